What follows belongs to an exercise in optimizing a design on an open flow for small area, a short achievable clock period and few clock cycles per item; a production flow would make more cautious choices.
At most, simulation tests tie the RTL to the original design; equivalence was not proved.
The runs stand in the order in which they began. Some may have run side by side, so a run need not build on the results above it, and the first need not be the original design.
Some runs may be left out. An edit can pass the tests and still lose a function that they never use.
Function not checked in run 3: the RTL went through the layout flow alone.
Power is estimated from default activity; no workload was simulated.

`design/flow/run.sh`:
```
#!/bin/bash
# synth_recipe.tcl (not shown) runs the flow's synth.tcl, then flattens the netlist and writes it again
# the make line also repeats each setting of config.mk as NAME=value (left out here)
make -C /OpenROAD-flow-scripts/flow DESIGN_CONFIG=/design/flow/config.mk WORK_HOME=/design/flow/orfs CLKGATE_MAP_FILE= SYNTH_SCRIPT=/design/flow/synth_recipe.tcl finish
```
`design/flow/config.mk`:
```
export PLATFORM = sky130hd
export DESIGN_NAME = LASER
export DESIGN_NICKNAME = LASER
export VERILOG_FILES = /design/flow/design.v
export SDC_FILE = /design/flow/constraint.sdc
export NUM_CORES = 4
export LEC_CHECK = 0
export CAP_MARGIN = 20
export CORE_MARGIN = 2
export CORE_UTILIZATION = 40
export SLEW_MARGIN = 20
```
`design/flow/constraint.sdc`:
```
create_clock -name core_clock -period 8.0 [get_ports {CLK}]
set_input_delay 1.6000 -clock core_clock [delete_from_list [all_inputs] [get_ports {CLK}]]
set_output_delay 1.6000 -clock core_clock [all_outputs]
set_load 0.01 [all_outputs]
```
`design/flow/design.v`:
```
module LASER (
input CLK,
input RST,
input [3:0] X,
input [3:0] Y,
output reg [3:0] C1X,
output reg [3:0] C1Y,
output reg [3:0] C2X,
output reg [3:0] C2Y,
output  DONE);
    reg [2:0] curr_state,next_state;
    localparam READDATA = 3'b000,
                BUSY = 3'b001,
                FINISH = 3'b010;
    always @(posedge CLK or posedge RST) begin
        if(RST)
            curr_state <= 3'b000;
        else
            curr_state <= next_state;
    end
    wire read_done;
    wire busy_done;
    reg [3:0] reg_X [39:0]; 
    reg [3:0] reg_Y [39:0]; 
    reg [5:0] cnt;
    reg [3:0] tmp_x,tmp_y;
        reg [3:0] find_cnt;
    assign DONE = (curr_state == FINISH);
    assign read_done = (curr_state == READDATA) & (cnt == 6'd40);
    assign busy_done = find_cnt == 4'd3;
    always @(*) begin
        case(curr_state)
            READDATA:begin
                if(read_done)                                              
                    next_state = BUSY;
                else
                    next_state = READDATA;  
            end
            BUSY:begin
                if(busy_done)
                    next_state = FINISH;
                else
                    next_state = BUSY;
            end
            default:begin
                next_state = READDATA;
            end
        endcase
    end
    always @(posedge CLK or posedge RST) begin
        if(RST)
            cnt <= 6'b0;
        else if((curr_state == READDATA) & (next_state == BUSY))
            cnt <= 6'b0;
        else if(curr_state == READDATA)
            cnt <= cnt + 1'b1; 
        else if(curr_state == BUSY)
            cnt <=(cnt == 6'd40)?6'b0 :( cnt + 1'b1);
        else 
            cnt <= 6'b0;
    end
    always @(posedge CLK) begin
        if(curr_state == READDATA) begin
            reg_X[cnt] <= X;
            reg_Y[cnt] <= Y;
        end
    end
    always @(posedge CLK or posedge RST) begin
        if(RST) begin
            tmp_x <= 4'b0;
            tmp_y <= 4'b0;
        end 
        else if(curr_state == BUSY) begin
            if((tmp_x == 4'd15) & (cnt == 6'd40)) begin
                tmp_x <= 4'd0;
                tmp_y <= tmp_y + 1'b1;
            end
            else if(cnt == 6'd40)
                tmp_x <= tmp_x + 1'b1;
            else begin
                tmp_x <= tmp_x;
                tmp_y <= tmp_y;
            end            
        end
        else begin
            tmp_x <= 4'b0;
            tmp_y <= 4'b0;
        end
    end
    reg cur_circle;
    reg [4:0] dist_x1, dist_x2, dist_y1, dist_y2;
    reg [4:0] tmp_max_x,tmp_max_y;
    reg [5:0] max_point, tmp_max;
    always @(posedge CLK or posedge RST) begin
        if(RST) begin
            cur_circle <= 1'b1;
        end
        else if(DONE) begin
            cur_circle <= 1'b1;
        end
        else if((curr_state == BUSY) & (cnt == 6'd40) & (tmp_y == 6'd15) & (tmp_x == 6'd15)) begin
            cur_circle <= !cur_circle;
        end
        else begin
            cur_circle <= cur_circle;
        end
    end
    always @(posedge CLK or posedge RST) begin
        if(RST) begin
            find_cnt <= 4'b0;
        end
        else if(find_cnt == 4'd3)
            find_cnt <= 4'b0 ;
        else if((curr_state == BUSY) & (cnt == 6'd40) & (tmp_y == 6'd15) & (tmp_x == 6'd15)) begin
            find_cnt <= find_cnt + 4'b1;
        end
        else begin
            find_cnt <= find_cnt ;
        end
    end
    always @(posedge CLK or posedge RST) begin
        if(RST)
            max_point <= 6'd0;
        else if(tmp_max > max_point)
            max_point <= tmp_max;
        else if(busy_done)
            max_point <= 6'd0;
        else
            max_point <= max_point;
    end
    always @(posedge CLK or posedge RST) begin
        if(RST) begin
            C1X <= 4'b0;
            C2X <= 4'b0;
            C1Y <= 4'b0;
            C2Y <= 4'b0;
        end
        else if(DONE) begin
            C1X <= 4'b0;
            C2X <= 4'b0;
            C1Y <= 4'b0;
            C2Y <= 4'b0;
        end
        else if(tmp_max >= max_point) begin
            if(cur_circle) begin
                C2X <= tmp_x;
                C2Y <= tmp_y;
            end
            else begin
                C1X <= tmp_x;
                C1Y <= tmp_y;
            end
        end
        else if(DONE )begin
            C1X <= 4'b0;
            C2X <= 4'b0;
            C1Y <= 4'b0;
            C2Y <= 4'b0;
        end
        else begin
            C1X <= C1X;
            C2X <= C2X;
            C1Y <= C1Y;
            C2Y <= C2Y;
        end
    end
    always @(posedge CLK or posedge RST) begin
        if(RST)
            tmp_max <= 6'b0;
        else if(cnt == 6'd40)
            tmp_max <= 6'b0;
        else if(curr_state == BUSY)
            tmp_max <= tmp_max + 
            ((dist_x1 + dist_y1 <= 6'd4) || (dist_x1 <= 3 & dist_y1 <= 2) || (dist_x1 <= 2 & dist_y1 <= 3)
            || (dist_x2 + dist_y2 <= 6'd4) || (dist_x2 <= 3 & dist_y2 <= 2) || (dist_x2 <= 2 & dist_y2 <= 3));
        else
            tmp_max <= 6'b0;
    end
    always @(*) begin
        if(cnt ==6'd40) begin
            dist_x1 = 5'd10;
            dist_y1 = 5'd10;
            dist_x2 = 5'd10;
            dist_y2 = 5'd10;
        end
        else if(!cur_circle) begin
            dist_x1 = (tmp_x > reg_X[cnt])? tmp_x - reg_X[cnt] : reg_X[cnt] - tmp_x;
            dist_y1 = (tmp_y > reg_Y[cnt])? tmp_y - reg_Y[cnt] : reg_Y[cnt] - tmp_y;
            dist_x2 = (C2X > reg_X[cnt])? C2X - reg_X[cnt] : reg_X[cnt] - C2X;
            dist_y2 = (C2Y > reg_Y[cnt])? C2Y - reg_Y[cnt] : reg_Y[cnt] - C2Y;
        end else begin
            dist_x1 = (tmp_x > reg_X[cnt])? tmp_x - reg_X[cnt] : reg_X[cnt] - tmp_x;
            dist_y1 = (tmp_y > reg_Y[cnt])? tmp_y - reg_Y[cnt] : reg_Y[cnt] - tmp_y;
            dist_x2 = (C1X > reg_X[cnt])? C1X - reg_X[cnt] : reg_X[cnt] - C1X;
            dist_y2 = (C1Y > reg_Y[cnt])? C1Y - reg_Y[cnt] : reg_Y[cnt] - C1Y;
        end
    end
endmodule
```
==> results of run 1 <==
## layout make-up
type / instances / area [sq um]
clock buffer: 41 / 1000
clock inverter: 28 / 282
fill: 3630 / 22800
inverter: 52 / 195
multi-input combinational: 746 / 5550
sequential: 369 / 10800
tap: 539 / 674
timing repair buffer: 48 / 425
## cell usage in the layout (no fill, tap or decap), drive strengths merged, types with 6 or more instances in the layout
master | synthesis | routed
and3 | 17 | 17
o2111ai | 9 | 9
o31ai | 7 | 7
a22oi | 130 | 130
inv | 51 | 53
nor3b | 6 | 6
nand3 | 23 | 23
a211oi | 7 | 7
mux2i | 20 | 20
buf | 28 | 22
edfxtp | 320 | 320
fa | 14 | 14
clkinv | 1 | 20
a221oi | 21 | 21
clkdlybuf4s50 | 0 | 26
a41o | 7 | 7
xnor2 | 18 | 18
mux2 | 6 | 6
o21ai | 42 | 42
nand2b | 8 | 8
nor2b | 20 | 20
dfrtp | 48 | 48
o211ai | 6 | 6
nand2 | 47 | 47
a21oi | 29 | 29
nand3b | 11 | 11
xor2 | 6 | 6
nor3 | 16 | 16
nand4 | 37 | 37
a22o | 19 | 19
ha | 71 | 71
clkbuf | 40 | 41
nor2 | 87 | 87
## report_power, final
group | switching (mW) | internal (mW)
Combinational | 0.0317 | 0.00675
Clock | 0.754 | 1.08
Sequential | 0 | 2.09
## cells by family after synthesis
group | count (synthesis) | share of synthesized area
AO/OA/AOI/OAI | 316 | 0.139
XOR/XNOR | 24 | 0.0125
adder cells (fa/ha/maj) | 85 | 0.0694
buffers and inverters | 120 | 0.0282
flip-flops | 369 | 0.644
multiplexers | 26 | 0.0159
AND/OR/NAND/NOR | 295 | 0.0908
## layer usage
| metal | part of all wire | vias up | track usage | routed length, microns |
|---|---|---|---|---|
| met4 | 0.025 | 0 | 0.0611 | 1060 |
| met2 | 0.48 | 397 | 0.325 | 20400 |
| li1 | - | 4871 | - | - |
| met5 | 0 | - | 0 | 0 |
| met1 | 0.43 | 5332 | 0.270 | 18300 |
| met3 | 0.069 | 75 | 0.0283 | 2950 |
## metrics by stage
stage / power (mW) / util / cells / instance area, sq um / hold WS (ps)
after detailed placement: 2.17 / 0.423 / 1754 / 17700 / 506
after global placement: 2.17 / 0.423 / 1754 / 17700 / 502
after global routing: 4.05 / 0.454 / 1823 / 19000 / 568
after floorplan: 2.14 / - / 1235 / 16800 / 478
after CTS: 3.98 / 0.454 / 1823 / 19000 / 518
final: 3.96 / 0.454 / 1823 / 19000 / 535
## worst min-delay path by stage
stage | start | endpoint | slack (ps) | cells past startpoint
3_5_place_dp | find_cnt[3] | find_cnt[3] | 510 | 1
2_1_floorplan | tmp_max[0] | max_point[0] | 480 | 2
3_3_place_gp | find_cnt[3] | find_cnt[3] | 500 | 1
6_report | find_cnt[3] | find_cnt[3] | 540 | 1
5_1_grt | find_cnt[3] | find_cnt[3] | 570 | 1
4_1_cts | find_cnt[3] | find_cnt[3] | 520 | 1
## flip-flops by register name, summed over array words and instances (netlist names)
signal and cells:
C1X 4, C1Y 4, C2X 4, C2Y 4, cnt 6, cur_circle 1
curr_state 2, find_cnt 4, max_point 6, reg_X 160, reg_Y 160, tmp_max 6
tmp_x 4, tmp_y 4
==> impl_metrics.env, run 1 <==
export IMPL_die_area_sq_mm=0.0437
export IMPL_ctsHoldBuffers=0
export IMPL_pin_count=27
export IMPL_max_cap_violations=0
export IMPL_syn_nets=1330
export IMPL_cp_arrival_ps=7060
export IMPL_ys_types=73
export IMPL_start_util=0.403
export IMPL_rr_endpoint="tmp_max[4]"
export IMPL_async_reset_ff_frac=0.133
export IMPL_reg2reg_depth=27
export IMPL_synth_edf_count=320
export IMPL_avgSynthCellArea_sq_um=13.6
export IMPL_cp_num_buf_inv=2
export IMPL_crit_path_end="tmp_max[4]"
export IMPL_ys_warn_count=1
export IMPL_synth_top_cell_by_area="edfxtp_1"
export IMPL_run_status="no timing/DRC/antenna violations"
export IMPL_cts_root_buffer_cell="clkbuf_16"
export IMPL_crit_top_cell="ha_1"
export IMPL_area_growth_pct=12.7
export IMPL_num_vias=10700
export IMPL_yosys_top_cells_count="edfxtp_1 (320), a22oi_1 (130), nor2_1 (87)"
export IMPL_cts_tree="built"
export IMPL_reg2reg_slack_ps=1370
export IMPL_maxSlewHeadroom=0.276
export IMPL_viasPerCell=5.86
export IMPL_ir_drop_v=0.000208
export IMPL_worstSetupStartpoint="cnt[0]"
export IMPL_die_y_microns=209
export IMPL_worst_setup_path_start_kind="flop"
export IMPL_path_delay_family="compound AO/OA/AOI/OAI gates"
export IMPL_synth_seq_cells=369
export IMPL_cp_end_kind="flop"
export IMPL_port_buffers=26
export IMPL_slowest_delay_ps=610
export IMPL_hold_viol=0
export IMPL_timing_rr_start="cnt[0]"
export IMPL_grt_pass1_vias=10700
export IMPL_synth_area_leaders="edfxtp_1 (57%), dfrtp_1 (7.1%), a22oi_1 (5.8%)"
export IMPL_wire_per_inst_microns=23.4
export IMPL_required_ps=8430
export IMPL_postRouteAntennaNets=0
export IMPL_syn_cell_area_sq_mm=0.0168
export IMPL_first_iter_violations=935
export IMPL_cts_buffers=39
export IMPL_cts_sinks=369
export IMPL_cp_max_fo=41
export IMPL_fin_crit_sh=0.829
export IMPL_fp_dieW_microns=209
export IMPL_post_cts_setup_buffers=0
export IMPL_rsz0062_at_grt="false"
export IMPL_path_depth=27
export IMPL_grt_ovfl_total=0
export IMPL_fmax_mhz=151
export IMPL_skew_ps=18.1
export IMPL_yosysMostFrequentCell="edfxtp_1"
export IMPL_gp_congestion=0.913
export IMPL_fin_setup_tns_ps=0
export IMPL_ys_flop_type="edfxtp_1"
export IMPL_synthCells=1235
export IMPL_slew_viol_final=0
export IMPL_crit_type="flop to flop"
export IMPL_hp_class="flop to flop"
export IMPL_grt_antenna_before_repair=0
export IMPL_drtPass1Iterations=5
export IMPL_cts_path_max_buffers=3
export IMPL_powerDensity_mw_per_mm2=209
export IMPL_post_dp_hpwl_microns=26700
export IMPL_period_minus_slack_ps=6630
export IMPL_yosysSeqAreaShare=0.644
export IMPL_grt_total_usage=0.197
export IMPL_yosysTopAreaCellShare=0.571
export IMPL_setup_viol=0
export IMPL_n_antenna_cell=0
export IMPL_cp_slowest_cell="and3_2"
export IMPL_layout_drive_gt1_share=0.0903
export IMPL_nets=1351
export IMPL_cts_max_level=2
export IMPL_clk_latency_ps=550
export IMPL_drc=0
export IMPL_path_clk_slew_ps=60
export IMPL_p_leak_nw=6.58
export IMPL_core_sq_mm=0.0418
export IMPL_fin_ws_ps=1370
export IMPL_ctsResizeCount=0
export IMPL_wl_microns=42700
export IMPL_worst_pin_slew_ps=1090
export IMPL_grt_pass1_wl_microns=65300
export IMPL_grt_max_degree=50
export IMPL_rows=75
export IMPL_post_place_ws_ps=1390
Testbench counts, summed over its fixed seeds: cycles 1,513,488, items 48.
## Run 2: large edit since run 1, in outline
design/flow/design.v: 198 -> 2267 lines; modules unchanged: 0
  LASER: edited, 198 -> 2267 lines, shown in part
==> module LASER, changes in run 2, first 63 of 2458 lines <==
@@ -1,198 +1,2267 @@
 module LASER (
-input CLK,
-input RST,
-input [3:0] X,
-input [3:0] Y,
-output reg [3:0] C1X,
-output reg [3:0] C1Y,
-output reg [3:0] C2X,
-output reg [3:0] C2Y,
-output  DONE);
-    reg [2:0] curr_state,next_state;
-    localparam READDATA = 3'b000,
-                BUSY = 3'b001,
-                FINISH = 3'b010;
-    always @(posedge CLK or posedge RST) begin
-        if(RST)
-            curr_state <= 3'b000;
-        else
-            curr_state <= next_state;
+    input CLK,
+    input RST,
+    input [3:0] X,
+    input [3:0] Y,
+    output [3:0] C1X,
+    output [3:0] C1Y,
+    output [3:0] C2X,
+    output [3:0] C2Y,
+    output DONE);
+reg rd;             
+reg [5:0] cnt;      
+reg iss;            
+reg pre;            
+reg [3:0] cy;       
+reg [1:0] pass;     
+reg done;
+reg v2, l2, v3, l3, v4, l4;
+reg [3:0] y2, y3, y4;
+reg [3:0] ox, oy;   
+reg [3:0] bx, by;   
+reg [5:0] bc;       
+assign DONE = done;
+assign C1X = ox;
+assign C1Y = oy;
+assign C2X = bx;
+assign C2Y = by;
+function automatic covd;
+    input [3:0] dx, dy;
+    covd = (dx <= 4 && dy == 0) || (dx <= 3 && (dy == 1 || dy == 2)) ||
+           (dx <= 2 && dy == 3) || (dx == 0 && dy == 4);
+endfunction
+reg [4*40-1:0] PX, PY;
+reg [40-1:0] PA;
+wire [40-1:0] cov;    
+wire [15:0] ohx = 16'd1 << ox;
+always @(posedge CLK) begin
+    PX <= {PX[4*40-5:0], rd ? X : PX[4*40-1:4*40-4]};
+    PY <= {PY[4*40-5:0], rd ? Y : PY[4*40-1:4*40-4]};
+    PA <= {pre ? ~cov[40-2:0] : PA[40-2:0], rd ? !covd(X, Y) : (pre ? ~cov[40-1] : PA[40-1])};
+end
+wire [3:0] px0 = PX[3:0];
+wire [3:0] py0 = PY[3:0];
+wire [4:0] d0 = {1'b0, cy} - {1'b0, py0};
==> impl_metrics.env, run 2 <==
export IMPL_avgSynthCellArea_sq_um=7.53
export IMPL_wl_microns=415000
export IMPL_final_cell_mix="nor2_1 (1143), inv_1 (1013), nand2_1 (941), a21oi_1 (927), o21ai_0 (744)"
export IMPL_port_buffers=26
export IMPL_yosysSeqAreaShare=0.184
export IMPL_post_cts_setup_buffers=0
export IMPL_postRouteAntennaNets=0
export IMPL_synth_top_cell_by_area="dfxtp_1"
export IMPL_ys_types=141
export IMPL_grt_total_usage=0.368
export IMPL_slew_viol_final=0
export IMPL_synth_area_leaders="dfxtp_1 (17%), fa_1 (13%), ha_1 (5.5%)"
export IMPL_cp_arrival_ps=7210
export IMPL_synth_seq_cells=768
export IMPL_fin_setup_tns_ps=0
export IMPL_period_minus_slack_ps=6540
export IMPL_rr_endpoint="cy[0]"
export IMPL_crit_type="flop to flop"
export IMPL_synthCells=11300
export IMPL_core_sq_mm=0.212
export IMPL_fmax_mhz=153
export IMPL_gp_congestion=1.07
export IMPL_required_ps=8660
export IMPL_fillCellCount=21400
export IMPL_synth_edf_count=8
export IMPL_viasPerCell=6.75
export IMPL_cts_tree="built"
export IMPL_layout_drive_gt1_share=0.0644
export IMPL_rows=169
export IMPL_yosysTopAreaCellShare=0.171
export IMPL_path_clk_slew_ps=60
export IMPL_placed_cells=13600
export IMPL_reg_top3="PX: 160 flops, PY: 160 flops, PA: 40 flops"
export IMPL_ctsHoldBuffers=0
export IMPL_cts_root_buffer_cell="clkbuf_16"
export IMPL_yosysMostFrequentCell="nor2_1"
export IMPL_grt_pass1_vias=84700
export IMPL_ctsResizeCount=0
export IMPL_setup_viol=0
export IMPL_skew_ps=86.8
export IMPL_post_dp_hpwl_microns=310000
export IMPL_die_y_microns=465
export IMPL_cts_path_max_buffers=3
export IMPL_whs_path_depth=0
export IMPL_wire_per_inst_microns=30.1
export IMPL_cp_max_fo=12
export IMPL_worst_pin_slew_ps=1150
export IMPL_reg2reg_depth=31
export IMPL_fp_dieW_microns=465
export IMPL_syn_nets=12200
export IMPL_finalHoldWorstSlack_ps=339
export IMPL_hp_class="flop to flop"
export IMPL_start_util=0.402
export IMPL_fin_area_sq_mm=0.0914
export IMPL_hold_viol=0
export IMPL_clk_latency_ps=830
export IMPL_grt_ovfl_total=0
export IMPL_cts_sinks=768
export IMPL_crit_top_cell="a21o_1"
export IMPL_cp_end_kind="flop"
export IMPL_reg2reg_slack_ps=1460
export IMPL_drc=0
export IMPL_cts_buffers=99
export IMPL_final_common_cell="nor2_1"
export IMPL_placed_cell_area_sq_mm=0.0876
export IMPL_worstSetupStartpoint="g1[0]"
export IMPL_worst_setup_path_start_kind="flop"
export IMPL_cts_max_level=3
export IMPL_pin_count=27
export IMPL_cp_slowest_cell="nor2b_1"
export IMPL_async_reset_ff_frac=0.0443
export IMPL_area_growth_pct=7.49
export IMPL_fin_cells=13800
export IMPL_rsz0062_at_grt="false"
export IMPL_slowest_delay_ps=610
export IMPL_max_cap_violations=0
export IMPL_crit_path_end="cy[0]"
export IMPL_syn_cell_area_sq_mm=0.0850
export IMPL_timing_rr_start="g1[0]"
export IMPL_drtPass1Iterations=8
export IMPL_first_iter_violations=14800
export IMPL_nets=11800
export IMPL_die_area_sq_mm=0.216
export IMPL_maxSlewHeadroom=0.233
export IMPL_grt_max_degree=47
export IMPL_grt_pass1_wl_microns=595000
export IMPL_ys_warn_count=1
export IMPL_run_status="no timing/DRC/antenna violations"
export IMPL_grt_antenna_before_repair=30
export IMPL_num_vias=93100
export IMPL_ys_flop_type="dfxtp_1"
export IMPL_fin_crit_sh=0.818
export IMPL_yosys_top_cells_count="nor2_1 (1148), inv_1 (1015), nand2_1 (944)"
run 2: final cells by class:
type                    instances  area, sq um  area share
repair buffers                202         1710      0.0187
clock inverters                64         1000      0.0110
diodes                         26         65.1    0.000712
multi-input cells            8747        62800       0.687
flip-flops and latches        768        15600       0.171
well taps                    2821         3530      0.0386
inverters                    1045         3920      0.0429
clock buffers                 121         2720      0.0298
run 2: through the flow:
| step | util | setup WS [ps] |
|---|---|---|
| after global placement | 0.414 | 1380 |
| after detailed placement | 0.414 | 1510 |
| final | 0.432 | 1460 |
| after floorplan | - | 373 |
| after global routing | 0.431 | 968 |
| after CTS | 0.431 | 1450 |
run 2: worst min-delay path by stage:
stage                    to     from
global route        PY[116]  PY[112]
detailed placement    y4[2]    y3[2]
finish              PY[116]  PY[112]
CTS                 PY[116]  PY[112]
floorplan           PX[144]  PX[140]
global placement         v3       v2
run 2: critical path: cells and delay by family, from the launching register on:
kind	cells	cell delay, ps
AOI/OAI and AO/OA	16	2660
and+or+nand+nor	6	1140
muxes	3	1140
adders and majority gates	3	790
buffers and inverters	3	350
DFF	1	330
run 2: logic make-up after synthesis:
family,count (synthesis),synth area share
compound gates,3996,0.321
fa+ha+maj,975,0.191
flops,768,0.184
mux,141,0.0174
buf+inv,1782,0.0807
simple gates,3537,0.196
xor+xnor,98,0.0102
run 2: routing by layer:
metal  track usage  vias to the layer above  share of wire
li1              -                    40200              -
met1         0.491                    44800           0.40
met2         0.526                     6650           0.41
met3         0.105                     1408           0.12
met4         0.216                       18          0.072
met5             0                        -        0.00031
Testbench counts for the RTL of run 2, summed over its fixed seeds: cycles 4,800, items 48.
Power of run 2 is not shown: the default activity estimate is doubtful for this run.
## Run 3: large edit since run 2, in outline
design/flow/design.v: 2267 -> 2507 lines; modules unchanged: 0
  LASER: edited, 2267 -> 2507 lines, shown in part
==> module LASER, changes in run 3, first 51 of 2283 lines <==
@@ -11,12 +11,12 @@
 reg rd;             
 reg [5:0] cnt;      
 reg iss;            
-reg pre;            
+reg prf;            
 reg [3:0] cy;       
 reg [1:0] pass;     
 reg done;
-reg v2, l2, v3, l3, v4, l4;
-reg [3:0] y2, y3, y4;
+reg v1, p1, l1, v2, l2, v3, l3, v4, l4;
+reg [3:0] y1, y2, y3, y4;
 reg [3:0] ox, oy;   
 reg [3:0] bx, by;   
 reg [5:0] bc;       
@@ -37,967 +37,1129 @@
 always @(posedge CLK) begin
     PX <= {PX[4*40-5:0], rd ? X : PX[4*40-1:4*40-4]};
     PY <= {PY[4*40-5:0], rd ? Y : PY[4*40-1:4*40-4]};
-    PA <= {pre ? ~cov[40-2:0] : PA[40-2:0], rd ? !covd(X, Y) : (pre ? ~cov[40-1] : PA[40-1])};
+    PA <= {(p1 ? !cov[37] : PA[38]),
+           (p1 ? !cov[36] : PA[37]),
+           (p1 ? !cov[35] : PA[36]),
+           (p1 ? !cov[34] : PA[35]),
+           (p1 ? !cov[33] : PA[34]),
+           (p1 ? !cov[32] : PA[33]),
+           (p1 ? !cov[31] : PA[32]),
+           (p1 ? !cov[30] : PA[31]),
+           (p1 ? !cov[29] : PA[30]),
+           (p1 ? !cov[28] : PA[29]),
+           (p1 ? !cov[27] : PA[28]),
+           (p1 ? !cov[26] : PA[27]),
+           (p1 ? !cov[25] : PA[26]),
+           (p1 ? !cov[24] : PA[25]),
+           (p1 ? !cov[23] : PA[24]),
+           (p1 ? !cov[22] : PA[23]),
+           (p1 ? !cov[21] : PA[22]),
+           (p1 ? !cov[20] : PA[21]),
+           (p1 ? !cov[19] : PA[20]),
+           (p1 ? !cov[18] : PA[19]),
+           (p1 ? !cov[17] : PA[18]),
+           (p1 ? !cov[16] : PA[17]),
+           (p1 ? !cov[15] : PA[16]),
+           (p1 ? !cov[14] : PA[15]),
+           (p1 ? !cov[13] : PA[14]),
+           (p1 ? !cov[12] : PA[13]),
+           (p1 ? !cov[11] : PA[12]),
+           (p1 ? !cov[10] : PA[11]),
+           (p1 ? !cov[9] : PA[10]),
+           (p1 ? !cov[8] : PA[9]),
--- a/design/flow/config.mk
+++ b/design/flow/config.mk
@@ -8,4 +8,5 @@
 export CAP_MARGIN = 20
 export CORE_MARGIN = 2
 export CORE_UTILIZATION = 40
+export SETUP_SLACK_MARGIN = 4.5
 export SLEW_MARGIN = 20
==> impl_metrics.env, run 3 <==
export IMPL_run_status="no timing/DRC/antenna violations"
export IMPL_postRouteAntennaNets=0
export IMPL_path_delay_family="compound AO/OA/AOI/OAI gates"
export IMPL_cts_max_level=3
export IMPL_cp_arrival_ps=4270
export IMPL_cts_tree="built"
export IMPL_hp_class="flop to flop"
export IMPL_synthCells=9560
export IMPL_period_minus_slack_ps=3740
export IMPL_drtPass1Iterations=7
export IMPL_top_layer="met5"
export IMPL_worst_setup_path_start_kind="flop"
export IMPL_die_y_microns=434
export IMPL_fin_cells=12000
export IMPL_num_vias=73100
export IMPL_viasPerCell=6.11
export IMPL_fmax_mhz=268
export IMPL_cp_max_fo=6
export IMPL_crit_top_cell="buf_6"
export IMPL_multi_input_area_sq_mm=0.0516
export IMPL_ys_types=113
export IMPL_port_buffers=26
export IMPL_required_ps=8530
export IMPL_syn_nets=10400
export IMPL_grt_total_usage=0.308
export IMPL_max_cap_violations=0
export IMPL_grt_pass1_vias=66800
export IMPL_cts_buffers=112
export IMPL_ctsHoldBuffers=0
export IMPL_crit_type="flop to flop"
export IMPL_synth_seq_cells=935
export IMPL_path_clk_slew_ps=60
export IMPL_drc=0
export IMPL_reg_top3="PX: 160 flops, PY: 160 flops"
export IMPL_yosysMostFrequentCell="nor2_1"
export IMPL_final_cell_mix="nor2_1 (1006), inv_1 (883), a21oi_1 (856), nand2_1 (816), o21ai_0 (806)"
export IMPL_nets=10200
export IMPL_cts_path_max_buffers=3
export IMPL_wire_per_inst_microns=25.4
export IMPL_reg2reg_slack_ps=4260
export IMPL_grt_antenna_before_repair=12
export IMPL_syn_cell_area_sq_mm=0.0741
export IMPL_grt_pass1_wl_microns=438000
export IMPL_rsz0062_at_grt="true"
export IMPL_grt_max_degree=44
export IMPL_post_dp_hpwl_microns=226000
export IMPL_final_common_cell="nor2_1"
export IMPL_wl_microns=304000
export IMPL_fin_crit_sh=0.467
export IMPL_clk_latency_ps=810
export IMPL_grt_ovfl_total=0
export IMPL_placed_cells=11500
export IMPL_cts_sinks=935
export IMPL_rows=157
export IMPL_placed_cell_area_sq_mm=0.0757
export IMPL_setup_viol=0
export IMPL_path_cells="a22oi_2 > nand2_4 > buf_6 > a2111o_1 > o211ai_1 > a21o_2 > a41oi_4 > buf_6 > o311ai_4 > a211o_1 > nand2b_4 > o211a_4 > nor2_4 > mux2_4"
export IMPL_ys_warn_count=1
export IMPL_cp_slowest_cell="a2111o_1"
export IMPL_skew_ps=50.2
export IMPL_async_reset_ff_frac=0.0439
export IMPL_yosysTopAreaCellShare=0.239
export IMPL_first_iter_violations=9790
export IMPL_start_util=0.404
export IMPL_synth_edf_count=8
export IMPL_avgSynthCellArea_sq_um=7.75
export IMPL_route_met2_wl_microns=130000
export IMPL_gp_congestion=1.08
export IMPL_fin_area_sq_mm=0.0850
export IMPL_ys_flop_type="dfxtp_1"
export IMPL_hold_viol=0
export IMPL_dr_wl_met3_microns=30200
export IMPL_worst_pin_slew_ps=1150
export IMPL_cp_num_buf_inv=2
export IMPL_core_sq_mm=0.183
export IMPL_seq_area_sq_mm=0.0195
export IMPL_drt_met1_wl_microns=127000
export IMPL_pin_count=27
export IMPL_layout_drive_gt1_share=0.143
export IMPL_synth_area_leaders="dfxtp_1 (24%), fa_1 (15%), a21oi_1 (6.1%)"
export IMPL_fp_dieW_microns=434
export IMPL_maxSlewHeadroom=0.231
export IMPL_fin_setup_tns_ps=0
export IMPL_fillCellCount=17900
export IMPL_die_area_sq_mm=0.189
export IMPL_yosys_top_cells_count="nor2_1 (1083), inv_1 (941), a21oi_1 (908)"
export IMPL_slew_viol_final=0
export IMPL_finalHoldWorstSlack_ps=345
export IMPL_synth_top_cell_by_area="dfxtp_1"
export IMPL_area_growth_pct=14.7
export IMPL_cp_end_kind="flop"
export IMPL_cts_root_buffer_cell="clkbuf_16"
export IMPL_slowest_delay_ps=470
export IMPL_yosysSeqAreaShare=0.257
-- run 3: cell count changes after synthesis, sizes merged, moves of 75 or more --
cell    before   now
nor2      1159  1084
dfxtp      726   886
mux2i       88    12
o21a       151    61
inv       1016   941
o221ai     104    29
a31oi      188    96
nand2      947   825
ha         371   276
buf        137    52
-- run 3: stage by stage --
step           setup slack (ps)  utilization
5_1_grt                    4130        0.463
3_3_place_gp               3370        0.413
2_1_floorplan              4500            -
6_report                   4260        0.463
4_1_cts                    4240        0.449
3_5_place_dp               3550        0.413
-- run 3: worst register-to-register path, cell delays in order (launching register included) --
cell and delay (ps):
dfxtp_4 360, a22oi_2 230, nand2_4 90, buf_6 140, a2111o_1 470, o211ai_1 180
a21o_2 260, a41oi_4 170, buf_6 160, o311ai_4 290, a211o_1 240, nand2b_4 90
o211a_4 260, nor2_4 220, mux2_4 340
-- run 3: final timing paths --
check,endpoint,cells past startpoint,from
max,oy[2],14,gm1[4]
min,PY[134],0,PY[130]
max reg2reg,oy[2],14,gm1[4]
min reg2reg,PY[134],0,PY[130]
max in group asynchronous,cy[3],3,RST
min in group asynchronous,cy[2],2,RST
-- run 3: area by class of cell --
cell class | instances | area share
multi-input combinational | 7046 | 0.608
sequential | 935 | 0.230
inverter | 964 | 0.0441
tap | 2464 | 0.0363
clock buffer | 140 | 0.0361
timing repair buffer | 334 | 0.0347
clock inverter | 70 | 0.0112
antenna | 4 | 0.000118
-- run 3: logic make-up after synthesis --
family / count (synthesis) / synth area share
flops: 935 / 0.257
fa+ha+maj: 836 / 0.197
xor+xnor: 148 / 0.0175
buf+inv: 1579 / 0.0805
mux: 30 / 0.00436
simple gates: 2819 / 0.169
compound gates: 3213 / 0.275
-- run 3: per-layer routing --
| metal | global-route usage | vias to the layer above |
|---|---|---|
| met3 | 0.0747 | 773 |
| met2 | 0.461 | 3935 |
| met4 | 0.137 | 18 |
| li1 | - | 33000 |
| met5 | 0 | - |
| met1 | 0.420 | 35300 |
-- run 3: repair_timing --
action,CTS,global route
setup buffers,96,143
cloned,3,2
pin swaps,66,105
endpoints found under the setup margin,230,175
resized for setup,496,494
Power of run 3 is not shown: the default activity estimate is doubtful for this run.
--- run 4: outline of the changes from run 3 ---
design/flow/design.v: 2507 -> 2452 lines; modules unchanged: 0
  LASER: edited, 2507 -> 2452 lines, shown in part
==> module LASER as of run 4, first 61 of 2452 lines <==
module LASER (
    input CLK,
    input RST,
    input [3:0] X,
    input [3:0] Y,
    output [3:0] C1X,
    output [3:0] C1Y,
    output [3:0] C2X,
    output [3:0] C2Y,
    output DONE);
reg rd;             
reg [5:0] cnt;      
reg iss;            
reg prf;            
reg [3:0] cy;       
reg [1:0] pass;     
reg done;
reg v1, p1, l1, v2, l2, v3, l3, v4, l4;
reg [3:0] y1, y2, y3, y4;
reg [3:0] ox, oy;   
reg [3:0] bx, by;   
reg [5:0] bc;       
wire fin = v4 & l4;  
assign DONE = done;
assign C1X = ox;
assign C1Y = oy;
assign C2X = bx;
assign C2Y = by;
function automatic covd;
    input [3:0] dx, dy;
    covd = (dx <= 4 && dy == 0) || (dx <= 3 && (dy == 1 || dy == 2)) ||
           (dx <= 2 && dy == 3) || (dx == 0 && dy == 4);
endfunction
reg [4*40-1:0] PX, PY;
reg [40-1:0] PA;
wire [40-1:0] cov;    
wire [15:0] ohx = 16'd1 << ox;
always @(posedge CLK) begin
    PX <= {PX[4*40-5:0], rd ? X : PX[4*40-1:4*40-4]};
    PY <= {PY[4*40-5:0], rd ? Y : PY[4*40-1:4*40-4]};
    if (fin)
        PA <= {40{1'b1}};
    else
        PA <= {(p1 ? !cov[37] : PA[38]),
               (p1 ? !cov[36] : PA[37]),
               (p1 ? !cov[35] : PA[36]),
               (p1 ? !cov[34] : PA[35]),
               (p1 ? !cov[33] : PA[34]),
               (p1 ? !cov[32] : PA[33]),
               (p1 ? !cov[31] : PA[32]),
               (p1 ? !cov[30] : PA[31]),
               (p1 ? !cov[29] : PA[30]),
               (p1 ? !cov[28] : PA[29]),
               (p1 ? !cov[27] : PA[28]),
               (p1 ? !cov[26] : PA[27]),
               (p1 ? !cov[25] : PA[26]),
               (p1 ? !cov[24] : PA[25]),
               (p1 ? !cov[23] : PA[24]),
               (p1 ? !cov[22] : PA[23]),
               (p1 ? !cov[21] : PA[22]),
               (p1 ? !cov[20] : PA[21]),
--- a/design/flow/config.mk
+++ b/design/flow/config.mk
@@ -8,5 +8,5 @@
 export CAP_MARGIN = 20
 export CORE_MARGIN = 2
 export CORE_UTILIZATION = 40
-export SETUP_SLACK_MARGIN = 4.5
+export SETUP_SLACK_MARGIN = 5.0
 export SLEW_MARGIN = 20
==> impl_metrics.env, run 4 <==
export IMPL_run_status="no timing/DRC/antenna violations"
export IMPL_cts_buffers=117
export IMPL_fillCellCount=19200
export IMPL_cts_max_level=3
export IMPL_hp_class="flop to flop"
export IMPL_layout_drive_gt1_share=0.125
export IMPL_synth_area_leaders="dfxtp_1 (24%), fa_1 (13%), ha_1 (7.1%)"
export IMPL_synth_top_cell_by_area="dfxtp_1"
export IMPL_viasPerCell=6.36
export IMPL_fin_crit_sh=0.397
export IMPL_ys_flop_type="dfxtp_1"
export IMPL_pin_count=27
export IMPL_worstSetupStartpoint="n10[3]"
export IMPL_start_util=0.402
export IMPL_worst_pin_slew_ps=1040
export IMPL_grt_ovfl_total=0
export IMPL_final_common_cell="inv_1"
export IMPL_required_ps=8670
export IMPL_ys_types=93
export IMPL_skew_ps=59.5
export IMPL_wire_per_inst_microns=26.8
export IMPL_maxSlewHeadroom=0.305
export IMPL_multi_input_area_sq_mm=0.0563
export IMPL_fp_dieW_microns=452
export IMPL_wl_microns=327000
export IMPL_nets=10400
export IMPL_yosysTopAreaCellShare=0.241
export IMPL_path_clk_slew_ps=70
export IMPL_cts_sinks=1015
export IMPL_cts_root_buffer_cell="clkbuf_16"
export IMPL_grt_antenna_before_repair=25
export IMPL_fmax_mhz=315
export IMPL_worst_setup_path_start_kind="flop"
export IMPL_placed_cells=11900
export IMPL_cp_end_kind="flop"
export IMPL_synth_seq_cells=1015
export IMPL_timing_rr_start="n10[3]"
export IMPL_cts_tree="built"
export IMPL_yosys_top_cells_count="dfxtp_1 (966), a21oi_1 (788), inv_1 (778)"
export IMPL_slew_viol_final=0
export IMPL_die_area_sq_mm=0.204
export IMPL_drtPass1Iterations=9
export IMPL_die_y_microns=452
export IMPL_hp_start="PY[83]"
export IMPL_route_met2_wl_microns=138000
export IMPL_drt_met1_wl_microns=134000
export IMPL_grt_pass1_wl_microns=472000
export IMPL_core_sq_mm=0.199
export IMPL_postRouteAntennaNets=0
export IMPL_cts_path_max_buffers=3
export IMPL_post_dp_hpwl_microns=242000
export IMPL_synth_edf_count=8
export IMPL_cp_arrival_ps=3850
export IMPL_drc=0
export IMPL_grt_max_degree=42
export IMPL_yosysSeqAreaShare=0.257
export IMPL_fin_cells=12200
export IMPL_seq_area_sq_mm=0.0211
export IMPL_rows=164
export IMPL_hold_viol=0
export IMPL_synthCells=9805
export IMPL_port_buffers=26
export IMPL_grt_pass1_vias=70900
export IMPL_yosysMostFrequentCell="dfxtp_1"
export IMPL_rsz0062_at_grt="true"
export IMPL_grt_total_usage=0.306
export IMPL_first_iter_violations=11300
export IMPL_async_reset_ff_frac=0.0404
export IMPL_fin_setup_tns_ps=0
export IMPL_clk_latency_ps=810
export IMPL_syn_cell_area_sq_mm=0.0802
export IMPL_setup_viol=0
export IMPL_dr_wl_met3_microns=35100
export IMPL_reg_top3="PX: 160 flops, PY: 160 flops"
export IMPL_avgSynthCellArea_sq_um=8.18
export IMPL_max_cap_violations=0
export IMPL_syn_nets=10800
export IMPL_area_growth_pct=11.7
export IMPL_period_minus_slack_ps=3170
export IMPL_num_vias=77500
export IMPL_ys_warn_count=1
export IMPL_cp_max_fo=7
export IMPL_gp_congestion=1.02
export IMPL_top_layer="met5"
export IMPL_final_cell_mix="inv_1 (757), nor2_1 (750), a21oi_1 (740), dfxtp_1 (699), o21ai_0 (693)"
export IMPL_crit_type="flop to flop"
[run 4: metrics by stage]
stage | worst slack [ps] | utilization | hold slack (ps) | instance area [sq um]
after CTS | 4860 | 0.439 | 342 | 87500
after detailed placement | 4470 | 0.413 | 335 | 82400
after global routing | 4760 | 0.449 | 353 | 89500
after global placement | 4270 | 0.413 | 332 | 82400
after floorplan | 4840 | - | 326 | 80700
final | 4830 | 0.449 | 337 | 89500
[run 4: area by class of cell]
| cell class | count | share of cell area |
|---|---|---|
| multi-input cells | 7327 | 0.629 |
| flip-flops and latches | 1015 | 0.236 |
| well taps | 2656 | 0.0371 |
| clock buffers | 140 | 0.0351 |
| inverters | 791 | 0.0337 |
| repair buffers | 174 | 0.0161 |
| clock inverters | 76 | 0.0123 |
| diodes | 11 | 0.000308 |
[run 4: critical path: stages (launching register included)]
cell      delay [ps]
dfxtp_2          360
inv_2             50
ha_4             270
nand2_2           60
a211oi_2         230
o211ai_1         130
buf_4            170
o21ai_4          120
nor2_2            90
a21oi_4          240
ha_4             250
nand2b_1         150
a21oi_1          190
o211ai_1         150
o21ai_4          170
clkinv_4         190
nor2_4           160
a21oi_4           50
[run 4: routing by layer]
metal,global-route usage,vias to the layer above
met5,0.00187,-
li1,-,34400
met1,0.414,37500
met3,0.0731,947
met4,0.164,20
met2,0.451,4613
[run 4: path summary, 6_finish.rpt]
kind                            endpoint  slack, ps  cells after the start
worst max-delay path              gm2[2]       4830                     17
worst min-delay path              PY[87]        340                      0
worst max register to register    gm2[2]       4830                     17
worst min register to register    PY[87]        340                      0
max in group asynchronous          cy[2]       6370                      3
min in group asynchronous          y4[3]       1240                      3
[run 4: cells by family after synthesis]
kind of cell               after synthesis  share of synthesized area
AOI/OAI and AO/OA                     3423                      0.286
and+or+nand+nor                       2681                      0.160
buffers and inverters                 1465                     0.0695
DFF                                   1015                      0.257
adders and majority gates              960                      0.197
xor gates and xnor gates               183                     0.0200
muxes                                   78                     0.0103
[run 4: what timing repair did]
| item | 4_1_cts | 5_1_grt |
|---|---|---|
| pin swaps | 18 | 64 |
| resized for setup | 342 | 431 |
| endpoints found under the hold margin | 0 | 0 |
| cloned | 2 | 0 |
| setup buffers | 38 | 40 |
| hold buffers | 0 | 0 |
| setup endpoints to repair | 418 | 294 |
Testbench counts for the RTL of run 4, summed over its fixed seeds: cycles 4,944, items 48.
Power of run 4 is not shown: the default activity estimate is doubtful for this run.
--- run 5: outline of the changes from run 4 ---
design/flow/design.v: 2452 -> 2455 lines; modules unchanged: 0
  LASER: edited, 2452 -> 2455 lines, shown in part
==> module LASER, changes in run 5, first 36 of 1959 lines <==
@@ -9,6 +9,7 @@
     output [3:0] C2Y,
     output DONE);
 reg rd;             
+reg rdq;            
 reg [5:0] cnt;      
 reg iss;            
 reg prf;            
@@ -79,1091 +80,1091 @@
                (p1 ? !cov[2] : PA[3]),
                (p1 ? !cov[1] : PA[2]),
                (p1 ? !cov[0] : PA[1]),
-               (p1 ? !cov[39] : PA[0]),
-               (rd ? !covd(X, Y) : (p1 ? !cov[38] : PA[39]))};
+               (rdq ? !covd(PX[3:0], PY[3:0]) : (p1 ? !cov[39] : PA[0])),
+               (p1 ? !cov[38] : PA[39])};
 end
-reg [40-1:0] G0, G2, G3, G4;    
+reg [40-1:0] GA, GB, GC;    
 always @(posedge CLK) begin
     begin : s0_0
         reg [4:0] d;
         d = {1'b0, cy} - {1'b0, PY[3:0]};
-        G0[0] <= (d == 5'd0 || d == 5'd1 || d == 5'd2 || d == 5'd3 || d == 5'd4 || d == 5'd31 || d == 5'd30 || d == 5'd29 || d == 5'd28);
-        G2[0] <= (d == 5'd0 || d == 5'd1 || d == 5'd2 || d == 5'd3 || d == 5'd31 || d == 5'd30 || d == 5'd29);
-        G3[0] <= (d == 5'd0 || d == 5'd1 || d == 5'd2 || d == 5'd31 || d == 5'd30);
-        G4[0] <= (d == 5'd0);
+        GA[0] <= (d == 5'd0 || d == 5'd1 || d == 5'd2 || d == 5'd3 || d == 5'd4 || d == 5'd31 || d == 5'd30 || d == 5'd29 || d == 5'd28);
+        GB[0] <= (d == 5'd1 || d == 5'd2 || d == 5'd3 || d == 5'd31 || d == 5'd30 || d == 5'd29);
+        GC[0] <= (d == 5'd0 || d == 5'd1 || d == 5'd2 || d == 5'd31 || d == 5'd30);
     end
     begin : s0_1
         reg [4:0] d;
         d = {1'b0, cy} - {1'b0, PY[7:4]};
-        G0[1] <= (d == 5'd0 || d == 5'd1 || d == 5'd2 || d == 5'd3 || d == 5'd4 || d == 5'd31 || d == 5'd30 || d == 5'd29 || d == 5'd28);
-        G2[1] <= (d == 5'd0 || d == 5'd1 || d == 5'd2 || d == 5'd3 || d == 5'd31 || d == 5'd30 || d == 5'd29);
--- a/design/flow/config.mk
+++ b/design/flow/config.mk
@@ -7,6 +7,6 @@
 export LEC_CHECK = 0
 export CAP_MARGIN = 20
 export CORE_MARGIN = 2
-export CORE_UTILIZATION = 40
+export CORE_UTILIZATION = 55
 export SETUP_SLACK_MARGIN = 5.0
 export SLEW_MARGIN = 20
==> impl_metrics.env, run 5 <==
export IMPL_run_status="no timing/DRC/antenna violations"
export IMPL_yosys_top_cells_count="dfxtp_1 (926), a21oi_1 (924), o21ai_0 (837)"
export IMPL_reg_top3="PX: 160 flops, PY: 160 flops"
export IMPL_postRouteAntennaNets=0
export IMPL_cts_path_max_buffers=3
export IMPL_crit_type="flop to flop"
export IMPL_path_cells="inv_1 > ha_1 > nand2b_1 > a21oi_2 > o211ai_1 > buf_4 > o21ai_4 > buf_4 > a21oi_4 > ha_4 > nand2b_4 > a211oi_2 > o211ai_1 > o21ai_2 > inv_2 > nor2_1 > a21oi_1"
export IMPL_pin_count=27
export IMPL_cp_slowest_cell="dfxtp_1"
export IMPL_cts_buffers=111
export IMPL_path_clk_slew_ps=60
export IMPL_cts_root_buffer_cell="clkbuf_16"
export IMPL_fp_dieW_microns=379
export IMPL_die_area_sq_mm=0.143
export IMPL_placed_cell_area_sq_mm=0.0784
export IMPL_grt_pass1_wl_microns=435000
export IMPL_ctsHoldBuffers=0
export IMPL_first_iter_violations=10400
export IMPL_maxSlewHeadroom=0.221
export IMPL_ys_types=88
export IMPL_synth_area_leaders="dfxtp_1 (24%), fa_1 (13%), ha_1 (7.4%)"
export IMPL_ys_warn_count=1
export IMPL_post_dp_hpwl_microns=227000
export IMPL_grt_antenna_before_repair=19
export IMPL_viasPerCell=6.60
export IMPL_synthCells=9371
export IMPL_cts_sinks=976
export IMPL_slowest_delay_ps=310
export IMPL_required_ps=8620
export IMPL_final_cell_mix="a21oi_1 (884), o21ai_0 (821), inv_1 (703), dfxtp_1 (676), nor2_1 (580)"
export IMPL_synth_seq_cells=976
export IMPL_core_sq_mm=0.139
export IMPL_syn_nets=10300
export IMPL_cp_max_fo=7
export IMPL_grt_pass1_vias=65900
export IMPL_num_vias=72800
export IMPL_setup_viol=0
export IMPL_wl_microns=302000
export IMPL_hold_viol=0
export IMPL_fin_crit_sh=0.382
export IMPL_worst_setup_path_start_kind="flop"
export IMPL_yosysSeqAreaShare=0.257
export IMPL_rsz0062_at_grt="true"
export IMPL_area_growth_pct=9.95
export IMPL_synth_edf_count=8
export IMPL_clk_latency_ps=760
export IMPL_final_common_cell="a21oi_1"
export IMPL_grt_max_degree=43
export IMPL_hp_class="flop to flop"
export IMPL_fin_setup_tns_ps=0
export IMPL_wire_per_inst_microns=27.3
export IMPL_fin_area_sq_mm=0.0849
export IMPL_syn_cell_area_sq_mm=0.0772
export IMPL_path_delay_family="compound AO/OA/AOI/OAI gates"
export IMPL_worst_pin_slew_ps=1170
export IMPL_layout_drive_gt1_share=0.121
export IMPL_port_buffers=26
export IMPL_yosysTopAreaCellShare=0.240
export IMPL_finalHoldWorstSlack_ps=344
export IMPL_max_cap_violations=0
export IMPL_cp_num_buf_inv=4
export IMPL_slew_viol_final=0
export IMPL_yosysMostFrequentCell="dfxtp_1"
export IMPL_gp_congestion=1.03
export IMPL_async_reset_ff_frac=0.0430
export IMPL_die_y_microns=379
export IMPL_start_util=0.554
export IMPL_nets=10000
export IMPL_cp_end_kind="flop"
export IMPL_synth_top_cell_by_area="dfxtp_1"
export IMPL_post_place_ws_ps=4350
export IMPL_skew_ps=44.9
export IMPL_rows=137
export IMPL_cts_tree="built"
export IMPL_period_minus_slack_ps=3060
export IMPL_drc=0
export IMPL_avgSynthCellArea_sq_um=8.24
export IMPL_fin_ws_ps=4940
export IMPL_grt_total_usage=0.407
export IMPL_drtPass1Iterations=8
export IMPL_fmax_mhz=327
export IMPL_cts_max_level=3
export IMPL_grt_ovfl_total=0
export IMPL_ys_flop_type="dfxtp_1"
export IMPL_cp_arrival_ps=3680
-- run 5: area by class of cell --
type                    instances  area [sq um]
diodes                          9          22.5
clock buffers                 139          3120
clock inverters                67           837
fillers                     12300         54500
inverters                     743          2820
multi-input cells            7069         54100
flip-flops and latches        976         20300
well taps                    1876          2350
repair buffers                157          1350
-- run 5: worst paths after layout --
kind,slack [ps],depth (start not counted),to,start
hold reg to reg,340,0,y2[0],y1[0]
min in group asynchronous,1350,2,y4[3],RST
max in group asynchronous,6050,2,cy[1],RST
setup reg to reg,4940,17,gm2[4],n11[2]
setup / recovery,4940,17,gm2[4],n11[2]
hold / removal,340,0,y2[0],y1[0]
-- run 5: per-layer routing --
metal / GRT usage / share of wire / up-vias
li1: - / - / 32500
met4: 0.243 / 0.069 / 14
met3: 0.0970 / 0.12 / 912
met1: 0.554 / 0.40 / 35000
met5: 0 / 0.00030 / -
met2: 0.585 / 0.41 / 4374
-- run 5: kinds of logic after synthesis --
| kind of cell | after synthesis | synth area share |
|---|---|---|
| AOI/OAI and AO/OA | 3295 | 0.272 |
| and+or+nand+nor | 2551 | 0.169 |
| buffers and inverters | 1328 | 0.0654 |
| DFF | 976 | 0.257 |
| adders and majority gates | 961 | 0.205 |
| xor gates and xnor gates | 180 | 0.0204 |
| muxes | 80 | 0.0110 |
-- run 5: metrics by stage --
stage	util	instances
after floorplan	-	9371
after global placement	0.562	10700
after detailed placement	0.562	10700
after CTS	0.596	11000
after global routing	0.609	11000
final	0.609	11000
-- run 5: timing repair --
| item | 4_1_cts | 5_1_grt |
|---|---|---|
| buffers inserted | 31 | 39 |
| pin swaps | 13 | 76 |
| setup endpoints to repair | 391 | 270 |
| cloned | 1 | 1 |
| resized for setup | 280 | 393 |
Testbench counts for the RTL of run 5, summed over its fixed seeds: cycles 4,944, items 48.
Power of run 5 is not shown: the default activity estimate is doubtful for this run.
## Run 6: large edit since run 5, in outline
design/flow/design.v: 2455 -> 2683 lines; modules unchanged: 0
  LASER: edited, 2455 -> 2683 lines, shown in part
==> module LASER, changes in run 6, first 54 of 1826 lines <==
@@ -14,7 +14,10 @@
 reg iss;            
 reg prf;            
 reg [3:0] cy;       
-reg [1:0] pass;     
+reg [1:0] ipass;    
+reg [1:0] rpass;    
+reg chk;            
+reg [3:0] sx, sy;   
 reg done;
 reg v1, p1, l1, v2, l2, v3, l3, v4, l4;
 reg [3:0] y1, y2, y3, y4;
@@ -22,11 +25,12 @@
 reg [3:0] bx, by;   
 reg [5:0] bc;       
 wire fin = v4 & l4;  
+reg [3:0] c1x, c1y, c2x, c2y;   
 assign DONE = done;
-assign C1X = ox;
-assign C1Y = oy;
-assign C2X = bx;
-assign C2Y = by;
+assign C1X = c1x;
+assign C1Y = c1y;
+assign C2X = c2x;
+assign C2Y = c2y;
 function automatic covd;
     input [3:0] dx, dy;
     covd = (dx <= 4 && dy == 0) || (dx <= 3 && (dy == 1 || dy == 2)) ||
@@ -34,12 +38,12 @@
 endfunction
 reg [4*40-1:0] PX, PY;
 reg [40-1:0] PA;
-wire [40-1:0] cov;    
 wire [15:0] ohx = 16'd1 << ox;
+wire [40-1:0] cov;    
 always @(posedge CLK) begin
     PX <= {PX[4*40-5:0], rd ? X : PX[4*40-1:4*40-4]};
     PY <= {PY[4*40-5:0], rd ? Y : PY[4*40-1:4*40-4]};
-    if (fin)
+    if (prf)
         PA <= {40{1'b1}};
     else
         PA <= {(p1 ? !cov[37] : PA[38]),
@@ -368,803 +372,1003 @@
 end
 wire [3:0] px0 = PX[7:4];
 wire a0 = GA[0] & PA[1];
-wire h2_0 = GB[0] | GC[0], h3_0 = GC[0], h4_0 = GC[0] & !GB[0];
-wire m0_0 = a0 & ((px0 == 0) | h2_0 & (px0 <= 2) | h3_0 & (px0 <= 3) | h4_0 & (px0 <= 4));
-wire m0_1 = a0 & ((px0 == 1) | h2_0 & (px0 <= 3) | h3_0 & (px0 <= 4) | h4_0 & (px0 <= 5));
-wire m0_2 = a0 & ((px0 == 2) | h2_0 & (px0 <= 4) | h3_0 & (px0 <= 5) | h4_0 & (px0 <= 6));
-wire m0_3 = a0 & ((px0 == 3) | h2_0 & (px0 >= 1 && px0 <= 5) | h3_0 & (px0 <= 6) | h4_0 & (px0 <= 7));
-wire m0_4 = a0 & ((px0 == 4) | h2_0 & (px0 >= 2 && px0 <= 6) | h3_0 & (px0 >= 1 && px0 <= 7) | h4_0 & (px0 <= 8));
--- a/design/flow/config.mk
+++ b/design/flow/config.mk
@@ -7,6 +7,6 @@
 export LEC_CHECK = 0
 export CAP_MARGIN = 20
 export CORE_MARGIN = 2
-export CORE_UTILIZATION = 55
+export CORE_UTILIZATION = 40
 export SETUP_SLACK_MARGIN = 5.0
 export SLEW_MARGIN = 20
==> impl_metrics.env, run 6 <==
export IMPL_run_status="no timing/DRC/antenna violations"
export IMPL_grt_ovfl_total=0
export IMPL_drc=0
export IMPL_maxSlewHeadroom=0.338
export IMPL_cts_tree="built"
export IMPL_fin_crit_sh=0.374
export IMPL_ys_flop_type="dfxtp_1"
export IMPL_area_growth_pct=11.6
export IMPL_hold_viol=0
export IMPL_crit_type="flop to flop"
export IMPL_pin_count=27
export IMPL_nets=9546
export IMPL_hp_class="flop to flop"
export IMPL_grt_pass1_vias=64000
export IMPL_cp_end_kind="flop"
export IMPL_worst_setup_path_start_kind="flop"
export IMPL_cts_root_buffer_cell="clkbuf_16"
export IMPL_synth_seq_cells=1003
export IMPL_gp_congestion=1.03
export IMPL_die_area_sq_mm=0.190
export IMPL_rows=158
export IMPL_ys_warn_count=1
export IMPL_first_iter_violations=9947
export IMPL_period_minus_slack_ps=2990
export IMPL_avgSynthCellArea_sq_um=8.49
export IMPL_synth_top_cell_by_area="dfxtp_1"
export IMPL_cts_buffers=117
export IMPL_synthCells=8800
export IMPL_path_clk_slew_ps=60
export IMPL_grt_total_usage=0.310
export IMPL_postRouteAntennaNets=0
export IMPL_core_sq_mm=0.185
export IMPL_max_cap_violations=0
export IMPL_syn_cell_area_sq_mm=0.0747
export IMPL_yosysSeqAreaShare=0.276
export IMPL_cts_path_max_buffers=3
export IMPL_async_reset_ff_frac=0.0449
export IMPL_grt_antenna_before_repair=28
export IMPL_yosysTopAreaCellShare=0.248
export IMPL_cp_arrival_ps=3640
export IMPL_grt_pass1_wl_microns=439000
export IMPL_timing_rr_start="ox[1]"
export IMPL_cts_sinks=1003
export IMPL_slew_viol_final=0
export IMPL_skew_ps=31.5
export IMPL_synth_edf_count=32
export IMPL_reg_top3="PX: 160 flops, PY: 160 flops"
export IMPL_wl_microns=308000
export IMPL_die_y_microns=436
export IMPL_num_vias=69000
export IMPL_clk_latency_ps=790
export IMPL_final_common_cell="inv_1"
export IMPL_cts_max_level=3
export IMPL_yosysMostFrequentCell="dfxtp_1"
export IMPL_ys_types=105
export IMPL_rsz0062_at_grt="true"
export IMPL_final_cell_mix="inv_1 (838), dfxtp_1 (699), a21oi_1 (659), nor2_1 (593), nand2_1 (581)"
export IMPL_viasPerCell=6.18
export IMPL_syn_nets=9770
export IMPL_fin_setup_tns_ps=0
export IMPL_start_util=0.403
export IMPL_yosys_top_cells_count="dfxtp_1 (926), inv_1 (850), a21oi_1 (700)"
export IMPL_hp_start="y3[2]"
export IMPL_final_core_util=0.450
export IMPL_cp_max_fo=26
export IMPL_worstSetupStartpoint="ox[1]"
export IMPL_ctsHoldBuffers=0
export IMPL_post_dp_hpwl_microns=228000
export IMPL_fmax_mhz=334
export IMPL_wire_per_inst_microns=27.6
export IMPL_drtPass1Iterations=9
export IMPL_fp_dieW_microns=436
export IMPL_setup_viol=0
export IMPL_layout_drive_gt1_share=0.113
export IMPL_grt_max_degree=46
export IMPL_required_ps=8640
export IMPL_worst_pin_slew_ps=987
export IMPL_port_buffers=26
export IMPL_synth_area_leaders="dfxtp_1 (25%), fa_1 (15%), ha_1 (6.8%)"
-- run 6: changes by cell type after synthesis, moves of 48 or more --
cell	before	now
inv_1	731	850
nand2b_1	350	191
nand3_1	98	216
fa_1	504	552
a21oi_1	924	700
nand3b_1	62	7
xor2_1	108	46
nor2b_1	315	246
clkbuf_1	494	373
o31ai_1	61	115
o21ai_0	837	560
-- run 6: metrics by stage --
step           hold WS (ps)  worst slack [ps]  instances  area (sq um)
2_1_floorplan           326              5080       8800         74800
3_3_place_gp            332              4180      10900         76700
3_5_place_dp            336              4100      10900         76700
4_1_cts                 341              5000      11100         81600
5_1_grt                 344              4920      11200         83400
6_report                337              5010      11200         83400
-- run 6: worst max-delay path: stages (launching register included) --
cell	delay [ps]
edfxtp_1	340
buf_6	330
nand2_2	340
nor3_4	610
buf_6	530
o211ai_1	190
a31oi_1	200
a2111o_1	130
o21ai_1	80
-- run 6: final cells by class --
cell class	count	area, sq um
Multi-Input combinational cell	6435	50500
Sequential cell	1003	21000
Fill cell	18100	102000
Tap cell	2480	3100
Timing Repair Buffer	156	1440
Antenna cell	5	12.5
Inverter	863	3280
Clock inverter	76	926
Clock buffer	144	3210
-- run 6: cells by family (layout without fill, tap and decap cells) --
group,Yosys count,in the layout,synth area share
AO/OA/AOI/OAI,2779,2780,0.244
XOR/XNOR,161,161,0.0189
adder cells (fa/ha/maj),966,966,0.217
buffers and inverters,1365,1239,0.0711
flip-flops,1003,1003,0.276
multiplexers,57,57,0.00817
other,0,5,0
AND/OR/NAND/NOR,2469,2471,0.164
-- run 6: worst paths after layout --
| check | endpoint | slack (ps) | cells past startpoint |
|---|---|---|---|
| max | PA[3] | 5010 | 8 |
| min | y4[2] | 340 | 0 |
| max reg2reg | PA[3] | 5010 | 8 |
| min reg2reg | y4[2] | 340 | 0 |
| max in group asynchronous | p1 | 6180 | 2 |
| min in group asynchronous | cy[3] | 1260 | 2 |
-- run 6: repair_timing --
action,4_1_cts,5_1_grt
cloned,3,1
buffers inserted,41,25
endpoints found under the setup margin,346,272
gates resized for setup,254,422
pin swaps,12,50
-- run 6: per-layer routing --
layer,up-vias,track usage,routed length (microns)
li1,30500,-,-
met1,33500,0.419,125000
met2,3988,0.465,132000
met3,906,0.0665,32400
met4,22,0.159,18700
met5,-,0,201
Testbench counts for the RTL of run 6, summed over its fixed seeds: cycles 4,670, items 48.
Power of run 6 is not shown: the default activity estimate is doubtful for this run.
==> run 7, diff against run 6 <==
--- a/design/flow/config.mk
+++ b/design/flow/config.mk
@@ -7,6 +7,6 @@
 export LEC_CHECK = 0
 export CAP_MARGIN = 20
 export CORE_MARGIN = 2
-export CORE_UTILIZATION = 40
+export CORE_UTILIZATION = 65
 export SETUP_SLACK_MARGIN = 5.0
 export SLEW_MARGIN = 20
==> impl_metrics.env, run 7 <==
export IMPL_final_common_cell="inv_1"
export IMPL_yosysTopAreaCellShare=0.248
export IMPL_syn_nets=9770
export IMPL_synth_top_cell_by_area="dfxtp_1"
export IMPL_placed_cell_area_sq_mm=0.0754
export IMPL_reg_top3="PX: 160 flops, PY: 160 flops"
export IMPL_postRouteAntennaNets=0
export IMPL_period_minus_slack_ps=3270
export IMPL_yosysMostFrequentCell="dfxtp_1"
export IMPL_ys_warn_count=1
export IMPL_area_growth_pct=9.54
export IMPL_rsz0062_at_grt="true"
export IMPL_start_util=0.654
export IMPL_fin_area_sq_mm=0.0818
export IMPL_async_reset_ff_frac=0.0449
export IMPL_cp_slowest_cell="dfxtp_1"
export IMPL_syn_cell_area_sq_mm=0.0747
export IMPL_yosysSeqAreaShare=0.276
export IMPL_final_cell_mix="inv_1 (830), dfxtp_1 (727), a21oi_1 (658), nor2_1 (591), nand2_1 (583)"
export IMPL_synthCells=8800
export IMPL_worst_setup_path_start_kind="flop"
export IMPL_ys_types=105
export IMPL_grt_max_degree=46
export IMPL_wire_per_inst_microns=28.7
export IMPL_clk_latency_ps=750
export IMPL_path_clk_slew_ps=70
export IMPL_die_area_sq_mm=0.118
export IMPL_grt_total_usage=0.476
export IMPL_gp_congestion=1.09
export IMPL_grt_pass1_vias=65500
export IMPL_skew_ps=22.8
export IMPL_finalHoldWorstSlack_ps=348
export IMPL_cts_sinks=1003
export IMPL_synth_seq_cells=1003
export IMPL_fin_crit_sh=0.409
export IMPL_cp_end_kind="flop"
export IMPL_num_vias=71500
export IMPL_avgSynthCellArea_sq_um=8.49
export IMPL_path_cells="ha_4 > nand2b_1 > a21oi_1 > o211ai_1 > o21ai_2 > nor2_1 > a21oi_2 > ha_4 > nand2b_1 > a21oi_1 > o211ai_1 > o21ai_2 > buf_4 > mux2i_2"
export IMPL_cp_num_buf_inv=1
export IMPL_cts_max_level=3
export IMPL_synth_area_leaders="dfxtp_1 (25%), fa_1 (15%), ha_1 (6.8%)"
export IMPL_drc=0
export IMPL_required_ps=8660
export IMPL_layout_drive_gt1_share=0.109
export IMPL_worst_pin_slew_ps=1010
export IMPL_ys_flop_type="dfxtp_1"
export IMPL_slowest_delay_ps=430
export IMPL_core_sq_mm=0.114
export IMPL_pin_count=27
export IMPL_grt_ovfl_total=0
export IMPL_crit_type="flop to flop"
export IMPL_cts_root_buffer_cell="clkbuf_16"
export IMPL_grt_antenna_before_repair=25
export IMPL_fmax_mhz=306
export IMPL_fin_setup_tns_ps=0
export IMPL_rows=124
export IMPL_port_buffers=26
export IMPL_run_status="no timing/DRC/antenna violations"
export IMPL_cp_arrival_ps=3920
export IMPL_first_iter_violations=12700
export IMPL_cts_tree="built"
export IMPL_slew_viol_final=0
export IMPL_post_dp_hpwl_microns=212000
export IMPL_yosys_top_cells_count="dfxtp_1 (926), inv_1 (850), a21oi_1 (700)"
export IMPL_cts_path_max_buffers=3
export IMPL_maxSlewHeadroom=0.327
export IMPL_nets=9536
export IMPL_hold_viol=0
export IMPL_max_cap_violations=0
export IMPL_grt_pass1_wl_microns=417000
export IMPL_path_delay_family="compound AO/OA/AOI/OAI gates"
export IMPL_cts_buffers=107
export IMPL_cp_max_fo=4
export IMPL_wl_microns=293000
export IMPL_fp_dieW_microns=343
export IMPL_die_y_microns=343
export IMPL_hp_class="flop to flop"
export IMPL_synth_edf_count=32
export IMPL_viasPerCell=7.01
export IMPL_drtPass1Iterations=11
export IMPL_setup_viol=0
-- run 7: cell counts after synthesis --
Identical to the previous run, type by type.
-- run 7: final cells by class --
class,count,area (sq um)
sequential,1003,20900
timing repair buffer,155,1400
antenna,22,55.1
clock buffer,139,3030
inverter,863,3270
clock inverter,64,776
multi-input combinational,6436,50500
fill,8507,32300
tap,1512,1890
-- run 7: cell families (layout without fill, tap and decap cells) --
family | after synthesis | count (layout) | synth area share
and+or+nand+nor | 2469 | 2471 | 0.164
DFF | 1003 | 1003 | 0.276
xor gates and xnor gates | 161 | 161 | 0.0189
buffers and inverters | 1365 | 1221 | 0.0711
AOI/OAI and AO/OA | 2779 | 2781 | 0.244
adders and majority gates | 966 | 966 | 0.217
other | 0 | 22 | 0
muxes | 57 | 57 | 0.00817
-- run 7: metrics by stage --
step                worst slack [ps]  std cells  utilization
global route                    4710      10200        0.716
floorplan                       5080       8800            -
detailed placement              4340       9895        0.661
finish                          4730      10200        0.717
global placement                4370       9895        0.661
CTS                             4880      10100        0.700
-- run 7: per-layer routing --
layer,routed length [microns],vias up,track usage
met5,195,-,0
met4,25500,24,0.310
met3,43100,1573,0.168
met2,118000,5648,0.675
met1,105000,33700,0.613
li1,-,30600,-
-- run 7: path summary, 6_finish.rpt --
kind,from,to,slack (ps),depth (start not counted)
setup / recovery,n14[2],gi3[0],4730,14
hold / removal,y3[0],y4[0],350,0
setup reg to reg,n14[2],gi3[0],4730,14
hold reg to reg,y3[0],y4[0],350,0
max in group asynchronous,RST,cy[3],5900,2
min in group asynchronous,RST,y4[0],1400,2
-- run 7: what timing repair did --
| item | 4_1_cts | 5_1_grt |
|---|---|---|
| hold buffers | 0 | 0 |
| gates resized for setup | 203 | 433 |
| hold endpoints to repair | 0 | 0 |
| buffers inserted | 39 | 30 |
| pin swaps | 16 | 61 |
| gates cloned | 3 | 2 |
| endpoints found under the setup margin | 300 | 290 |
Power of run 7 is not shown: the default activity estimate is doubtful for this run.
==> run 8, diff against run 7 <==
--- a/design/flow/design.v
+++ b/design/flow/design.v
@@ -2610,12 +2610,10 @@
         sx <= nbx;
         sy <= nby;
     end
-    if (fin & (rpass == 2'd3)) begin
-        c1x <= ox;
-        c1y <= oy;
-        c2x <= nbx;
-        c2y <= nby;
-    end
+    c1x <= ox;
+    c1y <= oy;
+    c2x <= nbx;
+    c2y <= nby;
 end
 always @(posedge CLK or posedge RST) begin
     if (RST) begin
--- a/design/flow/config.mk
+++ b/design/flow/config.mk
@@ -7,6 +7,6 @@
 export LEC_CHECK = 0
 export CAP_MARGIN = 20
 export CORE_MARGIN = 2
-export CORE_UTILIZATION = 65
+export CORE_UTILIZATION = 60
 export SETUP_SLACK_MARGIN = 5.0
 export SLEW_MARGIN = 20
==> impl_metrics.env, run 8 <==
export IMPL_grt_total_usage=0.454
export IMPL_cts_buffers=109
export IMPL_cp_num_buf_inv=2
export IMPL_cts_root_buffer_cell="clkbuf_16"
export IMPL_synth_edf_count=16
export IMPL_yosys_top_cells_count="dfxtp_1 (934), inv_1 (852), nor2_1 (714)"
export IMPL_cp_end_kind="flop"
export IMPL_postRouteAntennaNets=0
export IMPL_timing_rr_start="n5[3]"
export IMPL_grt_ovfl_total=0
export IMPL_fp_dieW_microns=358
export IMPL_port_buffers=26
export IMPL_path_cells="ha_4 > nand2_1 > a211oi_2 > o211ai_1 > o21ai_2 > buf_4 > mux2_4 > ha_4 > nand2_2 > a211oi_2 > o211ai_1 > o21ai_4 > clkinv_4 > nor2_4 > a21oi_2"
export IMPL_hp_class="flop to flop"
export IMPL_maxSlewHeadroom=0.151
export IMPL_cts_sinks=995
export IMPL_yosysTopAreaCellShare=0.249
export IMPL_layout_drive_gt1_share=0.107
export IMPL_synth_seq_cells=995
export IMPL_cts_tree="built"
export IMPL_path_clk_slew_ps=60
export IMPL_slowest_delay_ps=370
export IMPL_rsz0062_at_grt="true"
export IMPL_fillCellCount=10300
export IMPL_worstSetupStartpoint="n5[3]"
export IMPL_skew_ps=29.6
export IMPL_hold_viol=0
export IMPL_core_sq_mm=0.124
export IMPL_finalHoldWorstSlack_ps=344
export IMPL_ys_flop_type="dfxtp_1"
export IMPL_seq_area_sq_mm=0.0206
export IMPL_reg_top3="PX: 160 flops, PY: 160 flops"
export IMPL_fin_crit_sh=0.398
export IMPL_period_minus_slack_ps=3180
export IMPL_nets=9748
export IMPL_fmax_mhz=314
export IMPL_area_growth_pct=9.54
export IMPL_gp_congestion=1.16
export IMPL_cp_max_fo=8
export IMPL_multi_input_area_sq_mm=0.0513
export IMPL_clk_latency_ps=780
export IMPL_synth_top_cell_by_area="dfxtp_1"
export IMPL_die_y_microns=358
export IMPL_run_status="no timing/DRC/antenna violations"
export IMPL_ys_types=102
export IMPL_drtPass1Iterations=9
export IMPL_synthCells=9027
export IMPL_cp_arrival_ps=3830
export IMPL_final_common_cell="inv_1"
export IMPL_drc=0
export IMPL_start_util=0.606
export IMPL_num_vias=72200
export IMPL_worst_setup_path_start_kind="flop"
export IMPL_setup_viol=0
export IMPL_ys_warn_count=1
export IMPL_worst_pin_slew_ps=1270
export IMPL_cts_path_max_buffers=3
export IMPL_path_delay_family="compound AO/OA/AOI/OAI gates"
export IMPL_viasPerCell=6.86
export IMPL_avgSynthCellArea_sq_um=8.33
export IMPL_slew_viol_final=0
export IMPL_required_ps=8650
export IMPL_rows=129
export IMPL_hp_start="y1[1]"
export IMPL_grt_max_degree=46
export IMPL_fin_setup_tns_ps=0
export IMPL_first_iter_violations=10700
export IMPL_synth_area_leaders="dfxtp_1 (25%), fa_1 (15%), ha_1 (6.8%)"
export IMPL_max_cap_violations=0
export IMPL_pin_count=27
export IMPL_syn_nets=9997
export IMPL_grt_pass1_vias=66300
export IMPL_crit_type="flop to flop"
export IMPL_ctsHoldBuffers=0
export IMPL_grt_antenna_before_repair=20
export IMPL_wire_per_inst_microns=28.6
export IMPL_post_dp_hpwl_microns=221000
export IMPL_syn_cell_area_sq_mm=0.0752
export IMPL_yosysSeqAreaShare=0.270
export IMPL_die_area_sq_mm=0.128
export IMPL_wl_microns=301000
export IMPL_cp_slowest_cell="dfxtp_1"
export IMPL_async_reset_ff_frac=0.0452
export IMPL_cts_max_level=3
export IMPL_final_cell_mix="inv_1 (826), dfxtp_1 (732), nor2_1 (691), a21oi_1 (656), nand2_1 (635)"
export IMPL_grt_pass1_wl_microns=429000
export IMPL_yosysMostFrequentCell="dfxtp_1"
-- run 8: changes by cell type after synthesis, moves of 31 or more --
cell	previous run	this run
clkbuf_1	373	426
nor2b_1	246	210
nand2_1	586	641
and2_1	157	126
o21ai_0	560	602
buf_2	91	50
nor2_1	603	714
nor3_1	153	198
-- run 8: final timing paths --
path / end / slack, ps / depth (start not counted)
min in group asynchronous: y4[2] / 1350 / 2
hold / removal: y2[1] / 340 / 0
hold reg to reg: y2[1] / 340 / 0
setup / recovery: gm1[0] / 4820 / 15
setup reg to reg: gm1[0] / 4820 / 15
max in group asynchronous: cy[2] / 5980 / 2
-- run 8: through the flow --
step | setup WS (ps) | utilization | cells | cell area [sq um]
after floorplan | 5080 | - | 9027 | 75300
after global placement | 4510 | 0.614 | 10200 | 76200
after detailed placement | 4460 | 0.614 | 10200 | 76200
after CTS | 4940 | 0.650 | 10500 | 80700
after global routing | 4700 | 0.663 | 10500 | 82400
final | 4820 | 0.664 | 10500 | 82400
-- run 8: timing repair --
item / in CTS / in global routing
pin swaps: 20 / 65
resized for setup: 188 / 435
buffers inserted: 35 / 25
setup endpoints to repair: 269 / 290
cloned: 3 / 2
-- run 8: routing by layer --
metal | vias up | track usage | share of wire
met5 | - | 0 | 0.00048
met4 | 16 | 0.303 | 0.086
met3 | 1421 | 0.151 | 0.14
met2 | 5476 | 0.646 | 0.40
met1 | 34000 | 0.584 | 0.37
li1 | 31300 | - | -
-- run 8: cell families (layout without fill, tap and decap cells) --
logic type	count (synthesis)	count (layout)	synth area share
AO/OA/AOI/OAI	2768	2769	0.242
buffers and inverters	1382	1224	0.0701
flip-flops	995	995	0.270
adder cells (fa/ha/maj)	965	965	0.215
XOR/XNOR	153	153	0.0178
multiplexers	63	63	0.00893
other	0	14	0
AND/OR/NAND/NOR	2701	2703	0.176
-- run 8: layout make-up --
| class | instances | area share |
|---|---|---|
| antenna | 14 | 0.000425 |
| clock buffer | 143 | 0.0368 |
| clock inverter | 62 | 0.00925 |
| inverter | 862 | 0.0395 |
| multi-input combinational | 6653 | 0.622 |
| sequential | 995 | 0.250 |
| tap | 1637 | 0.0249 |
| timing repair buffer | 157 | 0.0168 |
Testbench counts for the RTL of run 8, summed over its fixed seeds: cycles 4,670, items 48.
Power of run 8 is not shown: the default activity estimate is doubtful for this run.
==> run 9, diff against run 8 <==
--- a/design/flow/config.mk
+++ b/design/flow/config.mk
@@ -7,6 +7,6 @@
 export LEC_CHECK = 0
 export CAP_MARGIN = 20
 export CORE_MARGIN = 2
-export CORE_UTILIZATION = 60
+export CORE_UTILIZATION = 40
 export SETUP_SLACK_MARGIN = 5.0
 export SLEW_MARGIN = 20
==> impl_metrics.env, run 9 <==
export IMPL_final_common_cell="inv_1"
export IMPL_synth_edf_count=16
export IMPL_cts_sinks=995
export IMPL_rr_endpoint="PA[23]"
export IMPL_synthCells=9027
export IMPL_crit_path_end="PA[23]"
export IMPL_path_clk_slew_ps=70
export IMPL_async_reset_ff_frac=0.0452
export IMPL_period_minus_slack_ps=3120
export IMPL_skew_ps=91.1
export IMPL_cts_max_level=3
export IMPL_nets=9743
export IMPL_synth_area_leaders="dfxtp_1 (25%), fa_1 (15%), ha_1 (6.8%)"
export IMPL_crit_type="flop to flop"
export IMPL_grt_max_degree=46
export IMPL_cp_end_kind="flop"
export IMPL_grt_total_usage=0.319
export IMPL_ys_warn_count=1
export IMPL_cts_tree="built"
export IMPL_gp_congestion=1.10
export IMPL_run_status="no timing/DRC/antenna violations"
export IMPL_die_area_sq_mm=0.192
export IMPL_port_buffers=26
export IMPL_drtPass1Iterations=11
export IMPL_fin_crit_sh=0.390
export IMPL_area_growth_pct=11.0
export IMPL_worst_setup_path_start_kind="flop"
export IMPL_pin_count=27
export IMPL_fin_setup_tns_ps=0
export IMPL_max_cap_violations=0
export IMPL_die_y_microns=438
export IMPL_reg_top3="PX: 160 flops, PY: 160 flops"
export IMPL_final_cell_mix="inv_1 (831), dfxtp_1 (714), nor2_1 (706), a21oi_1 (670), nand2_1 (637)"
export IMPL_synth_compound_gate_area_share=0.242
export IMPL_yosysTopAreaCellShare=0.249
export IMPL_slowest_delay_ps=580
export IMPL_grt_pass1_wl_microns=453000
export IMPL_syn_nets=9997
export IMPL_path_cells="buf_12 > nor2b_1 > and2_2 > buf_4 > nand2_1 > o21ai_0 > o31ai_1 > o2111a_1 > a31o_2"
export IMPL_ys_types=102
export IMPL_yosys_top_cells_count="dfxtp_1 (934), inv_1 (852), nor2_1 (714)"
export IMPL_grt_ovfl_total=0
export IMPL_grt_antenna_before_repair=34
export IMPL_syn_cell_area_sq_mm=0.0752
export IMPL_synth_seq_cells=995
export IMPL_worstSetupStartpoint="ox[0]"
export IMPL_fmax_mhz=320
export IMPL_clk_latency_ps=810
export IMPL_yosysSeqAreaShare=0.270
export IMPL_yosysMostFrequentCell="dfxtp_1"
export IMPL_avgSynthCellArea_sq_um=8.33
export IMPL_slew_viol_final=0
export IMPL_hp_class="flop to flop"
export IMPL_core_sq_mm=0.187
export IMPL_cts_path_max_buffers=3
export IMPL_postRouteAntennaNets=0
export IMPL_num_vias=70700
export IMPL_cp_arrival_ps=3800
export IMPL_cp_max_fo=34
export IMPL_synth_fa_ha_area_frac=0.215
export IMPL_layout_drive_gt1_share=0.105
export IMPL_cts_buffers=118
export IMPL_wire_per_inst_microns=28.0
export IMPL_first_iter_violations=10100
export IMPL_rsz0062_at_grt="true"
export IMPL_fp_dieW_microns=438
export IMPL_setup_viol=0
export IMPL_synth_xor_area_frac=0.0178
export IMPL_grt_pass1_vias=66600
export IMPL_start_util=0.401
export IMPL_rows=159
export IMPL_post_dp_hpwl_microns=236000
export IMPL_reg2reg_depth=9
export IMPL_synth_mux_area_frac=0.00893
export IMPL_synth_top_cell_by_area="dfxtp_1"
export IMPL_ctsHoldBuffers=0
export IMPL_worst_pin_slew_ps=1210
export IMPL_viasPerCell=6.21
export IMPL_maxSlewHeadroom=0.193
export IMPL_drc=0
export IMPL_yosys_area_share_simple=0.176
export IMPL_cp_slowest_cell="nor2b_1"
export IMPL_ys_flop_type="dfxtp_1"
export IMPL_timing_rr_start="ox[0]"
export IMPL_synth_top_family_by_area="compound AO/OA/AOI/OAI gates"
export IMPL_hold_viol=0
export IMPL_reg2reg_slack_ps=4880
export IMPL_wl_microns=319000
export IMPL_cts_root_buffer_cell="clkbuf_16"
export IMPL_required_ps=8680
-- run 9: cell counts after synthesis --
Identical to the previous run, type by type.
-- run 9: kinds of logic (layout without fill, tap and decap cells) --
| family | after synthesis | after routing |
|---|---|---|
| AO/OA/AOI/OAI | 2768 | 2768 |
| XOR/XNOR | 153 | 153 |
| adder cells (fa/ha/maj) | 965 | 965 |
| buffers and inverters | 1382 | 1227 |
| flip-flops | 995 | 995 |
| multiplexers | 63 | 63 |
| other | 0 | 11 |
| AND/OR/NAND/NOR | 2701 | 2704 |
-- run 9: what timing repair did --
action / CTS / global route
cloned: 1 / 2
setup endpoints to repair: 359 / 294
gates resized for setup: 245 / 339
setup buffers: 26 / 26
pin swaps: 15 / 66
-- run 9: per-stage QoR --
step                cell area [sq um]   util  setup slack [ps]  hold WS [ps]  std cells
floorplan                       75300      -              5080           326       9027
global placement                77200  0.412              4360           332      11100
detailed placement              77200  0.412              4230           336      11100
CTS                             82100  0.438              4870           309      11300
global route                    83400  0.445              4790           321      11400
finish                          83500  0.445              4880           309      11400
-- run 9: final cells by class --
class | count | area [sq um]
clock buffer | 148 | 3290
antenna | 11 | 27.5
tap | 2495 | 3120
multi-input combinational | 6653 | 51000
inverter | 862 | 3250
clock inverter | 74 | 827
fill | 18300 | 104000
timing repair buffer | 143 | 1330
sequential | 995 | 20600
-- run 9: worst max-delay path, delay by kind of cell (launching register included) --
family / cells / cell delay (ps)
flops: 1 / 400
buf+inv: 2 / 780
simple gates: 3 / 1190
compound gates: 4 / 560
-- run 9: per-layer routing --
layer / share of wire / global-route usage / wire length, microns / vias up
met2: 0.42 / 0.473 / 133000 / 4291
met1: 0.40 / 0.419 / 127000 / 34000
met4: 0.072 / 0.186 / 23000 / 14
li1: - / - / - / 31200
met3: 0.11 / 0.0809 / 35600 / 1105
met5: 0.00028 / 0 / 88 / -
-- run 9: how the worst min path moves through the flow --
stage,cells after the start,to,slack (ps),start
final,0,PY[118],310,PY[114]
after global routing,0,PY[118],320,PY[114]
after CTS,0,PY[118],310,PY[114]
after detailed placement,0,y2[3],340,y1[3]
after global placement,0,y2[2],330,y1[2]
after floorplan,0,PX[147],330,PX[143]
Power of run 9 is not shown: the default activity estimate is doubtful for this run.
==> run 10, diff against run 9 <==
--- a/design/flow/config.mk
+++ b/design/flow/config.mk
@@ -7,6 +7,6 @@
 export LEC_CHECK = 0
 export CAP_MARGIN = 20
 export CORE_MARGIN = 2
-export CORE_UTILIZATION = 40
+export CORE_UTILIZATION = 30
 export SETUP_SLACK_MARGIN = 5.0
 export SLEW_MARGIN = 20
==> impl_metrics.env, run 10 <==
export IMPL_ys_flop_type="dfxtp_1"
export IMPL_syn_nets=9997
export IMPL_synth_xor_area_frac=0.0178
export IMPL_post_dp_hpwl_microns=245000
export IMPL_crit_path_end="PA[0]"
export IMPL_slew_viol_final=0
export IMPL_ys_types=102
export IMPL_drc=0
export IMPL_num_vias=70500
export IMPL_run_status="no timing/DRC/antenna violations"
export IMPL_fin_crit_sh=0.391
export IMPL_grt_max_degree=46
export IMPL_crit_type="flop to flop"
export IMPL_fmax_mhz=320
export IMPL_wire_per_inst_microns=26.7
export IMPL_pin_count=27
export IMPL_syn_cell_area_sq_mm=0.0752
export IMPL_path_cells="clkbuf_8 > nor2b_1 > and3_4 > a221oi_1 > o2111ai_1 > a21oi_1 > a221o_1"
export IMPL_setup_viol=0
export IMPL_synth_mux_area_frac=0.00893
export IMPL_synth_edf_count=16
export IMPL_slowest_delay_ps=940
export IMPL_yosys_top_cells_count="dfxtp_1 (934), inv_1 (852), nor2_1 (714)"
export IMPL_area_growth_pct=13.0
export IMPL_synth_top_family_by_area="compound AO/OA/AOI/OAI gates"
export IMPL_path_depth=7
export IMPL_synth_area_leaders="dfxtp_1 (25%), fa_1 (15%), ha_1 (6.8%)"
export IMPL_final_cell_mix="inv_1 (828), dfxtp_1 (699), nor2_1 (698), a21oi_1 (658), nand2_1 (637)"
export IMPL_path_clk_slew_ps=70
export IMPL_path_delay_family="simple AND/OR/NAND/NOR gates"
export IMPL_fillCellCount=25500
export IMPL_reg_top3="PX: 160 flops, PY: 160 flops"
export IMPL_drtPass1Iterations=8
export IMPL_postRouteAntennaNets=0
export IMPL_die_area_sq_mm=0.255
export IMPL_drt_met1_wl_microns=136000
export IMPL_gp_congestion=1.02
export IMPL_cp_slowest_cell="and3_4"
export IMPL_hold_viol=0
export IMPL_dr_wl_met3_microns=30600
export IMPL_hp_start="y1[2]"
export IMPL_cts_sinks=995
export IMPL_period_minus_slack_ps=3130
export IMPL_worst_pin_slew_ps=1010
export IMPL_nets=9757
export IMPL_cp_max_fo=33
export IMPL_grt_pass1_wl_microns=465000
export IMPL_route_met2_wl_microns=139000
export IMPL_fp_dieW_microns=505
export IMPL_grt_total_usage=0.246
export IMPL_yosysTopAreaCellShare=0.249
export IMPL_die_y_microns=505
export IMPL_cts_root_buffer_cell="clkbuf_16"
export IMPL_ys_warn_count=1
export IMPL_yosysSeqAreaShare=0.270
export IMPL_cp_arrival_ps=3870
export IMPL_fin_setup_tns_ps=0
export IMPL_worstSetupStartpoint="ox[0]"
export IMPL_synthCells=9027
export IMPL_hp_class="flop to flop"
export IMPL_synth_top_cell_by_area="dfxtp_1"
export IMPL_max_cap_violations=0
export IMPL_top_layer="met5"
export IMPL_rows=183
export IMPL_synth_fa_ha_area_frac=0.215
export IMPL_fin_ws_ps=4870
export IMPL_grt_pass1_vias=66500
export IMPL_worst_setup_path_start_kind="flop"
export IMPL_wl_microns=326000
export IMPL_cts_path_max_buffers=3
export IMPL_cts_buffers=120
export IMPL_skew_ps=102
export IMPL_timing_rr_start="ox[0]"
export IMPL_first_iter_violations=9128
export IMPL_synth_seq_cells=995
export IMPL_required_ps=8740
export IMPL_synth_compound_gate_area_share=0.242
export IMPL_avgSynthCellArea_sq_um=8.33
export IMPL_layout_drive_gt1_share=0.113
export IMPL_port_buffers=26
export IMPL_yosysMostFrequentCell="dfxtp_1"
export IMPL_reg2reg_slack_ps=4870
export IMPL_reg2reg_depth=7
export IMPL_grt_antenna_before_repair=18
export IMPL_cp_num_buf_inv=1
export IMPL_maxSlewHeadroom=0.327
export IMPL_clk_latency_ps=860
export IMPL_core_sq_mm=0.249
export IMPL_yosys_area_share_simple=0.176
export IMPL_rsz0062_at_grt="true"
export IMPL_cts_tree="built"
export IMPL_grt_ovfl_total=0
export IMPL_viasPerCell=5.76
export IMPL_async_reset_ff_frac=0.0452
export IMPL_post_place_ws_ps=4080
export IMPL_start_util=0.302
export IMPL_rr_endpoint="PA[0]"
export IMPL_cts_max_level=3
export IMPL_final_common_cell="inv_1"
export IMPL_cp_end_kind="flop"
-- run 10: cell counts after synthesis --
Identical to the previous run, type by type.
-- run 10: final cells by class --
type / instances / area (sq um) / area share
well taps: 3330 / 4170 / 0.0490
clock inverters: 84 / 1030 / 0.0121
inverters: 862 / 3270 / 0.0385
multi-input cells: 6651 / 51200 / 0.602
diodes: 9 / 22.5 / 0.000265
flip-flops and latches: 995 / 20600 / 0.243
clock buffers: 145 / 3240 / 0.0381
repair buffers: 157 / 1410 / 0.0166
-- run 10: worst min-delay path by stage --
stage | slack (ps) | cells after the start | to
floorplan | 330 | 0 | PX[147]
global placement | 330 | 0 | y3[3]
detailed placement | 340 | 0 | l2
CTS | 320 | 0 | y2[2]
global route | 310 | 0 | y2[2]
finish | 310 | 0 | y2[2]
-- run 10: routing by layer --
metal	vias to the layer above	global-route usage
met1	34500	0.328
met4	6	0.133
met3	838	0.0501
met5	-	0
li1	31300	-
met2	3779	0.370
-- run 10: stage by stage --
step | instances | hold slack, ps | util | instance area [sq um]
2_1_floorplan | 9027 | 326 | - | 75300
3_3_place_gp | 11900 | 333 | 0.315 | 78300
3_5_place_dp | 11900 | 336 | 0.315 | 78300
5_1_grt | 12200 | 312 | 0.341 | 84900
6_report | 12200 | 308 | 0.341 | 85000
4_1_cts | 12200 | 317 | 0.335 | 83300
-- run 10: repair_timing --
action                                  CTS  global route
endpoints found under the setup margin  258           267
resized for setup                       275           410
pin swaps                                18            47
setup buffers                            38            21
gates cloned                              1             0
hold buffers                              0             0
-- run 10: worst register-to-register path, delay by kind of cell (launching register included) --
kind                   cells  cell delay [ps]
AOI/OAI and AO/OA          4              910
buffers and inverters      1              330
DFF                        1              330
and+or+nand+nor            2             1500
-- run 10: cells by family (layout without fill, tap and decap cells) --
logic type / Yosys count / in the layout
and+or+nand+nor: 2701 / 2702
xor gates and xnor gates: 153 / 153
adders and majority gates: 965 / 965
muxes: 63 / 63
buffers and inverters: 1382 / 1248
AOI/OAI and AO/OA: 2768 / 2768
DFF: 995 / 995
other: 0 / 9
Power of run 10 is not shown: the default activity estimate is doubtful for this run.
==> run 11, diff against run 10 <==
--- a/design/flow/config.mk
+++ b/design/flow/config.mk
@@ -5,8 +5,9 @@
 export SDC_FILE = /design/flow/constraint.sdc
 export NUM_CORES = 4
 export LEC_CHECK = 0
+export ABC_AREA = 1
 export CAP_MARGIN = 20
 export CORE_MARGIN = 2
-export CORE_UTILIZATION = 30
+export CORE_UTILIZATION = 40
 export SETUP_SLACK_MARGIN = 5.0
 export SLEW_MARGIN = 20
==> impl_metrics.env, run 11 <==
export IMPL_postRouteAntennaNets=0
export IMPL_avgSynthCellArea_sq_um=7.51
export IMPL_final_cell_mix="nand2_1 (1913), inv_1 (1399), nor2_1 (900), dfxtp_1 (862), o21ai_0 (692)"
export IMPL_hp_class="flop to flop"
export IMPL_yosysTopAreaCellShare=0.275
export IMPL_cts_max_level=3
export IMPL_die_y_microns=416
export IMPL_fin_ws_ps=4910
export IMPL_core_sq_mm=0.169
export IMPL_area_growth_pct=13.2
export IMPL_worst_pin_slew_ps=1150
export IMPL_post_dp_hpwl_microns=207000
export IMPL_ys_warn_count=1
export IMPL_worst_setup_path_start_kind="flop"
export IMPL_cp_end_kind="flop"
export IMPL_crit_type="flop to flop"
export IMPL_timing_rr_start="ox[3]"
export IMPL_grt_ovfl_total=0
export IMPL_hp_start="PY[103]"
export IMPL_max_cap_violations=0
export IMPL_start_util=0.402
export IMPL_grt_max_degree=46
export IMPL_nets=10000
export IMPL_async_reset_ff_frac=0.0452
export IMPL_cts_buffers=115
export IMPL_gp_congestion=1.02
export IMPL_port_buffers=26
export IMPL_num_vias=61100
export IMPL_reg2reg_slack_ps=4910
export IMPL_drc=0
export IMPL_ys_types=61
export IMPL_path_clk_slew_ps=70
export IMPL_final_common_cell="nand2_1"
export IMPL_die_area_sq_mm=0.173
export IMPL_rsz0062_at_grt="true"
export IMPL_period_minus_slack_ps=3090
export IMPL_synth_edf_count=16
export IMPL_synth_top_cell_by_area="dfxtp_1"
export IMPL_run_status="no timing/DRC/antenna violations"
export IMPL_ys_flop_type="dfxtp_1"
export IMPL_ctsHoldBuffers=0
export IMPL_cp_max_fo=32
export IMPL_clk_latency_ps=790
export IMPL_maxSlewHeadroom=0.234
export IMPL_whs_path_depth=0
export IMPL_wl_microns=259000
export IMPL_yosysSeqAreaShare=0.298
export IMPL_synth_area_leaders="dfxtp_1 (27%), fa_1 (16%), nand2_1 (11%)"
export IMPL_grt_total_usage=0.291
export IMPL_reg_top3="PX: 160 flops, PY: 160 flops"
export IMPL_grt_pass1_vias=57800
export IMPL_slew_viol_final=0
export IMPL_fmax_mhz=324
export IMPL_fp_dieW_microns=416
export IMPL_skew_ps=75.9
export IMPL_post_place_ws_ps=4570
export IMPL_syn_nets=10000
export IMPL_grt_pass1_wl_microns=375000
export IMPL_cts_path_max_buffers=3
export IMPL_synth_seq_cells=995
export IMPL_yosys_top_cells_count="nand2_1 (1950), inv_1 (1435), nor2_1 (950)"
export IMPL_hold_viol=0
export IMPL_synthCells=9067
export IMPL_setup_viol=0
export IMPL_worstHoldEndpoint="PY[107]"
export IMPL_syn_cell_area_sq_mm=0.0681
export IMPL_yosysMostFrequentCell="nand2_1"
export IMPL_required_ps=8640
export IMPL_rows=151
export IMPL_cts_root_buffer_cell="clkbuf_16"
export IMPL_viasPerCell=5.36
export IMPL_reg2reg_depth=8
export IMPL_cts_sinks=995
export IMPL_drtPass1Iterations=7
export IMPL_first_iter_violations=6120
export IMPL_wire_per_inst_microns=22.7
export IMPL_grt_antenna_before_repair=25
export IMPL_pin_count=27
export IMPL_layout_drive_gt1_share=0.0895
export IMPL_fin_crit_sh=0.386
export IMPL_rr_endpoint="PA[19]"
export IMPL_cts_tree="built"
export IMPL_fin_setup_tns_ps=0
export IMPL_cp_arrival_ps=3730
[run 11: cell families (layout without fill, tap and decap cells)]
kind of cell,Yosys count,count (layout),share of synthesized area
compound gates,1737,1737,0.141
xor+xnor,136,136,0.0175
simple gates,3516,3517,0.210
fa+ha+maj,960,960,0.237
flops,995,995,0.298
other cells,0,30,0
buf+inv,1719,1804,0.0958
mux,4,4,0.000588
[run 11: critical path: stages (launching register included)]
cell and delay [ps]:
edfxtp_1 550, buf_4 230, nor4_4 250, buf_4 700
inv_2 550, nor3_1 350, nor3_1 100, nand4_1 90
nand2_1 90
[run 11: worst max-delay path by stage]
stage | slack [ps] | cells past startpoint | from | to
detailed placement | 4570 | 17 | n4[3] | gm1[2]
global route | 4910 | 10 | PA[29] | r10[3]
CTS | 5000 | 9 | ox[3] | PA[3]
floorplan | 5020 | 17 | n10[3] | gm2[0]
global placement | 4600 | 17 | n4[3] | gm1[4]
finish | 4910 | 8 | ox[3] | PA[19]
[run 11: layout make-up]
type / count / area [sq um]
diodes: 30 / 75.1
clock buffers: 146 / 3230
clock inverters: 69 / 1050
fillers: 16900 / 92200
inverters: 1481 / 5610
multi-input cells: 6354 / 43000
flip-flops and latches: 995 / 20400
well taps: 2218 / 2780
repair buffers: 108 / 925
[run 11: routing by layer]
metal / track usage / share of wire / wire, microns
met1: 0.393 / 0.43 / 112000
met4: 0.138 / 0.052 / 13500
met3: 0.0619 / 0.085 / 22000
met5: 0 / 0.00044 / 114
met2: 0.445 / 0.43 / 111000
[run 11: repair_timing]
action                     in CTS  in global routing
cloned                          0                  2
gates resized for setup       194                499
setup buffers                   0                 36
setup endpoints to repair     261                321
pin swaps                      13                 91
[run 11: through the flow]
step,cells,instance area [sq um],hold WS [ps],util
3_5_place_dp,11100,70500,335,0.417
3_3_place_gp,11100,70500,332,0.417
5_1_grt,11400,77000,334,0.455
4_1_cts,11300,75300,318,0.445
2_1_floorplan,9067,68100,326,-
6_report,11400,77000,325,0.455
Power of run 11 is not shown: the default activity estimate is doubtful for this run.
==> run 12, diff against run 11 <==
--- a/design/flow/config.mk
+++ b/design/flow/config.mk
@@ -9,5 +9,7 @@
 export CAP_MARGIN = 20
 export CORE_MARGIN = 2
 export CORE_UTILIZATION = 40
+export CTS_CLUSTER_DIAMETER = 70
+export CTS_CLUSTER_SIZE = 30
 export SETUP_SLACK_MARGIN = 5.0
 export SLEW_MARGIN = 20
==> impl_metrics.env, run 12 <==
export IMPL_cp_end_kind="flop"
export IMPL_slew_viol_final=0
export IMPL_final_common_cell="nand2_1"
export IMPL_crit_type="flop to flop"
export IMPL_pin_count=27
export IMPL_maxSlewHeadroom=0.233
export IMPL_cts_path_max_buffers=3
export IMPL_viasPerCell=5.37
export IMPL_grt_pass1_vias=57600
export IMPL_synth_top_family_by_area="adder cells"
export IMPL_cts_root_buffer_cell="clkbuf_16"
export IMPL_avgSynthCellArea_sq_um=7.51
export IMPL_num_vias=61000
export IMPL_first_iter_violations=6195
export IMPL_nets=10000
export IMPL_fin_setup_tns_ps=0
export IMPL_yosys_top_cells_count="nand2_1 (1950), inv_1 (1435), nor2_1 (950)"
export IMPL_async_reset_ff_frac=0.0452
export IMPL_reg_top3="PX: 160 flops, PY: 160 flops"
export IMPL_path_clk_slew_ps=90
export IMPL_area_growth_pct=11.7
export IMPL_wire_per_inst_microns=22.7
export IMPL_synth_fa_ha_area_frac=0.237
export IMPL_layout_drive_gt1_share=0.0793
export IMPL_run_status="no timing/DRC/antenna violations"
export IMPL_grt_total_usage=0.291
export IMPL_yosysTopAreaCellShare=0.275
export IMPL_fillCellCount=17000
export IMPL_wl_microns=258000
export IMPL_rsz0062_at_grt="true"
export IMPL_rows=151
export IMPL_hold_viol=0
export IMPL_worst_setup_path_start_kind="flop"
export IMPL_slowest_delay_ps=670
export IMPL_port_buffers=26
export IMPL_core_sq_mm=0.169
export IMPL_yosysMostFrequentCell="nand2_1"
export IMPL_grt_ovfl_total=0
export IMPL_gp_congestion=1.02
export IMPL_max_cap_violations=0
export IMPL_path_cells="nand2_1 > nor2_1 > nand2_1 > a21oi_1 > inv_1 > o21ai_0 > inv_1 > o22ai_2 > fa_2 > fa_2"
export IMPL_die_y_microns=416
export IMPL_synth_edf_count=16
export IMPL_fin_ws_ps=4980
export IMPL_ys_warn_count=1
export IMPL_synth_mux_area_frac=0.000588
export IMPL_die_area_sq_mm=0.173
export IMPL_required_ps=8670
export IMPL_skew_ps=68.7
export IMPL_cts_buffers=95
export IMPL_synth_xor_area_frac=0.0175
export IMPL_cts_sinks=995
export IMPL_cp_arrival_ps=3690
export IMPL_final_core_util=0.449
export IMPL_synth_top_cell_by_area="dfxtp_1"
export IMPL_hp_class="flop to flop"
export IMPL_yosys_area_share_simple=0.210
export IMPL_cp_max_fo=6
export IMPL_cp_slowest_cell="fa_2"
export IMPL_dr_wl_met3_microns=22900
export IMPL_setup_viol=0
export IMPL_post_place_ws_ps=4570
export IMPL_synth_area_leaders="dfxtp_1 (27%), fa_1 (16%), nand2_1 (11%)"
export IMPL_final_cell_mix="nand2_1 (1930), inv_1 (1401), nor2_1 (897), dfxtp_1 (874), o21ai_0 (701)"
export IMPL_syn_nets=10000
export IMPL_drc=0
export IMPL_ys_flop_type="dfxtp_1"
export IMPL_clk_latency_ps=760
export IMPL_synth_compound_gate_area_share=0.141
export IMPL_ys_types=61
export IMPL_grt_pass1_wl_microns=374000
export IMPL_drt_met1_wl_microns=111000
export IMPL_worst_pin_slew_ps=1150
export IMPL_post_dp_hpwl_microns=207000
export IMPL_cts_tree="built"
export IMPL_fin_crit_sh=0.377
export IMPL_synth_seq_cells=995
export IMPL_drtPass1Iterations=8
export IMPL_fp_dieW_microns=416
export IMPL_grt_antenna_before_repair=21
export IMPL_fmax_mhz=331
export IMPL_syn_cell_area_sq_mm=0.0681
export IMPL_postRouteAntennaNets=0
export IMPL_route_met2_wl_microns=111000
export IMPL_period_minus_slack_ps=3020
export IMPL_ctsHoldBuffers=0
export IMPL_top_layer="met5"
export IMPL_grt_max_degree=46
export IMPL_yosysSeqAreaShare=0.298
export IMPL_synthCells=9067
export IMPL_start_util=0.402
export IMPL_cts_max_level=3
[run 12: area by class of cell]
| cell class | count | area (sq um) | share of cell area |
|---|---|---|---|
| Antenna cell | 19 | 47.5 | 0.000625 |
| Multi-Input combinational cell | 6354 | 42700 | 0.562 |
| Timing Repair Buffer | 103 | 886 | 0.0117 |
| Tap cell | 2218 | 2780 | 0.0365 |
| Clock buffer | 107 | 2540 | 0.0334 |
| Clock inverter | 70 | 1010 | 0.0133 |
| Sequential cell | 995 | 20400 | 0.268 |
| Inverter | 1481 | 5600 | 0.0737 |
[run 12: critical path, delay by kind of cell, from the launching register on]
family	cells	cell delay, ps
AOI/OAI and AO/OA	3	630
DFF	1	380
and+or+nand+nor	3	520
buffers and inverters	2	150
adders and majority gates	2	1260
[run 12: logic make-up (layout without fill, tap and decap cells)]
kind of cell | count (synthesis) | in the layout
and+or+nand+nor | 3516 | 3517
AOI/OAI and AO/OA | 1737 | 1737
buffers and inverters | 1719 | 1761
DFF | 995 | 995
adders and majority gates | 960 | 960
xor gates and xnor gates | 136 | 136
muxes | 4 | 4
other | 0 | 19
[run 12: per-layer routing]
metal  vias up  track usage
met5         -            0
met4        18        0.134
met3       586       0.0611
met2      2618        0.445
met1     28900        0.393
li1      28900            -
[run 12: through the flow]
step / cell area, sq um / instances / hold WS (ps)
CTS: 74600 / 11300 / 341
finish: 76000 / 11300 / 341
global placement: 70500 / 11100 / 332
global route: 76000 / 11300 / 349
floorplan: 68100 / 9067 / 326
detailed placement: 70500 / 11100 / 335
[run 12: path summary, 6_finish.rpt]
path	startpoint	end	slack, ps	cells after the start
worst max-delay path	PA[29]	r11[3]	4980	10
worst min-delay path	PY[127]	PY[131]	340	0
worst max register to register	PA[29]	r11[3]	4980	10
worst min register to register	PY[127]	PY[131]	340	0
max in group asynchronous	RST	prf	6100	2
min in group asynchronous	RST	done	1320	2
[run 12: repair_timing]
item | in CTS | in global routing
pin swaps | 9 | 79
gates resized for setup | 145 | 461
cloned | 0 | 2
endpoints found under the setup margin | 247 | 312
buffers inserted | 6 | 25
endpoints found under the hold margin | 0 | 0
Power of run 12 is not shown: the default activity estimate is doubtful for this run.
==> run 13, diff against run 12 <==
--- a/design/flow/config.mk
+++ b/design/flow/config.mk
@@ -9,7 +9,6 @@
 export CAP_MARGIN = 20
 export CORE_MARGIN = 2
 export CORE_UTILIZATION = 40
-export CTS_CLUSTER_DIAMETER = 70
-export CTS_CLUSTER_SIZE = 30
+export GPL_ROUTABILITY_DRIVEN = 0
 export SETUP_SLACK_MARGIN = 5.0
 export SLEW_MARGIN = 20
==> impl_metrics.env, run 13 <==
export IMPL_run_status="no timing/DRC/antenna violations"
export IMPL_yosysMostFrequentCell="nand2_1"
export IMPL_cts_root_buffer_cell="clkbuf_16"
export IMPL_drc=0
export IMPL_worst_setup_path_start_kind="flop"
export IMPL_maxSlewHeadroom=0.101
export IMPL_worst_pin_slew_ps=1350
export IMPL_period_minus_slack_ps=3030
export IMPL_drt_met1_wl_microns=97200
export IMPL_area_growth_pct=11.6
export IMPL_pin_count=27
export IMPL_synthCells=9067
export IMPL_syn_nets=10000
export IMPL_fin_crit_sh=0.379
export IMPL_synth_edf_count=16
export IMPL_rsz0062_at_grt="true"
export IMPL_setup_viol=0
export IMPL_grt_max_degree=46
export IMPL_cts_tree="built"
export IMPL_drtPass1Iterations=8
export IMPL_avgSynthCellArea_sq_um=7.51
export IMPL_hp_class="flop to flop"
export IMPL_crit_type="flop to flop"
export IMPL_fin_setup_tns_ps=0
export IMPL_cp_arrival_ps=3630
export IMPL_fillCellCount=16600
export IMPL_ys_flop_type="dfxtp_1"
export IMPL_postRouteAntennaNets=0
export IMPL_yosys_area_share_simple=0.210
export IMPL_viasPerCell=5.39
export IMPL_dr_wl_met3_microns=24000
export IMPL_yosysSeqAreaShare=0.298
export IMPL_grt_antenna_before_repair=18
export IMPL_cts_sinks=995
export IMPL_die_y_microns=416
export IMPL_core_sq_mm=0.169
export IMPL_path_cells="buf_4 > nor4_4 > buf_4 > inv_2 > nor3_1 > nor3_1 > nand4_1 > nand2_1"
export IMPL_synth_area_leaders="dfxtp_1 (27%), fa_1 (16%), nand2_1 (11%)"
export IMPL_fmax_mhz=330
export IMPL_num_vias=61300
export IMPL_synth_compound_gate_area_share=0.141
export IMPL_cts_buffers=110
export IMPL_start_util=0.402
export IMPL_slowest_delay_ps=680
export IMPL_finalHoldWorstSlack_ps=325
export IMPL_skew_ps=81.2
export IMPL_wl_microns=243000
export IMPL_cp_slowest_cell="buf_4"
export IMPL_top_layer="met5"
export IMPL_hold_viol=0
export IMPL_layout_drive_gt1_share=0.0718
export IMPL_max_cap_violations=0
export IMPL_first_iter_violations=6710
export IMPL_yosysTopAreaCellShare=0.275
export IMPL_synth_fa_ha_area_frac=0.237
export IMPL_synth_seq_cells=995
export IMPL_wire_per_inst_microns=21.4
export IMPL_multi_input_area_sq_mm=0.0424
export IMPL_synth_top_family_by_area="adder cells"
export IMPL_cp_max_fo=32
export IMPL_grt_total_usage=0.272
export IMPL_post_dp_hpwl_microns=188000
export IMPL_cp_end_kind="flop"
export IMPL_nets=10000
export IMPL_route_met2_wl_microns=106000
export IMPL_async_reset_ff_frac=0.0452
export IMPL_required_ps=8600
export IMPL_yosys_top_cells_count="nand2_1 (1950), inv_1 (1435), nor2_1 (950)"
export IMPL_synth_mux_area_frac=0.000588
export IMPL_die_area_sq_mm=0.173
export IMPL_fp_dieW_microns=416
export IMPL_slew_viol_final=0
export IMPL_synth_xor_area_frac=0.0175
export IMPL_final_cell_mix="nand2_1 (1937), inv_1 (1406), nor2_1 (917), dfxtp_1 (897), o21ai_0 (734)"
export IMPL_port_buffers=26
export IMPL_syn_cell_area_sq_mm=0.0681
export IMPL_grt_pass1_wl_microns=355000
export IMPL_seq_area_sq_mm=0.0204
export IMPL_ys_types=61
export IMPL_grt_ovfl_total=0
export IMPL_placed_cell_area_sq_mm=0.0705
export IMPL_grt_pass1_vias=57600
export IMPL_synth_top_cell_by_area="dfxtp_1"
export IMPL_fin_area_sq_mm=0.0759
export IMPL_final_common_cell="nand2_1"
export IMPL_clk_latency_ps=790
export IMPL_cts_max_level=3
export IMPL_reg_top3="PX: 160 flops, PY: 160 flops"
export IMPL_path_clk_slew_ps=70
export IMPL_rows=151
export IMPL_cts_path_max_buffers=3
export IMPL_ys_warn_count=1
## run 13: cell counts after synthesis
No cell type changed its count.
## run 13: layout make-up
class | count | share of cell area
well taps | 2218 | 0.0365
inverters | 1481 | 0.0741
multi-input cells | 6354 | 0.559
clock buffers | 137 | 0.0405
flip-flops and latches | 995 | 0.268
repair buffers | 99 | 0.0108
diodes | 15 | 0.000494
repair inverters | 1 | 0.0000989
clock inverters | 70 | 0.0108
## run 13: final timing paths
check,from,to,slack [ps],cells after the start
worst max register to register,ox[3],PA[25],4970,8
min in group asynchronous,RST,done,1370,2
worst min-delay path,PY[19],PY[23],330,0
worst max-delay path,ox[3],PA[25],4970,8
max in group asynchronous,RST,cy[1],5940,2
worst min register to register,PY[19],PY[23],330,0
## run 13: logic make-up (layout without fill, tap and decap cells)
family                   count (synthesis)  count (layout)
AO/OA/AOI/OAI                         1737            1737
XOR/XNOR                               136             136
adder cells (fa/ha/maj)                960             960
buffers and inverters                 1719            1788
flip-flops                             995             995
multiplexers                             4               4
other                                    0              15
AND/OR/NAND/NOR                       3516            3517
## run 13: metrics by stage
step,worst slack (ps),utilization,instances
floorplan,5020,-,9067
global placement,4220,0.416,11100
detailed placement,4620,0.416,11100
CTS,5000,0.441,11300
global route,4890,0.448,11400
finish,4970,0.449,11400
## run 13: worst max-delay path: cells and delay by family, from the launching register on
family	cells	cell delay, ps
simple gates	5	900
buf+inv	3	1410
flops	1	510
## run 13: layer usage
layer	vias up	GRT usage
li1	28900	-
met1	28600	0.345
met2	3041	0.425
met3	752	0.0667
met4	14	0.150
met5	-	0
## run 13: timing repair
action / CTS / global route
cloned: 0 / 3
setup endpoints to repair: 194 / 323
resized for setup: 109 / 362
hold buffers: 0 / 0
pin swaps: 4 / 46
setup buffers: 6 / 31
Power of run 13 is not shown: the default activity estimate is doubtful for this run.
==> run 14, diff against run 13 <==
--- a/design/flow/config.mk
+++ b/design/flow/config.mk
@@ -9,6 +9,8 @@
 export CAP_MARGIN = 20
 export CORE_MARGIN = 2
 export CORE_UTILIZATION = 40
+export CTS_CLUSTER_DIAMETER = 70
+export CTS_CLUSTER_SIZE = 30
 export GPL_ROUTABILITY_DRIVEN = 0
 export SETUP_SLACK_MARGIN = 5.0
 export SLEW_MARGIN = 20
==> impl_metrics.env, run 14 <==
export IMPL_setup_viol=0
export IMPL_synth_top_cell_by_area="dfxtp_1"
export IMPL_ys_warn_count=1
export IMPL_cp_slowest_cell="buf_4"
export IMPL_ys_flop_type="dfxtp_1"
export IMPL_start_util=0.402
export IMPL_cp_num_buf_inv=3
export IMPL_finalHoldWorstSlack_ps=327
export IMPL_area_growth_pct=10.5
export IMPL_required_ps=8610
export IMPL_wl_microns=242000
export IMPL_fin_crit_sh=0.374
export IMPL_die_y_microns=416
export IMPL_period_minus_slack_ps=2990
export IMPL_rows=151
export IMPL_layout_drive_gt1_share=0.0680
export IMPL_pin_count=27
export IMPL_cp_arrival_ps=3600
export IMPL_rsz0062_at_grt="true"
export IMPL_grt_max_degree=46
export IMPL_viasPerCell=5.39
export IMPL_hp_class="flop to flop"
export IMPL_post_dp_hpwl_microns=188000
export IMPL_yosysTopAreaCellShare=0.275
export IMPL_fmax_mhz=334
export IMPL_grt_pass1_wl_microns=355000
export IMPL_cts_max_level=3
export IMPL_synth_seq_cells=995
export IMPL_avgSynthCellArea_sq_um=7.51
export IMPL_grt_antenna_before_repair=20
export IMPL_fp_dieW_microns=416
export IMPL_num_vias=61000
export IMPL_cts_buffers=79
export IMPL_yosysSeqAreaShare=0.298
export IMPL_synthCells=9067
export IMPL_cts_tree="built"
export IMPL_final_cell_mix="nand2_1 (1941), inv_1 (1400), nor2_1 (920), dfxtp_1 (881), o21ai_0 (721)"
export IMPL_yosys_top_cells_count="nand2_1 (1950), inv_1 (1435), nor2_1 (950)"
export IMPL_grt_ovfl_total=0
export IMPL_syn_nets=10000
export IMPL_slew_viol_final=0
export IMPL_skew_ps=75.9
export IMPL_reg_top3="PX: 160 flops, PY: 160 flops"
export IMPL_async_reset_ff_frac=0.0452
export IMPL_run_status="no timing/DRC/antenna violations"
export IMPL_hold_viol=0
export IMPL_synth_edf_count=16
export IMPL_worst_setup_path_start_kind="flop"
export IMPL_crit_type="flop to flop"
export IMPL_drc=0
export IMPL_fillCellCount=16700
export IMPL_cp_end_kind="flop"
export IMPL_cp_max_fo=32
export IMPL_port_buffers=26
export IMPL_path_cells="buf_4 > nor4_4 > buf_4 > inv_2 > nor3_1 > nor3_1 > nand4_1 > nand2_1"
export IMPL_path_delay_family="buffers and inverters"
export IMPL_yosysMostFrequentCell="nand2_1"
export IMPL_ys_types=61
export IMPL_path_clk_slew_ps=90
export IMPL_postRouteAntennaNets=0
export IMPL_grt_total_usage=0.272
export IMPL_first_iter_violations=6867
export IMPL_synth_area_leaders="dfxtp_1 (27%), fa_1 (16%), nand2_1 (11%)"
export IMPL_cts_root_buffer_cell="clkbuf_16"
export IMPL_final_core_util=0.444
export IMPL_cts_path_max_buffers=3
export IMPL_core_sq_mm=0.169
export IMPL_grt_pass1_vias=57200
export IMPL_wire_per_inst_microns=21.4
export IMPL_clk_latency_ps=760
export IMPL_ctsHoldBuffers=0
export IMPL_slowest_delay_ps=670
export IMPL_cts_sinks=995
export IMPL_maxSlewHeadroom=0.215
export IMPL_fin_setup_tns_ps=0
export IMPL_drtPass1Iterations=10
export IMPL_die_area_sq_mm=0.173
export IMPL_worst_pin_slew_ps=1180
export IMPL_max_cap_violations=0
export IMPL_syn_cell_area_sq_mm=0.0681
export IMPL_final_common_cell="nand2_1"
export IMPL_nets=9978
==> run 14: what timing repair did <==
item | 4_1_cts | 5_1_grt
gates cloned | 0 | 3
setup endpoints to repair | 187 | 300
gates resized for setup | 94 | 409
setup buffers | 7 | 26
hold endpoints to repair | 0 | 0
pin swaps | 5 | 57
==> run 14: worst reg2reg max path: stages, from the launching register on <==
cell and delay (ps):
edfxtp_1 500, buf_4 220, nor4_4 250, buf_4 670
inv_2 570, nor3_1 360, nor3_1 100, nand4_1 140
nand2_1 80
==> run 14: worst paths after layout <==
kind,start,endpoint,slack [ps],depth (start not counted)
worst max-delay path,ox[3],PA[36],5010,8
worst min-delay path,PY[19],PY[23],330,0
worst max register to register,ox[3],PA[36],5010,8
worst min register to register,PY[19],PY[23],330,0
max in group asynchronous,RST,cy[1],5900,2
min in group asynchronous,RST,done,1420,2
==> run 14: metrics by stage <==
step / instance area [sq um] / setup slack (ps) / instances
4_1_cts: 73900 / 5000 / 11300
3_3_place_gp: 70500 / 4220 / 11100
2_1_floorplan: 68100 / 5020 / 9067
6_report: 75200 / 5010 / 11300
5_1_grt: 75100 / 4930 / 11300
3_5_place_dp: 70500 / 4620 / 11100
==> run 14: cells by family (layout without fill, tap and decap cells) <==
| group | after synthesis | count (layout) | synth area share |
|---|---|---|---|
| AO/OA/AOI/OAI | 1737 | 1737 | 0.141 |
| adder cells (fa/ha/maj) | 960 | 960 | 0.237 |
| buffers and inverters | 1719 | 1722 | 0.0958 |
| multiplexers | 4 | 4 | 0.000588 |
| AND/OR/NAND/NOR | 3516 | 3518 | 0.210 |
| XOR/XNOR | 136 | 136 | 0.0175 |
| other | 0 | 17 | 0 |
| flip-flops | 995 | 995 | 0.298 |
==> run 14: layer usage <==
layer	track usage	share of wire
met1	0.345	0.40
met2	0.420	0.43
met3	0.0648	0.097
met4	0.165	0.070
met5	0	0.00059
==> run 14: area by class of cell <==
cell class	instances	area [sq um]	share of cell area
multi-input combinational	6355	42400	0.565
clock inverter	62	1050	0.0139
timing repair buffer	96	828	0.0110
sequential	995	20400	0.271
antenna	17	42.5	0.000566
clock buffer	83	2020	0.0269
inverter	1481	5620	0.0748
tap	2218	2780	0.0369
Power of run 14 is not shown: the default activity estimate is doubtful for this run.

==> re-timing with driven ports <==
The results above use ideal ports. As a check the final layouts listed here were re-extracted and re-timed, cells and wires unchanged. Step 1 (the two cells are an assumption about what drives the block):
set clk [get_ports {CLK}]
set_driving_cell -lib_cell sky130_fd_sc_hd__clkbuf_16 $clk
set_driving_cell -lib_cell sky130_fd_sc_hd__buf_2 [delete_from_list [all_inputs] $clk]
Step 2 adds t to the input delays and takes it off the output delays; t is the mean of the earliest and latest rising clock arrival at the registers after step 1. Input paths then give back, and output paths get back, about the clock's delay inside the block. Three values: ideal ports, drivers, drivers and shift; two values: the first two.
run | t (ns) | slack for setup (ns) | worst setup path at the end | pins driven straight from the clock port
run 1 | 0.589 | 1.366 / 1.366 / 1.366 | register to register | 1
run 2 | 0.885 | 1.458 / 1.458 / 1.458 | register to register | 1
run 3 | 0.865 | 4.263 / 4.263 / 4.263 | register to register | 1
run 4 | 0.872 | 4.827 / 4.827 / 4.526 | input to register | 1
run 5 | 0.822 | 4.940 / 4.922 / 4.940 | register to register | 1
run 6 | 0.859 | 5.008 / 4.995 / 5.008 | register to register | 1
run 7 | 0.827 | 4.732 / 4.732 / 4.732 | register to register | 1
run 8 | 0.845 | 4.819 / 4.819 / 4.819 | register to register | 1
run 9 | 0.852 | 4.880 / 4.880 / 4.880 | register to register | 1
run 10 | 0.902 | 4.871 / 4.871 / 4.871 | register to register | 1
run 11 | 0.842 | 4.915 / 4.915 / 4.915 | register to register | 1
run 12 | 0.812 | 4.983 / 4.955 / 4.983 | register to register | 1
run 13 | 0.835 | 4.971 / 4.969 / 4.971 | register to register | 1
run 14 | 0.799 | 5.008 / 4.964 / 5.008 | register to register | 1
After both steps every run listed still meets setup and hold. For run 4, which loses most, drivers alone change the setup slack by 0.000 ns; drivers and shift together by -0.301 ns.
